Source: an optimization exercise on an open RTL-to-GDS flow (aim: small area). Production flows keep margins and buffers that such runs may drop. Only simulation tests tie the RTL to the original design; equivalence was not proved. Order is by start time. A run may have started before the one above it ended, and the first run may already hold edits. Not every run is shown, and edits may drop behaviour that the tests do not exercise. Power and IR drop assume default switching activity.

`design/flow/run.sh`:
```
#!/bin/bash
# synth_recipe.tcl (not shown) runs the flow's synth.tcl, then flattens the netlist and writes it again
# the make line also repeats each setting of config.mk as NAME=value (left out here)
make -C /OpenROAD-flow-scripts/flow DESIGN_CONFIG=/design/flow/config.mk WORK_HOME=/design/flow/orfs CLKGATE_MAP_FILE= SYNTH_SCRIPT=/design/flow/synth_recipe.tcl finish
```
`design/flow/config.mk`:
```
export PLATFORM = sky130hd
export DESIGN_NAME = ReConf_FirFilter
export DESIGN_NICKNAME = ReConf_FirFilter
export VERILOG_FILES = /design/flow/design.v
export SDC_FILE = /design/flow/constraint.sdc
export NUM_CORES = 4
export LEC_CHECK = 0
export CAP_MARGIN = 30
export CORE_MARGIN = 2
export CORE_UTILIZATION = 40
export SLEW_MARGIN = 40
```
`design/flow/constraint.sdc`:
```
create_clock -name core_clock -period 12.0 [get_ports {iClk12M}]
set_input_delay 2.4000 -clock core_clock [delete_from_list [all_inputs] [get_ports {iClk12M}]]
set_output_delay 2.4000 -clock core_clock [all_outputs]
set_load 0.01 [all_outputs]
```
`design/flow/design.v`:
```
module Controller (
    input               iClk12M,         
    input               iRsn,            
    input               iEnSample600k,   
    input               iCoeffUpdateFlag, 
    input       [5:0]   iNumOfCoeff,     
    input       [5:0]   iAddrRam,        
    output reg  [3:0]   oCsnRam,         
    output reg  [3:0]   oWrnRam,         
    output reg  [15:0]  oAddrRam,        
    output reg          oEnDelay,        
    output reg  [3:0]   oEnMul,          
    output reg  [3:0]   oEnAdd,          
    output reg  [3:0]   oEnAcc           
);
    parameter IDLE         = 2'b00;       
    parameter COEFF_UPDATE = 2'b01;       
    parameter FILTER_OP    = 2'b10;       
    reg [1:0] current_state, next_state;  
    reg [5:0] rCoeffCnt;                 
    reg [5:0] rSampleCnt;                
    always @(posedge iClk12M or negedge iRsn) begin
        if (!iRsn)
            current_state <= IDLE;
        else
            current_state <= next_state;
    end
    always @(*) begin
        case (current_state)
            IDLE: begin
                next_state = iCoeffUpdateFlag ? COEFF_UPDATE : FILTER_OP;
            end
            COEFF_UPDATE: begin
                next_state = (rCoeffCnt >= iNumOfCoeff) ? FILTER_OP : COEFF_UPDATE;
            end
            FILTER_OP: begin
                next_state = iCoeffUpdateFlag ? COEFF_UPDATE : FILTER_OP;
            end
            default: next_state = IDLE;
        endcase
    end
    always @(posedge iClk12M or negedge iRsn) begin
        if (!iRsn)
            rCoeffCnt <= 6'h0;
        else if (current_state == COEFF_UPDATE)
            rCoeffCnt <= (rCoeffCnt >= iNumOfCoeff) ? 6'h0 : rCoeffCnt + 1'b1;
        else
            rCoeffCnt <= 6'h0;
    end
    always @(posedge iClk12M or negedge iRsn) begin
        if (!iRsn) begin
            oCsnRam <= 4'hF;
            oWrnRam <= 4'hF;
            oAddrRam <= 16'h0;
            oEnDelay <= 1'b0;
            oEnMul <= 4'h0;
            oEnAdd <= 4'h0;
            oEnAcc <= 4'h0;
        end
        else begin
            case (current_state)
                COEFF_UPDATE: begin
                    oCsnRam <= 4'h0;      
                    oWrnRam <= 4'h0;      
                    oAddrRam <= {4{iAddrRam[3:0]}};   
                    oEnDelay <= 1'b0;     
                    oEnMul <= 4'h0;       
                    oEnAdd <= 4'h0;
                    oEnAcc <= 4'h0;
                end
                FILTER_OP: begin
                    oCsnRam <= 4'h0;      
                    oWrnRam <= 4'hF;      
                    oAddrRam <= {4{rCoeffCnt[3:0]}};
                    oEnDelay <= iEnSample600k;
                    oEnMul <= {4{iEnSample600k}};
                    oEnAdd <= {4{iEnSample600k}};
                    oEnAcc <= {4{iEnSample600k}};
                end
                default: begin
                    oCsnRam <= 4'hF;
                    oWrnRam <= 4'hF;
                    oAddrRam <= 16'h0;
                    oEnDelay <= 1'b0;
                    oEnMul <= 4'h0;
                    oEnAdd <= 4'h0;
                    oEnAcc <= 4'h0;
                end
            endcase
        end
    end
endmodule
module SpSram10x16 (
    input               iClk,            
    input               iRsn,            
    input               iCsn,            
    input               iWrn,            
    input       [3:0]   iAddr,           
    input      [15:0]   iWrDt,           
    output reg [15:0]   oRdDt,           
    output reg [159:0]  oCoeff           
);
    reg [15:0] rMem [0:9];
    integer i;
    always @(posedge iClk) begin
        if (!iCsn && !iWrn && iAddr < 4'd10)
            rMem[iAddr] <= iWrDt;
    end
    always @(posedge iClk or negedge iRsn) begin
        if (!iRsn) begin
            oRdDt <= 16'h0;
            oCoeff <= 160'h0;
        end
        else if (!iCsn && iWrn) begin
            if (iAddr < 4'd10) begin
                oRdDt <= rMem[iAddr];
            end
            oCoeff <= {rMem[9], rMem[8], rMem[7], rMem[6], rMem[5],
                      rMem[4], rMem[3], rMem[2], rMem[1], rMem[0]};
        end
    end
endmodule
module DelayChain (
    input               iClk,            
    input               iRsn,            
    input               iEnDelay,        
    input               iEnSample600k,   
    input       [2:0]   iFirIn,          
    output      [29:0]  oDelay1_10,      
    output      [29:0]  oDelay11_20,     
    output      [29:0]  oDelay21_30,     
    output      [29:0]  oDelay31_40      
);
    reg [2:0] rShiftReg [0:39];  
    integer i;
    always @(posedge iClk or negedge iRsn) begin
        if (!iRsn) begin
            for (i = 0; i < 40; i = i + 1)
                rShiftReg[i] <= 3'b0;
        end
        else if (iEnDelay && iEnSample600k) begin   
            rShiftReg[0] <= iFirIn;
            for (i = 1; i < 40; i = i + 1)
                rShiftReg[i] <= rShiftReg[i-1];
        end
    end
    assign oDelay1_10   = {rShiftReg[9],  rShiftReg[8],  rShiftReg[7],  rShiftReg[6],  rShiftReg[5],
                          rShiftReg[4],  rShiftReg[3],  rShiftReg[2],  rShiftReg[1],  rShiftReg[0]};
    assign oDelay11_20  = {rShiftReg[19], rShiftReg[18], rShiftReg[17], rShiftReg[16], rShiftReg[15],
                          rShiftReg[14], rShiftReg[13], rShiftReg[12], rShiftReg[11], rShiftReg[10]};
    assign oDelay21_30  = {rShiftReg[29], rShiftReg[28], rShiftReg[27], rShiftReg[26], rShiftReg[25],
                          rShiftReg[24], rShiftReg[23], rShiftReg[22], rShiftReg[21], rShiftReg[20]};
    assign oDelay31_40  = {rShiftReg[39], rShiftReg[38], rShiftReg[37], rShiftReg[36], rShiftReg[35],
                          rShiftReg[34], rShiftReg[33], rShiftReg[32], rShiftReg[31], rShiftReg[30]};
endmodule
module MacUnit (
    input               iEnMul,          
    input               iEnAdd,          
    input               iEnAcc,          
    input      [29:0]   iDelay,          
    input      [159:0]  iCoeff,          
    output     [15:0]   oMacResult       
);
    wire [15:0] wMulResult [0:9];        
    wire [15:0] wAddResult;              
    reg  [15:0] rMacResult;              
    wire [2:0] wDelay [0:9];
    wire [15:0] wCoeff [0:9];
    generate
        genvar j;
        for (j = 0; j < 10; j = j + 1) begin : signal_split
            assign wDelay[j] = iDelay[29-j*3 -: 3];
            assign wCoeff[j] = iCoeff[159-j*16 -: 16];
        end
    endgenerate
    generate
        genvar k;
        for (k = 0; k < 10; k = k + 1) begin : mul_stage
            assign wMulResult[k] = {{13{wDelay[k][2]}}, wDelay[k]} * wCoeff[k];
        end
    endgenerate
    assign wAddResult = wMulResult[0] + wMulResult[1] + wMulResult[2] + 
                       wMulResult[3] + wMulResult[4] + wMulResult[5] + 
                       wMulResult[6] + wMulResult[7] + wMulResult[8] + 
                       wMulResult[9];
    assign oMacResult = (iEnMul && iEnAdd && iEnAcc) ? wAddResult : 16'h0;
endmodule
module FinalSum (
    input               iClk,
    input               iRsn,
    input               iEnDelay,        
    input               iEnSample600k,   
    input      [15:0]   iMac1,
    input      [15:0]   iMac2,
    input      [15:0]   iMac3,
    input      [15:0]   iMac4,
    output reg [15:0]   oFirOut
);
    reg [17:0] sum_stage1_a, sum_stage1_b;
    reg [18:0] final_sum;
    always @(posedge iClk or negedge iRsn) begin
        if (!iRsn) begin
            sum_stage1_a <= 18'h0;
            sum_stage1_b <= 18'h0;
        end else if (iEnDelay && iEnSample600k) begin   
            sum_stage1_a <= {iMac1[15], iMac1[15:0]} + {iMac2[15], iMac2[15:0]};
            sum_stage1_b <= {iMac3[15], iMac3[15:0]} + {iMac4[15], iMac4[15:0]};
        end
    end
    always @(posedge iClk or negedge iRsn) begin
        if (!iRsn) begin
            oFirOut <= 16'h0;
        end else begin
            final_sum = {sum_stage1_a[17], sum_stage1_a} + {sum_stage1_b[17], sum_stage1_b};
            if (final_sum[18] && !final_sum[17])
                oFirOut <= 16'h8000;   
            else if (!final_sum[18] && final_sum[17])
                oFirOut <= 16'h7FFF;   
            else
                oFirOut <= final_sum[16:1];   
        end
    end
endmodule
module ReConf_FirFilter (
    input               iClk12M,          
    input               iRsn,             
    input               iEnSample600k,    
    input               iCoeffUpdateFlag,  
    input       [2:0]   iFirIn,           
    input       [5:0]   iNumOfCoeff,      
    input       [5:0]   iAddrRam,         
    input      [15:0]   iWrDtRam,         
    output     [15:0]   oFirOut           
);
    wire [3:0]  wCsnRam;                  
    wire [3:0]  wWrnRam;                  
    wire [15:0] wAddrRam;                 
    wire [15:0] wRdDtRam [0:3];           
    wire [159:0] wCoeff [0:3];            
    wire [3:0]  wEnMul;                   
    wire [3:0]  wEnAdd;                   
    wire [3:0]  wEnAcc;                   
    wire        wEnDelay;                 
    wire [29:0] wDelay1_10;               
    wire [29:0] wDelay11_20;              
    wire [29:0] wDelay21_30;              
    wire [29:0] wDelay31_40;              
    wire [15:0] wMac1;                    
    wire [15:0] wMac2;                    
    wire [15:0] wMac3;                    
    wire [15:0] wMac4;                    
    Controller controller_inst (
        .iClk12M(iClk12M),
        .iRsn(iRsn),
        .iEnSample600k(iEnSample600k),
        .iCoeffUpdateFlag(iCoeffUpdateFlag),
        .iNumOfCoeff(iNumOfCoeff),
        .iAddrRam(iAddrRam),
        .oCsnRam(wCsnRam),
        .oWrnRam(wWrnRam),
        .oAddrRam(wAddrRam),
        .oEnDelay(wEnDelay),
        .oEnMul(wEnMul),
        .oEnAdd(wEnAdd),
        .oEnAcc(wEnAcc)
    );
    generate
        genvar i;
        for (i = 0; i < 4; i = i + 1) begin : ram_inst
            SpSram10x16 ram (
                .iClk(iClk12M),
                .iRsn(iRsn),
                .iCsn(wCsnRam[i]),
                .iWrn(wWrnRam[i]),
                .iAddr(wAddrRam[4*i+3 : 4*i]),
                .iWrDt(iWrDtRam),
                .oRdDt(wRdDtRam[i]),
                .oCoeff(wCoeff[i])         
            );
        end
    endgenerate
    DelayChain delay_chain_inst (
        .iClk(iClk12M),
        .iRsn(iRsn),
        .iEnDelay(wEnDelay),
        .iEnSample600k(iEnSample600k),   
        .iFirIn(iFirIn),
        .oDelay1_10(wDelay1_10),
        .oDelay11_20(wDelay11_20),
        .oDelay21_30(wDelay21_30),
        .oDelay31_40(wDelay31_40)
    );
    MacUnit mac1_inst (
        .iEnMul(wEnMul[0]),
        .iEnAdd(wEnAdd[0]),
        .iEnAcc(wEnAcc[0]),
        .iDelay(wDelay1_10),
        .iCoeff(wCoeff[0]),
        .oMacResult(wMac1)
    );
    MacUnit mac2_inst (
        .iEnMul(wEnMul[1]),
        .iEnAdd(wEnAdd[1]),
        .iEnAcc(wEnAcc[1]),
        .iDelay(wDelay11_20),
        .iCoeff(wCoeff[1]),
        .oMacResult(wMac2)
    );
    MacUnit mac3_inst (
        .iEnMul(wEnMul[2]),
        .iEnAdd(wEnAdd[2]),
        .iEnAcc(wEnAcc[2]),
        .iDelay(wDelay21_30),
        .iCoeff(wCoeff[2]),
        .oMacResult(wMac3)
    );
    MacUnit mac4_inst (
        .iEnMul(wEnMul[3]),
        .iEnAdd(wEnAdd[3]),
        .iEnAcc(wEnAcc[3]),
        .iDelay(wDelay31_40),
        .iCoeff(wCoeff[3]),
        .oMacResult(wMac4)
    );
    FinalSum final_sum_inst (
        .iClk(iClk12M),
        .iRsn(iRsn),
        .iEnDelay(wEnDelay),     
        .iEnSample600k(iEnSample600k),   
        .iMac1(wMac1),
        .iMac2(wMac2),
        .iMac3(wMac3),
        .iMac4(wMac4),
        .oFirOut(oFirOut)
    );
endmodule
```
==> results of run 1 <==
-- layer usage --
layer	vias up	track usage, %	part of all wire (%)
met1	26500	34.8	38
met3	573	4.53	7.5
met4	8	17.4	8.0
met2	2121	43.2	46
met5	-	0	0.017
li1	21400	-	-
-- synthesized netlist by cell type, types with 3 or more instances --
master	instances	area share, %
sky130_fd_sc_hd__nand3_1	17	0.11
sky130_fd_sc_hd__fa_1	1547	41
sky130_fd_sc_hd__xor2_1	75	0.88
sky130_fd_sc_hd__a31oi_1	7	0.059
sky130_fd_sc_hd__and3_1	9	0.075
sky130_fd_sc_hd__nand2b_1	409	3.4
sky130_fd_sc_hd__o21ai_0	73	0.49
sky130_fd_sc_hd__nor2b_1	121	1.0
sky130_fd_sc_hd__xnor2_1	272	3.2
sky130_fd_sc_hd__dfrtp_1	345	12
sky130_fd_sc_hd__a211o_1	5	0.059
sky130_fd_sc_hd__a21oi_1	70	0.47
sky130_fd_sc_hd__mux2i_1	4	0.054
sky130_fd_sc_hd__a22oi_1	5	0.050
sky130_fd_sc_hd__maj3_1	4	0.054
sky130_fd_sc_hd__nor2_1	125	0.63
sky130_fd_sc_hd__clkbuf_1	326	1.6
sky130_fd_sc_hd__xnor3_1	4	0.12
sky130_fd_sc_hd__a211oi_1	5	0.050
sky130_fd_sc_hd__inv_1	1695	8.5
sky130_fd_sc_hd__o211ai_1	6	0.060
sky130_fd_sc_hd__o31ai_1	4	0.040
sky130_fd_sc_hd__buf_2	11	0.074
sky130_fd_sc_hd__or3_1	7	0.059
sky130_fd_sc_hd__ha_1	314	5.3
sky130_fd_sc_hd__nand2_1	947	4.8
sky130_fd_sc_hd__nor3_1	35	0.23
sky130_fd_sc_hd__clkinv_1	8	0.040
sky130_fd_sc_hd__and2_1	435	3.6
sky130_fd_sc_hd__nand4_1	3	0.025
sky130_fd_sc_hd__o21a_1	17	0.17
sky130_fd_sc_hd__mux2_2	274	4.1
sky130_fd_sc_hd__or2_2	9	0.075
sky130_fd_sc_hd__a41oi_1	4	0.047
sky130_fd_sc_hd__o21bai_1	8	0.080
sky130_fd_sc_hd__edfxtp_1	160	6.4
sky130_fd_sc_hd__o41ai_1	3	0.035
sky130_fd_sc_hd__a21o_1	38	0.38
-- kinds of logic (layout without fill, tap and decap cells) --
group / after synthesis / in the layout / synth area share, %
and+or+nand+nor: 2126 / 2126 / 14.1
other: 0 / 8 / 0
buffers and inverters: 2043 / 1962 / 10.3
muxes: 278 / 278 / 4.18
DFF: 507 / 507 / 18.0
adders and majority gates: 1865 / 1865 / 46.7
xor gates and xnor gates: 351 / 351 / 4.19
AOI/OAI and AO/OA: 274 / 274 / 2.42
-- where the power goes --
part | total [mW] | internal [mW] | switching, mW
clock | 2.13 | 1.22 | 0.904
combinational | 10.4 | 4.25 | 6.15
sequential | 3.65 | 2.14 | 1.51
total | 16.2 | 7.62 | 8.56
-- state kept, by name, summed over array words and instances, names as in the netlist --
name / flops
ram_inst.ram.rMem: 160
delay_chain_inst.rShiftReg: 120
final_sum_inst.sum_stage1_a: 18
controller_inst.oWrnRam: 1
controller_inst.rCoeffCnt: 6
controller_inst.oEnAcc: 1
ram_inst.ram.oCoeff: 160
controller_inst.oAddrRam: 4
controller_inst.current_state: 2
controller_inst.oCsnRam: 1
final_sum_inst.sum_stage1_b: 18
final_sum_inst.oFirOut: 16
-- worst paths after layout --
| check | startpoint | to | slack [ps] | cells after the start |
|---|---|---|---|---|
| min reg2reg | ram_inst[0].ram.rMem[7][9] | ram_inst[3].ram.oCoeff[121] | 470 | 1 |
| max in group asynchronous | iRsn | delay_chain_inst.rShiftReg[34][2] | 8400 | 3 |
| max reg2reg | delay_chain_inst.rShiftReg[28][2] | final_sum_inst.sum_stage1_b[15] | 2210 | 27 |
| max | delay_chain_inst.rShiftReg[28][2] | final_sum_inst.sum_stage1_b[15] | 2210 | 27 |
| min | ram_inst[0].ram.rMem[7][9] | ram_inst[3].ram.oCoeff[121] | 470 | 1 |
| min in group asynchronous | iRsn | final_sum_inst.oFirOut[11] | 1650 | 1 |
-- final cells by class --
class | count | area [um2] | area share, %
Multi-Input combinational cell | 4894 | 53700 | 66.9
Sequential cell | 507 | 13500 | 16.9
Inverter | 1703 | 6390 | 7.97
Tap cell | 2480 | 3100 | 3.87
Clock buffer | 83 | 1820 | 2.27
Timing Repair Buffer | 138 | 1230 | 1.53
Clock inverter | 38 | 463 | 0.577
Antenna cell | 8 | 20.0 | 0.0250
-- critical path, cell delays in order (launching register included) --
cell	delay, ps
sky130_fd_sc_hd__dfrtp_1	750
sky130_fd_sc_hd__clkinv_1	820
sky130_fd_sc_hd__nor2_1	330
sky130_fd_sc_hd__fa_1	470
sky130_fd_sc_hd__fa_1	520
sky130_fd_sc_hd__fa_1	460
sky130_fd_sc_hd__fa_1	760
sky130_fd_sc_hd__fa_1	550
sky130_fd_sc_hd__fa_1	470
sky130_fd_sc_hd__fa_1	500
sky130_fd_sc_hd__inv_1	50
sky130_fd_sc_hd__fa_1	470
sky130_fd_sc_hd__inv_1	40
sky130_fd_sc_hd__ha_1	310
sky130_fd_sc_hd__o21ai_0	240
sky130_fd_sc_hd__o21bai_1	130
sky130_fd_sc_hd__a31oi_1	240
sky130_fd_sc_hd__o21ai_0	310
sky130_fd_sc_hd__o41ai_1	480
sky130_fd_sc_hd__xnor2_1	110
sky130_fd_sc_hd__and2_1	170
sky130_fd_sc_hd__ha_1	440
sky130_fd_sc_hd__and3_1	260
sky130_fd_sc_hd__a311oi_1	250
sky130_fd_sc_hd__nor2_1	70
sky130_fd_sc_hd__or3_1	300
sky130_fd_sc_hd__nand2_1	70
sky130_fd_sc_hd__o21ai_0	60
==> out/qor.json, run 1 <==
{
  "cts": {
    "clk_pin_slew_ps": 60,
    "clock_sink_count": 507,
    "clock_tree.htree_level_count": 3,
    "max-clock-path-buffers": 3,
    "cts_buffer_count": 67,
    "clock_insertion_delay_worst_skew_ps": 710,
    "clock_tree.root_cell": "sky130_fd_sc_hd__clkbuf_16",
    "cts_setup_buffers": 0,
    "post_cts_hold_buffer_count": 0,
    "cts_tree": "built",
    "post_cts_resized": 0
  },
  "global_route": {
    "number_of_global_route_vias_before_repair": 54500,
    "grt_max_degree": 109,
    "grt.overflow.total": 0,
    "grtUsageTotal_pct": 27.3,
    "grt_pass1_wl_um": 374000,
    "grt_antenna_before_repair": 14
  },
  "sta": {
    "hold_slack_ps": 470,
    "setup_viol": 0,
    "clock-skew-final_ps": 40.9,
    "setup_repair_after_global_routing_missed_its_margin": "no",
    "drv_slew": 0,
    "finalCritPeriodShare_pct": 81.6,
    "achievable-frequency_mhz": 102,
    "finalSetupTns_ps": 0,
    "report.final.hold_viol_count": 0,
    "timing.slew.headroom_pct": 39.3,
    "layout_min_cycle_time_ps": 9790,
    "worstMarginPinSlew_ps": 910,
    "setup_slack_ps": 2210
  },
  "critical_path": {
    "critical_path_class": "flop to flop",
    "crit_path_max_fanout": 10,
    "setup.worst_path.start_class": "flop",
    "worst_ep_arrival_time_ps": 10350,
    "cp.required_ps": 12560,
    "worst_setup_path_end_kind": "flop"
  },
  "cells_and_area": {
    "utilization_pct": 43.2,
    "final_common_cell": "sky130_fd_sc_hd__inv_1",
    "nNetsFinal": 9207,
    "post_route_cells_drive_above_1_share_pct": 7.67,
    "finalInstanceArea_um2": 80200,
    "num-fill-cells": 18000,
    "layoutNonFillerInstCount": 9851,
    "final_cell_mix": "sky130_fd_sc_hd__inv_1 (1,695), sky130_fd_sc_hd__fa_1 (1,547), sky130_fd_sc_hd__nand2_1 (946)",
    "area_growth_syn_to_layout_pct": 7.33
  },
  "detailed_routing": {
    "post_drt_wl_per_cell_um": 25.6,
    "route.final.wire_length_um": 252000,
    "firstDrtPassIters": 8,
    "routed_via_density": 5.14,
    "dr.first_iter.drc_count": 4242,
    "antenna_nets_post_route": 0,
    "num_vias": 50600,
    "drc": 0
  },
  "place": {
    "detailedPlacementHpwl_um": 205000,
    "dp_cells": 9720,
    "pre_cts_slack_ps": 2380,
    "gp_congestion": 1.03,
    "placedInstanceArea_um2": 77900,
    "port_buffer_cells": 48
  },
  "logic_synthesis": {
    "mappedNetlistArea_um2": 74700,
    "synth.avg_cell_area_um2": 10.0,
    "yosysUniqueCellTypes": 70,
    "yosysWarningCount": 7,
    "syn-instance-count": 7444,
    "synth-seq-area-share_pct": 18.0,
    "yosys_register_bits": 507,
    "ys.flop_type": "sky130_fd_sc_hd__dfrtp_1",
    "mappedNetlistNets": 9340,
    "synth_async_sr_flop_share_pct": 68.4,
    "synth_enable_flop_cells": 160
  },
  "floorplanning": {
    "die-area_um2": 190000,
    "die_h_um": 436,
    "initial_core_util_pct": 40.3,
    "placementRows": 158,
    "io_pins": 51,
    "die_x_um": 436,
    "core_um2": 186000
  },
  "outcome": {
    "outcome": "no timing/DRC/antenna violations"
  },
  "power": {
    "cellLeakagePower_nw": 38.3,
    "p_total_mw": 16.2,
    "powerDensity_nw_per_um2": 202,
    "peakVddDrop_mv": 0.539
  },
  "flow_run": {
    "cap_viol_max_count": 0
  },
  "hold_path": {
    "hold_crit_path_type": "flop to flop"
  }
}
--- run 2: outline of the changes from run 1 ---
design/flow/design.v: 336 -> 5836 lines; modules unchanged: 0
  Controller: edited, 92 -> 40 lines
  SpSram10x16: edited, 30 -> 18 lines
  DelayChain: edited, 33 -> 16 lines
  MacUnit: edited, 32 -> 5541 lines, shown in part
  FullAdd: new, 4 lines
  HalfAdd: new, 4 lines
  FinalSum: edited, 36 -> 167 lines
  ReConf_FirFilter: edited, 113 -> 46 lines
==> module Controller as of run 2 <==
module Controller (
    input              iClk12M,
    input              iRsn,
    input              iEnSample600k,
    input              iCoeffUpdateFlag,
    input      [5:0]   iNumOfCoeff,
    input      [5:0]   iAddrRam,
    output reg         oWrEn,       
    output reg [3:0]   oWrAddr,     
    output reg         oRdMode,     
    output reg         oRdMode1,    
    output             oSample      
);
    reg        rUpd, rFilt;         
    reg [5:0]  rCnt;
    reg        rEnD;
    wire       wDone = (rCnt >= iNumOfCoeff);
    always @(posedge iClk12M or negedge iRsn) begin
        if (!iRsn) begin
            rUpd     <= 1'b0;
            rFilt    <= 1'b0;
            rCnt     <= 6'd0;
            oWrEn    <= 1'b0;
            oRdMode  <= 1'b0;
            oRdMode1 <= 1'b0;
            rEnD     <= 1'b0;
        end else begin
            rUpd     <= rUpd ? !wDone : iCoeffUpdateFlag;
            rFilt    <= rUpd ? wDone : !iCoeffUpdateFlag;
            rCnt     <= (rUpd && !wDone) ? rCnt + 6'd1 : 6'd0;
            oWrEn    <= rUpd && (iAddrRam[3:0] < 4'd10);
            oRdMode  <= rFilt;
            oRdMode1 <= oRdMode;
            rEnD     <= rFilt && iEnSample600k;
        end
    end
    always @(posedge iClk12M)
        oWrAddr <= iAddrRam[3:0];
    assign oSample = rEnD && iEnSample600k;
endmodule
==> module SpSram10x16 as of run 2 <==
module SpSram10x16 (
    input              iClk,
    input              iWrEn,
    input      [3:0]   iAddr,
    input      [15:0]  iWrDt,
    output     [159:0] oCoeff       
);
    reg [15:0] rMem [0:9];
    genvar k;
    generate
        for (k = 0; k < 10; k = k + 1) begin : g_word
            always @(posedge iClk)
                if (iWrEn && iAddr == k)
                    rMem[k] <= iWrDt;
            assign oCoeff[16*k +: 16] = rMem[k];
        end
    endgenerate
endmodule
==> module DelayChain as of run 2 <==
module DelayChain (
    input              iClk,
    input              iRsn,
    input              iShift,
    input      [2:0]   iFirIn,
    output     [119:0] oDelay       
);
    reg [119:0] rLine;
    always @(posedge iClk or negedge iRsn) begin
        if (!iRsn)
            rLine <= 120'd0;
        else if (iShift)
            rLine <= {rLine[116:0], iFirIn};
    end
    assign oDelay = rLine;
endmodule
==> module MacUnit, changes in run 2, first 65 of 5571 lines <==
@@ -1,32 +1,5541 @@
 module MacUnit (
-    input               iEnMul,          
-    input               iEnAdd,          
-    input               iEnAcc,          
-    input      [29:0]   iDelay,          
-    input      [159:0]  iCoeff,          
-    output     [15:0]   oMacResult       
+    input  [159:0] iCoeff,    
+    input  [119:0] iDelay,    
+    output [63:0]  oMacN      
 );
-    wire [15:0] wMulResult [0:9];        
-    wire [15:0] wAddResult;              
-    reg  [15:0] rMacResult;              
-    wire [2:0] wDelay [0:9];
-    wire [15:0] wCoeff [0:9];
-    generate
-        genvar j;
-        for (j = 0; j < 10; j = j + 1) begin : signal_split
-            assign wDelay[j] = iDelay[29-j*3 -: 3];
-            assign wCoeff[j] = iCoeff[159-j*16 -: 16];
-        end
-    endgenerate
-    generate
-        genvar k;
-        for (k = 0; k < 10; k = k + 1) begin : mul_stage
-            assign wMulResult[k] = {{13{wDelay[k][2]}}, wDelay[k]} * wCoeff[k];
-        end
-    endgenerate
-    assign wAddResult = wMulResult[0] + wMulResult[1] + wMulResult[2] + 
-                       wMulResult[3] + wMulResult[4] + wMulResult[5] + 
-                       wMulResult[6] + wMulResult[7] + wMulResult[8] + 
-                       wMulResult[9];
-    assign oMacResult = (iEnMul && iEnAdd && iEnAcc) ? wAddResult : 16'h0;
+    wire s1;
+    wire c2;
+    wire s3;
+    wire c4;
+    wire s5;
+    wire c6;
+    wire s7;
+    wire c8;
+    wire s9;
+    wire c10;
+    wire s11;
+    wire c12;
+    wire s13;
+    wire c14;
+    wire s15;
+    wire c16;
+    wire s17;
+    wire c18;
+    wire s19;
+    wire c20;
+    wire s21;
+    wire c22;
+    wire s23;
+    wire c24;
+    wire s25;
+    wire c26;
+    wire s27;
+    wire c28;
+    wire s29;
+    wire c30;
==> module FullAdd as of run 2 <==
module FullAdd (input a, input b, input c, output s, output co);
    assign s = a ^ b ^ c;
    assign co = (a & b) | (a & c) | (b & c);
endmodule
==> module HalfAdd as of run 2 <==
module HalfAdd (input a, input b, output s, output co);
    assign s = a ^ b;
    assign co = a & b;
endmodule
==> module FinalSum as of run 2 <==
module FinalSum (
    input  [63:0] iMacN,      
    output [15:0] oSat
);
    wire s1;
    wire c2;
    wire s3;
    wire c4;
    wire s5;
    wire c6;
    wire s7;
    wire c8;
    wire s9;
    wire c10;
    wire s11;
    wire c12;
    wire s13;
    wire c14;
    wire s15;
    wire c16;
    wire s17;
    wire c18;
    wire s19;
    wire c20;
    wire s21;
    wire c22;
    wire s23;
    wire c24;
    wire s25;
    wire c26;
    wire s27;
    wire c28;
    wire s29;
    wire c30;
    wire s31;
    wire c32;
    wire s33;
    wire c34;
    wire s35;
    wire c36;
    wire s37;
    wire c38;
    wire s39;
    wire c40;
    wire s41;
    wire c42;
    wire s43;
    wire c44;
    wire s45;
    wire c46;
    wire s47;
    wire c48;
    wire s49;
    wire c50;
    wire s51;
    wire c52;
    wire s53;
    wire c54;
    wire s55;
    wire c56;
    wire s57;
    wire c58;
    wire s59;
    wire c60;
    wire s61;
    wire c62;
    wire s63;
    wire c64;
    wire s65;
    wire c66;
    wire s67;
    wire c68;
    wire c69;
    wire s70;
    wire c71;
    wire s72;
    wire c73;
    wire s74;
    wire c75;
    wire s76;
    wire c77;
    wire s78;
    wire c79;
    wire s80;
    wire c81;
    wire s82;
    wire c83;
    wire s84;
    wire c85;
    wire s86;
    wire c87;
    wire s88;
    wire c89;
    wire s90;
    wire c91;
    wire s92;
    wire c93;
    wire s94;
    wire c95;
    wire s96;
    wire c97;
    wire s98;
    wire c99;
    wire s100;
    wire c101;
    wire s102;
    wire c103;
    wire x104;
    assign s1 = ~(iMacN[0] ^ iMacN[16]);
    assign c2 = iMacN[0] | iMacN[16];
    FullAdd u4 (.a(iMacN[1]), .b(iMacN[17]), .c(c2), .s(s3), .co(c4));
    FullAdd u6 (.a(iMacN[2]), .b(iMacN[18]), .c(c4), .s(s5), .co(c6));
    FullAdd u8 (.a(iMacN[3]), .b(iMacN[19]), .c(c6), .s(s7), .co(c8));
    FullAdd u10 (.a(iMacN[4]), .b(iMacN[20]), .c(c8), .s(s9), .co(c10));
    FullAdd u12 (.a(iMacN[5]), .b(iMacN[21]), .c(c10), .s(s11), .co(c12));
    FullAdd u14 (.a(iMacN[6]), .b(iMacN[22]), .c(c12), .s(s13), .co(c14));
    FullAdd u16 (.a(iMacN[7]), .b(iMacN[23]), .c(c14), .s(s15), .co(c16));
    FullAdd u18 (.a(iMacN[8]), .b(iMacN[24]), .c(c16), .s(s17), .co(c18));
    FullAdd u20 (.a(iMacN[9]), .b(iMacN[25]), .c(c18), .s(s19), .co(c20));
    FullAdd u22 (.a(iMacN[10]), .b(iMacN[26]), .c(c20), .s(s21), .co(c22));
    FullAdd u24 (.a(iMacN[11]), .b(iMacN[27]), .c(c22), .s(s23), .co(c24));
    FullAdd u26 (.a(iMacN[12]), .b(iMacN[28]), .c(c24), .s(s25), .co(c26));
    FullAdd u28 (.a(iMacN[13]), .b(iMacN[29]), .c(c26), .s(s27), .co(c28));
    FullAdd u30 (.a(iMacN[14]), .b(iMacN[30]), .c(c28), .s(s29), .co(c30));
    FullAdd u32 (.a(iMacN[15]), .b(iMacN[31]), .c(c30), .s(s31), .co(c32));
    FullAdd u34 (.a(c32), .b(iMacN[15]), .c(iMacN[31]), .s(s33), .co(c34));
    assign s35 = ~(iMacN[32] ^ iMacN[48]);
    assign c36 = iMacN[32] | iMacN[48];
    FullAdd u38 (.a(iMacN[33]), .b(iMacN[49]), .c(c36), .s(s37), .co(c38));
    FullAdd u40 (.a(iMacN[34]), .b(iMacN[50]), .c(c38), .s(s39), .co(c40));
    FullAdd u42 (.a(iMacN[35]), .b(iMacN[51]), .c(c40), .s(s41), .co(c42));
    FullAdd u44 (.a(iMacN[36]), .b(iMacN[52]), .c(c42), .s(s43), .co(c44));
    FullAdd u46 (.a(iMacN[37]), .b(iMacN[53]), .c(c44), .s(s45), .co(c46));
    FullAdd u48 (.a(iMacN[38]), .b(iMacN[54]), .c(c46), .s(s47), .co(c48));
    FullAdd u50 (.a(iMacN[39]), .b(iMacN[55]), .c(c48), .s(s49), .co(c50));
    FullAdd u52 (.a(iMacN[40]), .b(iMacN[56]), .c(c50), .s(s51), .co(c52));
    FullAdd u54 (.a(iMacN[41]), .b(iMacN[57]), .c(c52), .s(s53), .co(c54));
    FullAdd u56 (.a(iMacN[42]), .b(iMacN[58]), .c(c54), .s(s55), .co(c56));
    FullAdd u58 (.a(iMacN[43]), .b(iMacN[59]), .c(c56), .s(s57), .co(c58));
    FullAdd u60 (.a(iMacN[44]), .b(iMacN[60]), .c(c58), .s(s59), .co(c60));
    FullAdd u62 (.a(iMacN[45]), .b(iMacN[61]), .c(c60), .s(s61), .co(c62));
    FullAdd u64 (.a(iMacN[46]), .b(iMacN[62]), .c(c62), .s(s63), .co(c64));
    FullAdd u66 (.a(iMacN[47]), .b(iMacN[63]), .c(c64), .s(s65), .co(c66));
    FullAdd u68 (.a(c66), .b(iMacN[47]), .c(iMacN[63]), .s(s67), .co(c68));
    assign c69 = s1 | s35;
    FullAdd u71 (.a(s3), .b(s37), .c(c69), .s(s70), .co(c71));
    FullAdd u73 (.a(s5), .b(s39), .c(c71), .s(s72), .co(c73));
    FullAdd u75 (.a(s7), .b(s41), .c(c73), .s(s74), .co(c75));
    FullAdd u77 (.a(s9), .b(s43), .c(c75), .s(s76), .co(c77));
    FullAdd u79 (.a(s11), .b(s45), .c(c77), .s(s78), .co(c79));
    FullAdd u81 (.a(s13), .b(s47), .c(c79), .s(s80), .co(c81));
    FullAdd u83 (.a(s15), .b(s49), .c(c81), .s(s82), .co(c83));
    FullAdd u85 (.a(s17), .b(s51), .c(c83), .s(s84), .co(c85));
    FullAdd u87 (.a(s19), .b(s53), .c(c85), .s(s86), .co(c87));
    FullAdd u89 (.a(s21), .b(s55), .c(c87), .s(s88), .co(c89));
    FullAdd u91 (.a(s23), .b(s57), .c(c89), .s(s90), .co(c91));
    FullAdd u93 (.a(s25), .b(s59), .c(c91), .s(s92), .co(c93));
    FullAdd u95 (.a(s27), .b(s61), .c(c93), .s(s94), .co(c95));
    FullAdd u97 (.a(s29), .b(s63), .c(c95), .s(s96), .co(c97));
    FullAdd u99 (.a(s31), .b(s65), .c(c97), .s(s98), .co(c99));
    FullAdd u101 (.a(s33), .b(s67), .c(c99), .s(s100), .co(c101));
    FullAdd u103 (.a(c34), .b(c68), .c(c101), .s(s102), .co(c103));
    assign x104 = c34 ^ c68 ^ c103;
    wire [18:1] f = ~{x104, s102, s100, s98, s96, s94, s92, s90, s88, s86, s84, s82, s80, s78, s76, s74, s72, s70};
    assign oSat = ( f[18] && !f[17]) ? 16'h8000 :
                  (!f[18] &&  f[17]) ? 16'h7FFF : f[16:1];
endmodule
==> module ReConf_FirFilter as of run 2 <==
module ReConf_FirFilter (
    input              iClk12M,
    input              iRsn,
    input              iEnSample600k,
    input              iCoeffUpdateFlag,
    input      [2:0]   iFirIn,
    input      [5:0]   iNumOfCoeff,
    input      [5:0]   iAddrRam,
    input      [15:0]  iWrDtRam,
    output reg [15:0]  oFirOut
);
    wire         wWrEn, wRdMode, wRdMode1, wSample;
    wire [3:0]   wWrAddr;
    wire [159:0] wCoeff;
    wire [119:0] wDelay;
    wire [63:0]  wMacN;
    wire [15:0]  wSat;
    Controller controller_inst (
        .iClk12M(iClk12M), .iRsn(iRsn), .iEnSample600k(iEnSample600k),
        .iCoeffUpdateFlag(iCoeffUpdateFlag), .iNumOfCoeff(iNumOfCoeff),
        .iAddrRam(iAddrRam), .oWrEn(wWrEn), .oWrAddr(wWrAddr),
        .oRdMode(wRdMode), .oRdMode1(wRdMode1), .oSample(wSample));
    SpSram10x16 ram_inst (
        .iClk(iClk12M), .iWrEn(wWrEn), .iAddr(wWrAddr), .iWrDt(iWrDtRam),
        .oCoeff(wCoeff));
    DelayChain delay_chain_inst (
        .iClk(iClk12M), .iRsn(iRsn), .iShift(wSample), .iFirIn(iFirIn),
        .oDelay(wDelay));
    MacUnit mac_inst (.iCoeff(wCoeff), .iDelay(wDelay), .oMacN(wMacN));
    FinalSum final_sum_inst (.iMacN(wMacN), .oSat(wSat));
    reg [15:0] rRes;
    reg        rOutLd;
    always @(posedge iClk12M or negedge iRsn) begin
        if (!iRsn) begin
            rRes    <= 16'h0;
            rOutLd  <= 1'b0;
            oFirOut <= 16'h0;
        end else begin
            if (wRdMode1)
                rRes <= wSat;
            rOutLd <= wSample;
            if (rOutLd)
                oFirOut <= rRes;
        end
    end
endmodule
--- a/design/flow/config.mk
+++ b/design/flow/config.mk
@@ -5,6 +5,7 @@
 export SDC_FILE = /design/flow/constraint.sdc
 export NUM_CORES = 4
 export LEC_CHECK = 0
+export ABC_AREA = 1
 export CAP_MARGIN = 30
 export CORE_MARGIN = 2
 export CORE_UTILIZATION = 40
==> run 2 against run 1 <==
Effect of this change: the layout now fails its checks (negative setup slack); critical path depth is 14 higher; worst hold slack worse by 110 ps; core utilization is 8.2 points higher; register-to-register slack worse by 4400 ps; via count is 1.9% higher; cell area is 22% lower; count of clock-buffer cells in the layout is 12 lower; largest cell class unchanged; wire length is 21% higher; sequential cell count is 178 lower; synthesized area is 34% lower; critical endpoint is now rRes[9]; sequential share of layout area is 2.5 points lower.
==> out/qor.json, run 2 <==
{
  "outcome": {
    "outcome": "complete, but fails checks",
    "layout_violations": "negative setup slack"
  },
  "floorplanning": {
    "initial_core_util_pct": 40.2,
    "die-area_um2": 125000,
    "core_um2": 122000,
    "io_pins": 51,
    "die_h_um": 354,
    "die_x_um": 354,
    "placementRows": 128
  },
  "cells_and_area": {
    "layout_top_registers": "ram_inst.rMem x160, delay_chain_inst.rLine x120",
    "nNetsFinal": 7717,
    "final_common_cell": "sky130_fd_sc_hd__inv_1",
    "layoutNonFillerInstCount": 8395,
    "top_register": "ram_inst.rMem",
    "num-fill-cells": 11600,
    "largest_register_ff_count": 160,
    "post_route_cells_drive_above_1_share_pct": 23.9,
    "final_cell_mix": "sky130_fd_sc_hd__inv_1 (1,165), sky130_fd_sc_hd__buf_4 (1,134), sky130_fd_sc_hd__nand2_1 (1,118)",
    "area_growth_syn_to_layout_pct": 27.7
  },
  "cts": {
    "clk_pin_slew_ps": 60,
    "clock_sink_count": 329,
    "clock_tree.htree_level_count": 2,
    "cts_tree": "built",
    "clock_tree.root_cell": "sky130_fd_sc_hd__clkbuf_16",
    "cts_buffer_count": 49,
    "clock_insertion_delay_worst_skew_ps": 690,
    "post_cts_hold_buffer_count": 0,
    "max-clock-path-buffers": 3
  },
  "logic_synthesis": {
    "synth_async_sr_flop_share_pct": 50.2,
    "ys.flop_type": "sky130_fd_sc_hd__dfrtp_1",
    "synth.top_cell.area_share_pct": 35.1,
    "yosysWarningCount": 5,
    "synth-seq-area-share_pct": 18.4,
    "yosysUniqueCellTypes": 41,
    "synth_top_family_by_area": "adder cells",
    "synth_simple_gate_area_share_pct": 12.0,
    "post_synth_fa_ha_maj_area_fraction_pct": 37.7,
    "synth.cells.most_frequent": "sky130_fd_sc_hd__inv_1 (1,185), sky130_fd_sc_hd__nand2_1 (1,130), sky130_fd_sc_hd__fa_1 (859)",
    "synth.most_common_cell": "sky130_fd_sc_hd__inv_1",
    "synth.avg_cell_area_um2": 8.52,
    "post_synth_main_area_contributors": "sky130_fd_sc_hd__fa_1 (35%), sky130_fd_sc_hd__edfxtp_1 (9.8%), sky130_fd_sc_hd__inv_1 (9.1%)",
    "synth_top_cell_by_area": "sky130_fd_sc_hd__fa_1",
    "mappedNetlistNets": 6743,
    "synth.area.mux_share_pct": 0.0230,
    "mappedNetlistArea_um2": 49000,
    "yosys.area_share.xor_xnor_pct": 1.15,
    "synth-compound-area-share_pct": 18.5,
    "synth_enable_flop_cells": 160,
    "syn-instance-count": 5747,
    "yosys_register_bits": 329
  },
  "detailed_routing": {
    "post_drt_wl_per_cell_um": 36.4,
    "firstDrtPassIters": 8,
    "routed_via_density": 6.14,
    "antenna_nets_post_route": 0,
    "drc": 0,
    "num_vias": 51600,
    "dr.first_iter.drc_count": 8043,
    "route.final.wire_length_um": 306000
  },
  "sta": {
    "setup_viol": 16,
    "timing.slew.headroom_pct": 35.3,
    "layout_min_cycle_time_ps": 14170,
    "drv_slew": 0,
    "finalCritPeriodShare_pct": 118,
    "hold_slack_ps": 358,
    "setup_slack_ps": -2170,
    "report.final.hold_viol_count": 0,
    "clock-skew-final_ps": 36.7,
    "finalSetupTns_ps": -34320,
    "achievable-frequency_mhz": 70.6,
    "setup_repair_after_global_routing_missed_its_margin": "yes",
    "worstMarginPinSlew_ps": 968
  },
  "place": {
    "dp_cells": 8275,
    "port_buffer_cells": 48,
    "detailedPlacementHpwl_um": 253000,
    "gp_congestion": 1.15
  },
  "global_route": {
    "grt.overflow.total": 0,
    "number_of_global_route_vias_before_repair": 50500,
    "grt_antenna_before_repair": 20,
    "grt_max_degree": 98,
    "grtUsageTotal_pct": 48.3,
    "grt_pass1_wl_um": 411000
  },
  "critical_path": {
    "timing.critical_path.max_delay_family": "adder cells",
    "worst_setup_path_end_kind": "flop",
    "crit_path_max_fanout": 13,
    "timing.critical_path.slowest_stage_cell": "sky130_fd_sc_hd__fa_1",
    "setup.worst_path.start_class": "flop",
    "worstPathBufferInverterCount": 10,
    "cp.required_ps": 12530,
    "crit_path_max_incr_delay_ps": 620,
    "startpoint": "ram_inst.rMem[2][0]",
    "rr_startpoint": "ram_inst.rMem[2][0]",
    "critical_path_class": "flop to flop",
    "critPathMostFrequentCell": "sky130_fd_sc_hd__fa_2",
    "worst_ep_arrival_time_ps": 14700
  },
  "hold_path": {
    "hold_crit_path_type": "flop to flop",
    "hold_crit_start": "controller_inst.oRdMode"
  },
  "flow_run": {
    "cap_viol_max_count": 0
  }
}
run 2: repair_timing:
item	4_1_cts	5_1_grt
setup buffers	15	5
gates resized for setup	33	50
endpoints found under the setup margin	16	16
pin swaps	25	46
run 2: area by class of cell:
class                           count  area (um2)  area share [%]
Clock buffer                       71        1410            2.26
Antenna cell                        8        20.0          0.0320
Clock inverter                     21         234           0.374
Inverter                         1262        4740            7.58
Multi-Input combinational cell   3830       34900            55.8
Tap cell                         1625        2030            3.25
Sequential cell                   329        9020            14.4
Timing Repair Buffer             1249       10200            16.3
run 2: cell families after synthesis:
| logic type | after synthesis |
|---|---|
| mux | 1 |
| xor+xnor | 62 |
| simple gates | 1466 |
| compound gates | 1340 |
| flops | 329 |
| buf+inv | 1588 |
| fa+ha+maj | 961 |
run 2: per-layer routing:
metal,track usage (%),share of wire (%)
met5,1.47,0.12
met4,29.5,8.3
met3,19.3,14
met2,71.5,42
met1,59.0,36
run 2: worst paths after layout:
check | cells after the start | slack [ps] | to
hold reg to reg | 0 | 360 | controller_inst.oRdMode1
min in group asynchronous | 1 | 1730 | delay_chain_inst.rLine[119]
max in group asynchronous | 3 | 8500 | delay_chain_inst.rLine[39]
setup / recovery | 41 | -2170 | rRes[9]
hold / removal | 0 | 360 | controller_inst.oRdMode1
setup reg to reg | 41 | -2170 | rRes[9]
run 2: metrics by stage:
stage	setup WS (ps)	util [%]	area (um2)
floorplan	-728	-	49900
global placement	-2100	49.7	60500
detailed placement	-2130	49.7	60500
CTS	-2060	51.2	62300
global route	-2380	51.4	62500
finish	-2170	51.4	62500
Power of run 2 is not shown: default switching activity piles up to over one toggle a cycle in this logic, so the estimate is an artifact.
==> inputs of run 3 (changes only) <==
--- a/design/flow/config.mk
+++ b/design/flow/config.mk
@@ -10,3 +10,5 @@
 export CORE_MARGIN = 2
 export CORE_UTILIZATION = 40
 export SLEW_MARGIN = 40
+export SYNTH_HIERARCHICAL = 1
+export SYNTH_MINIMUM_KEEP_SIZE = 0
==> run 3 against run 2 <==
Effect of this change: still fails the layout checks on negative setup slack; cell count decreased by 9.1%; fmax up 2.7%; critical endpoint is now rRes[13]; first-iteration DRC count shrank 10%; clock skew up 12 ps; largest cell class unchanged; wire length down 12%; sequential share of layout area increased by 1.0 points; setup slack gained 370 ps; non-clock buffer count shrank 51; critical path depth down 5; via count is 7.4% lower.
==> out/qor.json, run 3 <==
{
  "logic_synthesis": {
    "synth.top_cell.area_share_pct": 36.9,
    "yosysUniqueCellTypes": 50,
    "synth_top_cell_by_area": "sky130_fd_sc_hd__fa_1",
    "post_synth_main_area_contributors": "sky130_fd_sc_hd__fa_1 (37%), sky130_fd_sc_hd__o22ai_1 (11%), sky130_fd_sc_hd__edfxtp_1 (10%)",
    "mappedNetlistArea_um2": 46600,
    "syn-instance-count": 5190,
    "yosys_register_bits": 329,
    "yosysWarningCount": 11,
    "synth.cells.most_frequent": "sky130_fd_sc_hd__nand2_1 (921), sky130_fd_sc_hd__fa_1 (859), sky130_fd_sc_hd__o22ai_1 (821)",
    "synth.most_common_cell": "sky130_fd_sc_hd__nand2_1",
    "synth-seq-area-share_pct": 19.4,
    "mappedNetlistNets": 6186,
    "synth_enable_flop_cells": 160,
    "ys.flop_type": "sky130_fd_sc_hd__dfrtp_1",
    "synth_async_sr_flop_share_pct": 50.2,
    "synth.avg_cell_area_um2": 8.97
  },
  "cells_and_area": {
    "largest_register_ff_count": 160,
    "layout_top_registers": "ram_inst.rMem x160, delay_chain_inst.rLine x120",
    "area_growth_syn_to_layout_pct": 25.5,
    "final_common_cell": "sky130_fd_sc_hd__buf_4",
    "final_cell_mix": "sky130_fd_sc_hd__buf_4 (1,121), sky130_fd_sc_hd__nand2_1 (896), sky130_fd_sc_hd__o22ai_1 (813)",
    "top_register": "ram_inst.rMem",
    "nNetsFinal": 7063,
    "finalInstanceArea_um2": 58400,
    "post_route_cells_drive_above_1_share_pct": 25.4,
    "utilization_pct": 50.4
  },
  "outcome": {
    "layout_violations": "negative setup slack",
    "outcome": "complete, but fails checks"
  },
  "critical_path": {
    "cp.required_ps": 12550,
    "crit_path_max_fanout": 8,
    "timing.critical_path.slowest_stage_cell": "sky130_fd_sc_hd__fa_1",
    "crit_path_max_incr_delay_ps": 730,
    "critical_path_class": "flop to flop",
    "worst_ep_arrival_time_ps": 14350,
    "setup.worst_path.start_class": "flop",
    "worst_setup_path_end_kind": "flop"
  },
  "detailed_routing": {
    "dr.first_iter.drc_count": 7221,
    "antenna_nets_post_route": 0,
    "post_drt_wl_per_cell_um": 35.3,
    "firstDrtPassIters": 6,
    "routed_via_density": 6.26,
    "drc": 0,
    "num_vias": 47800,
    "route.final.wire_length_um": 269000
  },
  "sta": {
    "achievable-frequency_mhz": 72.4,
    "worstMarginPinSlew_ps": 977,
    "drv_slew": 0,
    "clock-skew-final_ps": 49.0,
    "setup_repair_after_global_routing_missed_its_margin": "yes",
    "timing.slew.headroom_pct": 34.6,
    "setup_viol": 16,
    "setup_slack_ps": -1800,
    "report.final.hold_viol_count": 0,
    "layout_min_cycle_time_ps": 13800,
    "finalCritPeriodShare_pct": 115
  },
  "cts": {
    "max-clock-path-buffers": 3,
    "post_cts_hold_buffer_count": 0,
    "clk_pin_slew_ps": 60,
    "cts_tree": "built",
    "clock_tree.root_cell": "sky130_fd_sc_hd__clkbuf_16",
    "clock_sink_count": 329,
    "clock_tree.htree_level_count": 2,
    "cts_buffer_count": 47,
    "clock_insertion_delay_worst_skew_ps": 710
  },
  "place": {
    "detailedPlacementHpwl_um": 227000,
    "port_buffer_cells": 48,
    "gp_congestion": 1.11,
    "pre_cts_slack_ps": -2460,
    "placedInstanceArea_um2": 56100
  },
  "floorplanning": {
    "core_um2": 116000,
    "io_pins": 51,
    "die_h_um": 345,
    "initial_core_util_pct": 40.2,
    "placementRows": 125,
    "die_x_um": 345,
    "die-area_um2": 119000
  },
  "global_route": {
    "grt.overflow.total": 0,
    "grt_pass1_wl_um": 371000,
    "grt_antenna_before_repair": 11,
    "grt_max_degree": 82,
    "number_of_global_route_vias_before_repair": 47400,
    "grtUsageTotal_pct": 44.9
  },
  "flow_run": {
    "cap_viol_max_count": 0
  },
  "hold_path": {
    "hold_crit_path_type": "flop to flop"
  }
}
## run 3: Yosys stat by module (local to each module, per instance)
module            copies in the design  area [um2]  cells
MacUnit                              1       16700   3271
DelayChain                           1        4480    507
Controller                           1         712     79
FinalSum                             1         334     75
HalfAdd                             81        12.5      1
SpSram10x16                          1        4890    181
ReConf_FirFilter                     1        1290    137
FullAdd                            859        20.0      1
## run 3: timing repair
| item | in CTS | in global routing |
|---|---|---|
| setup buffers | 9 | 3 |
| cloned | 2 | 0 |
| resized for setup | 103 | 76 |
| setup endpoints to repair | 16 | 16 |
| pin swaps | 79 | 103 |
## run 3: worst paths after layout
| check | start | to | slack (ps) | depth (start not counted) |
|---|---|---|---|---|
| max in group asynchronous | iRsn | delay_chain_inst.rLine[71] | 8510 | 4 |
| min in group asynchronous | iRsn | controller_inst.oRdMode1 | 1610 | 1 |
| min | oFirOut[3] | oFirOut[3] | 470 | 2 |
| max reg2reg | ram_inst.rMem[1][0] | rRes[13] | -1800 | 36 |
| max | ram_inst.rMem[1][0] | rRes[13] | -1800 | 36 |
| min reg2reg | oFirOut[3] | oFirOut[3] | 470 | 2 |
## run 3: logic make-up after synthesis
logic type,share of synthesized area [%]
AO/OA/AOI/OAI,20.6
AND/OR/NAND/NOR,11.1
adder cells (fa/ha/maj),39.7
buffers and inverters,8.09
flip-flops,19.4
XOR/XNOR,1.23
## run 3: cell type report
type                       instances  area [um2]
sequential                       329        9010
clock buffer                      62        1320
inverter                         527        2000
timing repair buffer            1198        9400
fill                           11000       57500
tap                             1524        1910
antenna                            1        2.50
clock inverter                    26         315
multi-input combinational       3964       34500
## run 3: stage by stage
stage               instances  TNS (ps)  hold slack (ps)
floorplan                5190    -19110              331
global placement         7523    -35970              454
detailed placement       7527    -38550              458
CTS                      7626    -28790              474
global route             7630    -33600              484
finish                   7631    -28350              469
## run 3: per-layer routing
metal	wire length (um)	GRT usage [%]	part of all wire (%)
met1	97600	54.6	36
met4	21000	26.1	7.8
met3	36400	17.6	14
met2	114000	67.6	42
met5	50	0	0.019
## run 3: critical path, delay by kind of cell, from the launching register on
family	cells	cell delay, ps
AOI/OAI and AO/OA	2	240
and+or+nand+nor	5	460
adders and majority gates	27	12380
DFF	1	400
buffers and inverters	2	170
Power of run 3 is not shown: the default activity estimate is doubtful for this run.
## Run 4: large edit since run 3, in outline
design/flow/design.v: 5836 -> 5876 lines; modules unchanged: 5
  MacUnit: edited, 5541 -> 5570 lines, shown in part
  FinalSumAB: new, 98 lines
  FinalSumOut: new, 75 lines
  ReConf_FirFilter: edited, 46 -> 51 lines
  removed: FinalSum
==> module MacUnit, changes in run 4, first 117 of 8591 lines <==
@@ -33,38 +33,38 @@
     wire c28;
     wire s29;
     wire c30;
-    wire x31;
-    wire s32;
-    wire c33;
-    wire s34;
-    wire c35;
-    wire s36;
-    wire c37;
-    wire s38;
-    wire c39;
-    wire s40;
-    wire c41;
-    wire s42;
-    wire c43;
-    wire s44;
-    wire c45;
-    wire s46;
-    wire c47;
-    wire s48;
-    wire c49;
-    wire s50;
-    wire c51;
-    wire s52;
-    wire c53;
-    wire s54;
-    wire c55;
-    wire s56;
-    wire c57;
-    wire s58;
-    wire c59;
-    wire s60;
-    wire c61;
-    wire x62;
+    wire s31;
+    wire c32;
+    wire s33;
+    wire c34;
+    wire s35;
+    wire c36;
+    wire s37;
+    wire c38;
+    wire s39;
+    wire c40;
+    wire s41;
+    wire c42;
+    wire s43;
+    wire c44;
+    wire s45;
+    wire c46;
+    wire s47;
+    wire c48;
+    wire s49;
+    wire c50;
+    wire s51;
+    wire c52;
+    wire s53;
+    wire c54;
+    wire s55;
+    wire c56;
+    wire s57;
+    wire c58;
+    wire s59;
+    wire c60;
+    wire s61;
+    wire c62;
     wire s63;
     wire c64;
     wire s65;
@@ -95,38 +95,38 @@
     wire c90;
     wire s91;
     wire c92;
-    wire x93;
-    wire s94;
-    wire c95;
-    wire s96;
-    wire c97;
-    wire s98;
-    wire c99;
-    wire s100;
-    wire c101;
-    wire s102;
-    wire c103;
-    wire s104;
-    wire c105;
-    wire s106;
-    wire c107;
-    wire s108;
-    wire c109;
-    wire s110;
-    wire c111;
-    wire s112;
-    wire c113;
-    wire s114;
-    wire c115;
-    wire s116;
-    wire c117;
-    wire s118;
-    wire c119;
-    wire s120;
-    wire c121;
-    wire s122;
-    wire c123;
-    wire x124;
+    wire s93;
+    wire c94;
+    wire s95;
+    wire c96;
+    wire s97;
+    wire c98;
+    wire s99;
+    wire c100;
+    wire s101;
+    wire c102;
==> module FinalSumAB as of run 4 <==
module FinalSumAB (
    input  [63:0] iMacN,      
    output [35:0] oABN        
);
    wire s1;
    wire c2;
    wire s3;
    wire c4;
    wire s5;
    wire c6;
    wire s7;
    wire c8;
    wire s9;
    wire c10;
    wire s11;
    wire c12;
    wire s13;
    wire c14;
    wire s15;
    wire c16;
    wire s17;
    wire c18;
    wire s19;
    wire c20;
    wire s21;
    wire c22;
    wire s23;
    wire c24;
    wire s25;
    wire c26;
    wire s27;
    wire c28;
    wire s29;
    wire c30;
    wire s31;
    wire c32;
    wire s33;
    wire c34;
    wire s35;
    wire c36;
    wire s37;
    wire c38;
    wire s39;
    wire c40;
    wire s41;
    wire c42;
    wire s43;
    wire c44;
    wire s45;
    wire c46;
    wire s47;
    wire c48;
    wire s49;
    wire c50;
    wire s51;
    wire c52;
    wire s53;
    wire c54;
    wire s55;
    wire c56;
    wire s57;
    wire c58;
    wire s59;
    wire c60;
    assign s1 = ~(iMacN[0] ^ iMacN[16]);
    assign c2 = iMacN[0] | iMacN[16];
    FullAdd u4 (.a(iMacN[1]), .b(iMacN[17]), .c(c2), .s(s3), .co(c4));
    FullAdd u6 (.a(iMacN[2]), .b(iMacN[18]), .c(c4), .s(s5), .co(c6));
    FullAdd u8 (.a(iMacN[3]), .b(iMacN[19]), .c(c6), .s(s7), .co(c8));
    FullAdd u10 (.a(iMacN[4]), .b(iMacN[20]), .c(c8), .s(s9), .co(c10));
    FullAdd u12 (.a(iMacN[5]), .b(iMacN[21]), .c(c10), .s(s11), .co(c12));
    FullAdd u14 (.a(iMacN[6]), .b(iMacN[22]), .c(c12), .s(s13), .co(c14));
    FullAdd u16 (.a(iMacN[7]), .b(iMacN[23]), .c(c14), .s(s15), .co(c16));
    FullAdd u18 (.a(iMacN[8]), .b(iMacN[24]), .c(c16), .s(s17), .co(c18));
    FullAdd u20 (.a(iMacN[9]), .b(iMacN[25]), .c(c18), .s(s19), .co(c20));
    FullAdd u22 (.a(iMacN[10]), .b(iMacN[26]), .c(c20), .s(s21), .co(c22));
    FullAdd u24 (.a(iMacN[11]), .b(iMacN[27]), .c(c22), .s(s23), .co(c24));
    FullAdd u26 (.a(iMacN[12]), .b(iMacN[28]), .c(c24), .s(s25), .co(c26));
    FullAdd u28 (.a(iMacN[13]), .b(iMacN[29]), .c(c26), .s(s27), .co(c28));
    FullAdd u30 (.a(iMacN[14]), .b(iMacN[30]), .c(c28), .s(s29), .co(c30));
    assign s31 = ~(iMacN[32] ^ iMacN[48]);
    assign c32 = iMacN[32] | iMacN[48];
    FullAdd u34 (.a(iMacN[33]), .b(iMacN[49]), .c(c32), .s(s33), .co(c34));
    FullAdd u36 (.a(iMacN[34]), .b(iMacN[50]), .c(c34), .s(s35), .co(c36));
    FullAdd u38 (.a(iMacN[35]), .b(iMacN[51]), .c(c36), .s(s37), .co(c38));
    FullAdd u40 (.a(iMacN[36]), .b(iMacN[52]), .c(c38), .s(s39), .co(c40));
    FullAdd u42 (.a(iMacN[37]), .b(iMacN[53]), .c(c40), .s(s41), .co(c42));
    FullAdd u44 (.a(iMacN[38]), .b(iMacN[54]), .c(c42), .s(s43), .co(c44));
    FullAdd u46 (.a(iMacN[39]), .b(iMacN[55]), .c(c44), .s(s45), .co(c46));
    FullAdd u48 (.a(iMacN[40]), .b(iMacN[56]), .c(c46), .s(s47), .co(c48));
    FullAdd u50 (.a(iMacN[41]), .b(iMacN[57]), .c(c48), .s(s49), .co(c50));
    FullAdd u52 (.a(iMacN[42]), .b(iMacN[58]), .c(c50), .s(s51), .co(c52));
    FullAdd u54 (.a(iMacN[43]), .b(iMacN[59]), .c(c52), .s(s53), .co(c54));
    FullAdd u56 (.a(iMacN[44]), .b(iMacN[60]), .c(c54), .s(s55), .co(c56));
    FullAdd u58 (.a(iMacN[45]), .b(iMacN[61]), .c(c56), .s(s57), .co(c58));
    FullAdd u60 (.a(iMacN[46]), .b(iMacN[62]), .c(c58), .s(s59), .co(c60));
    assign oABN = {iMacN[63], iMacN[47], c60, s59, s57, s55, s53, s51, s49, s47, s45, s43, s41, s39, s37, s35, s33, s31, iMacN[31], iMacN[15], c30, s29, s27, s25, s23, s21, s19, s17, s15, s13, s11, s9, s7, s5, s3, s1};
endmodule
==> module FinalSumOut as of run 4 <==
module FinalSumOut (
    input  [35:0] iABN,       
    output [15:0] oSat
);
    wire s1;
    wire c2;
    wire s3;
    wire c4;
    wire s5;
    wire c6;
    wire s7;
    wire c8;
    wire c9;
    wire s10;
    wire c11;
    wire s12;
    wire c13;
    wire s14;
    wire c15;
    wire s16;
    wire c17;
    wire s18;
    wire c19;
    wire s20;
    wire c21;
    wire s22;
    wire c23;
    wire s24;
    wire c25;
    wire s26;
    wire c27;
    wire s28;
    wire c29;
    wire s30;
    wire c31;
    wire s32;
    wire c33;
    wire s34;
    wire c35;
    wire s36;
    wire c37;
    wire s38;
    wire c39;
    wire s40;
    wire c41;
    wire s42;
    wire c43;
    wire x44;
    FullAdd u2 (.a(iABN[15]), .b(iABN[16]), .c(iABN[17]), .s(s1), .co(c2));
    FullAdd u4 (.a(c2), .b(iABN[16]), .c(iABN[17]), .s(s3), .co(c4));
    FullAdd u6 (.a(iABN[33]), .b(iABN[34]), .c(iABN[35]), .s(s5), .co(c6));
    FullAdd u8 (.a(c6), .b(iABN[34]), .c(iABN[35]), .s(s7), .co(c8));
    assign c9 = iABN[0] | iABN[18];
    FullAdd u11 (.a(iABN[1]), .b(iABN[19]), .c(c9), .s(s10), .co(c11));
    FullAdd u13 (.a(iABN[2]), .b(iABN[20]), .c(c11), .s(s12), .co(c13));
    FullAdd u15 (.a(iABN[3]), .b(iABN[21]), .c(c13), .s(s14), .co(c15));
    FullAdd u17 (.a(iABN[4]), .b(iABN[22]), .c(c15), .s(s16), .co(c17));
    FullAdd u19 (.a(iABN[5]), .b(iABN[23]), .c(c17), .s(s18), .co(c19));
    FullAdd u21 (.a(iABN[6]), .b(iABN[24]), .c(c19), .s(s20), .co(c21));
    FullAdd u23 (.a(iABN[7]), .b(iABN[25]), .c(c21), .s(s22), .co(c23));
    FullAdd u25 (.a(iABN[8]), .b(iABN[26]), .c(c23), .s(s24), .co(c25));
    FullAdd u27 (.a(iABN[9]), .b(iABN[27]), .c(c25), .s(s26), .co(c27));
    FullAdd u29 (.a(iABN[10]), .b(iABN[28]), .c(c27), .s(s28), .co(c29));
    FullAdd u31 (.a(iABN[11]), .b(iABN[29]), .c(c29), .s(s30), .co(c31));
    FullAdd u33 (.a(iABN[12]), .b(iABN[30]), .c(c31), .s(s32), .co(c33));
    FullAdd u35 (.a(iABN[13]), .b(iABN[31]), .c(c33), .s(s34), .co(c35));
    FullAdd u37 (.a(iABN[14]), .b(iABN[32]), .c(c35), .s(s36), .co(c37));
    FullAdd u39 (.a(s1), .b(s5), .c(c37), .s(s38), .co(c39));
    FullAdd u41 (.a(s3), .b(s7), .c(c39), .s(s40), .co(c41));
    FullAdd u43 (.a(c4), .b(c8), .c(c41), .s(s42), .co(c43));
    assign x44 = c4 ^ c8 ^ c43;
    wire [18:1] f = ~{x44, s42, s40, s38, s36, s34, s32, s30, s28, s26, s24, s22, s20, s18, s16, s14, s12, s10};
    assign oSat = ( f[18] && !f[17]) ? 16'h8000 :
                  (!f[18] &&  f[17]) ? 16'h7FFF : f[16:1];
endmodule
==> module ReConf_FirFilter, changes in run 4 <==
@@ -27,20 +27,25 @@
         .iClk(iClk12M), .iRsn(iRsn), .iShift(wSample), .iFirIn(iFirIn),
         .oDelay(wDelay));
     MacUnit mac_inst (.iCoeff(wCoeff), .iDelay(wDelay), .oMacN(wMacN));
-    FinalSum final_sum_inst (.iMacN(wMacN), .oSat(wSat));
-    reg [15:0] rRes;
+    wire [35:0]  wABN;
+    FinalSumAB final_ab_inst (.iMacN(wMacN), .oABN(wABN));
+    reg [35:0] rABN;
     reg        rOutLd;
     always @(posedge iClk12M or negedge iRsn) begin
         if (!iRsn) begin
-            rRes    <= 16'h0;
-            rOutLd  <= 1'b0;
-            oFirOut <= 16'h0;
+            rABN   <= {36{1'b1}};
+            rOutLd <= 1'b0;
         end else begin
             if (wRdMode1)
-                rRes <= wSat;
+                rABN <= wABN;
             rOutLd <= wSample;
-            if (rOutLd)
-                oFirOut <= rRes;
         end
     end
+    FinalSumOut final_out_inst (.iABN(rABN), .oSat(wSat));
+    always @(posedge iClk12M or negedge iRsn) begin
+        if (!iRsn)
+            oFirOut <= 16'h0;
+        else if (rOutLd)
+            oFirOut <= wSat;
+    end
 endmodule
removed: design/flow/run.sh
==> design/flow/flow/run.sh (new file) <==
#!/bin/bash
set -euo pipefail
here=$(pwd)
bash standard.sh SYNTH_SCRIPT="$here/flow/synth.tcl" finish > "$here/flow_make.log" 2>&1
==> design/flow/flow/abc.script (new file) <==
strash
dch -f
amap
topo
stime -c
==> design/flow/flow/synth.tcl (new file) <==
set my_abc_script [file join [file dirname [file normalize [info script]]] abc.script]
set ::env(SYNTH_KEEP_MODULES) "FullAdd HalfAdd"
proc synth {args} { yosys synth -nofsm -noshare -noabc {*}$args }
proc abc {args} {
  set i [lsearch -exact $args -script]
  if { $i >= 0 } { lset args [expr {$i + 1}] $::my_abc_script }
  yosys abc {*}$args
}
proc extract_fa {args} { yosys extract_fa {*}$args FullAdd HalfAdd }
source $::env(SCRIPTS_DIR)/synth.tcl
# left out here: clear keep_hierarchy, flatten, clean up, hide names made inside functions, write 1_2_yosys.v
==> design/flow/standard.sh (new file) <==
#!/bin/bash
# synth_recipe.tcl (not shown) runs the flow's synth.tcl, then flattens the netlist and writes it again
# the make line also repeats each setting of config.mk as NAME=value (left out here)
make -C /OpenROAD-flow-scripts/flow DESIGN_CONFIG=/design/flow/config.mk WORK_HOME=/design/flow/orfs CLKGATE_MAP_FILE= SYNTH_SCRIPT=/design/flow/synth_recipe.tcl "${@:-finish}"
==> design/flow/config.mk (replaced) <==
export PLATFORM = sky130hd
export DESIGN_NAME = ReConf_FirFilter
export DESIGN_NICKNAME = ReConf_FirFilter
export VERILOG_FILES = /design/flow/design.v
export SDC_FILE = /design/flow/constraint.sdc
export NUM_CORES = 4
export LEC_CHECK = 0
export ABC_AREA = 1
export CAP_MARGIN = 10
export CELL_PAD_IN_SITES_DETAIL_PLACEMENT = 1
export CELL_PAD_IN_SITES_GLOBAL_PLACEMENT = 1
export CORE_MARGIN = 2
export CORE_UTILIZATION = 45
export CTS_CLUSTER_DIAMETER = 100
export CTS_CLUSTER_SIZE = 30
export GPL_TIMING_DRIVEN = 0
export SETUP_SLACK_MARGIN = 0.1
export SLEW_MARGIN = 10
==> run 4 against run 3 <==
Effect of this change: synthesized cell count is 44% lower; highest routed layer unchanged; synthesized area down 14%; critical path type unchanged; cell count decreased by 44%; core utilization rose by 0.88 points; first-iteration DRC count up 61%; sequential cell count grew 20; the run now finishes clean; critical path depth fell by 10.
==> out/qor.json, run 4 <==
{
  "critical_path": {
    "crit-reg2reg-capture": "rABN[14]",
    "worst_setup_path_end_kind": "flop",
    "crit_path_end": "rABN[14]",
    "startpoint": "ram_inst.rMem[1][0]",
    "cp.required_ps": 12570,
    "worst_setup_slack_for_register_to_register_paths_ps": 210,
    "crit_path_max_fanout": 13,
    "setup.worst_path.start_class": "flop",
    "critical_path_class": "flop to flop",
    "worst_r2r_path_depth": 26,
    "rr_startpoint": "ram_inst.rMem[1][0]",
    "worst_ep_arrival_time_ps": 12360
  },
  "detailed_routing": {
    "firstDrtPassIters": 27,
    "routed_via_density": 8.91,
    "drc": 0,
    "antenna_nets_post_route": 0,
    "num_vias": 38200,
    "route.final.wire_length_um": 222000,
    "dr.first_iter.drc_count": 11600,
    "post_drt_wl_per_cell_um": 51.9
  },
  "cts": {
    "clock_insertion_delay_worst_skew_ps": 620,
    "cts_setup_buffers": 0,
    "max-clock-path-buffers": 3,
    "clk_pin_slew_ps": 110,
    "post_cts_hold_buffer_count": 0,
    "post_cts_resized": 0,
    "clock_tree.root_cell": "sky130_fd_sc_hd__clkbuf_16",
    "cts_buffer_count": 19,
    "clock_tree.htree_level_count": 1,
    "cts_tree": "built",
    "clock_sink_count": 349
  },
  "logic_synthesis": {
    "synth.cells.most_frequent": "sky130_fd_sc_hd__fa_1 (904), sky130_fd_sc_hd__a222oi_1 (900), sky130_fd_sc_hd__clkinv_1 (270)",
    "synth-seq-area-share_pct": 23.8,
    "yosysUniqueCellTypes": 25,
    "post_synth_main_area_contributors": "sky130_fd_sc_hd__fa_1 (45%), sky130_fd_sc_hd__a222oi_1 (22%), sky130_fd_sc_hd__edfxtp_1 (12%)",
    "synth_async_sr_flop_share_pct": 53.0,
    "mappedNetlistNets": 3858,
    "yosys_register_bits": 349,
    "synth_enable_flop_cells": 160,
    "synth_top_cell_by_area": "sky130_fd_sc_hd__fa_1",
    "synth.most_common_cell": "sky130_fd_sc_hd__fa_1",
    "mappedNetlistArea_um2": 40200,
    "synth.avg_cell_area_um2": 13.8,
    "ys.flop_type": "sky130_fd_sc_hd__edfxtp_1",
    "syn-instance-count": 2906,
    "synth.top_cell.area_share_pct": 45.0,
    "yosysWarningCount": 5
  },
  "floorplanning": {
    "core_um2": 88500,
    "placementRows": 109,
    "die_x_um": 303,
    "initial_core_util_pct": 45.5,
    "io_pins": 51,
    "die-area_um2": 91800,
    "die_h_um": 303
  },
  "sta": {
    "setup_viol": 0,
    "clock-skew-final_ps": 21.5,
    "achievable-frequency_mhz": 84.8,
    "drv_slew": 0,
    "worstMarginPinSlew_ps": 1310,
    "setup_repair_after_global_routing_missed_its_margin": "no",
    "report.final.hold_viol_count": 0,
    "finalCritPeriodShare_pct": 98.3,
    "timing.slew.headroom_pct": 12.8,
    "setup_slack_ps": 205,
    "layout_min_cycle_time_ps": 11790
  },
  "cells_and_area": {
    "post_route_cells_drive_above_1_share_pct": 12.0,
    "utilization_pct": 51.3,
    "final_cell_mix": "sky130_fd_sc_hd__fa_1 (904), sky130_fd_sc_hd__a222oi_1 (900), sky130_fd_sc_hd__clkinv_1 (269)",
    "area_growth_syn_to_layout_pct": 12.9,
    "largest_register_ff_count": 160,
    "top_register": "ram_inst.rMem",
    "final_common_cell": "sky130_fd_sc_hd__fa_1",
    "num-fill-cells": 8640,
    "layout_top_registers": "ram_inst.rMem x160, delay_chain_inst.rLine x120, rABN x36",
    "nNetsFinal": 4056
  },
  "global_route": {
    "grt_max_degree": 99,
    "grtUsageTotal_pct": 48.0,
    "number_of_global_route_vias_before_repair": 40700,
    "grt_antenna_before_repair": 4,
    "grt.overflow.total": 0,
    "grt_pass1_wl_um": 307000
  },
  "flow_run": {
    "cap_viol_max_count": 0
  },
  "outcome": {
    "outcome": "no timing/DRC/antenna violations"
  },
  "place": {
    "port_buffer_cells": 48,
    "gp_congestion": 1.06,
    "detailedPlacementHpwl_um": 169000,
    "pre_cts_slack_ps": 508
  },
  "hold_path": {
    "hold_crit_path_type": "flop to flop"
  }
}
-- run 4: layer usage --
layer / up-vias / routed length (um) / track usage (%)
met5: - / 16 / 0.207
met4: 2 / 16400 / 25.4
met3: 1203 / 37500 / 20.7
met2: 4353 / 93200 / 70.5
met1: 19600 / 75300 / 60.1
li1: 13000 / - / -
-- run 4: logic make-up (layout without fill, tap and decap cells) --
group	Yosys count	in the layout	share of synthesized area, %
adders and majority gates	917	917	45.4
other	0	2	0
buffers and inverters	270	481	2.52
and+or+nand+nor	267	267	2.63
DFF	349	349	23.8
AOI/OAI and AO/OA	1103	1103	25.7
-- run 4: Yosys stat by module (local to each module, per instance) --
module            flip-flops and latches  copies in the design  area [um2]
FullAdd                                0                   904        20.0
ReConf_FirFilter                     349                     1       22000
HalfAdd                                0                    13        12.5
-- run 4: final cells by class --
cell class	count	area (um2)	area share, %
Clock buffer	22	487	1.07
Antenna cell	2	5.00	0.0110
Timing Repair Buffer	177	2470	5.45
Clock inverter	12	166	0.367
Tap cell	1165	1460	3.21
Multi-Input combinational cell	2287	30200	66.6
Inverter	270	1020	2.24
Sequential cell	349	9560	21.1
-- run 4: worst min path at each step --
stage	slack (ps)	cells past startpoint	end	startpoint
after floorplan	330	0	controller_inst.oRdMode1	controller_inst.oRdMode
after global placement	330	0	controller_inst.oRdMode1	controller_inst.oRdMode
after detailed placement	360	0	controller_inst.oRdMode1	controller_inst.oRdMode
after CTS	390	0	controller_inst.oRdMode1	controller_inst.oRdMode
after global routing	410	0	controller_inst.oRdMode1	controller_inst.oRdMode
final	380	0	controller_inst.oRdMode1	controller_inst.oRdMode
-- run 4: worst max-delay path, cell delays in order (launching register included) --
cell and delay, ps:
sky130_fd_sc_hd__edfxtp_1 700, sky130_fd_sc_hd__ha_1 340, sky130_fd_sc_hd__fa_1 390, sky130_fd_sc_hd__fa_1 780, sky130_fd_sc_hd__a222oi_1 370, sky130_fd_sc_hd__clkinv_1 140, sky130_fd_sc_hd__nand2_1 140, sky130_fd_sc_hd__o21ai_0 150
sky130_fd_sc_hd__fa_1 540, sky130_fd_sc_hd__fa_1 420, sky130_fd_sc_hd__fa_1 420, sky130_fd_sc_hd__fa_1 480, sky130_fd_sc_hd__fa_1 430, sky130_fd_sc_hd__fa_1 420, sky130_fd_sc_hd__fa_1 520, sky130_fd_sc_hd__fa_1 450
sky130_fd_sc_hd__fa_1 430, sky130_fd_sc_hd__fa_1 490, sky130_fd_sc_hd__fa_1 610, sky130_fd_sc_hd__fa_1 510, sky130_fd_sc_hd__fa_1 430, sky130_fd_sc_hd__fa_1 430, sky130_fd_sc_hd__fa_1 430, sky130_fd_sc_hd__fa_1 400
sky130_fd_sc_hd__fa_1 410, sky130_fd_sc_hd__fa_1 700, sky130_fd_sc_hd__o22a_1 180
-- run 4: metrics by stage --
| stage | instances | instance area (um2) | hold WS (ps) | TNS [ps] |
|---|---|---|---|---|
| floorplan | 2906 | 40200 | 331 | 0 |
| CTS | 4282 | 45400 | 387 | 0 |
| finish | 4284 | 45400 | 382 | 0 |
| global placement | 4119 | 42200 | 333 | -19030 |
| global route | 4282 | 45400 | 406 | 0 |
| detailed placement | 4248 | 44700 | 361 | 0 |
Power of run 4 is not shown: default switching activity piles up to over one toggle a cycle in this logic, so the estimate is an artifact.
## Run 5: large edit since run 4, in outline
design/flow/design.v: 5876 -> 5521 lines; modules unchanged: 8
  MacUnit: edited, 5570 -> 5210 lines, shown in part
  SelDec: new, 5 lines
==> module MacUnit, changes in run 5, first 105 of 8672 lines <==
@@ -163,76 +163,76 @@
     wire c158;
     wire s159;
     wire c160;
-    wire na161;
-    wire nb162;
-    wire ns163;
-    wire nc164;
-    wire nc165;
-    wire nc166;
+    wire ga161;
+    wire gb162;
+    wire gs163;
+    wire ga164;
+    wire gb165;
+    wire gs166;
     wire pp167;
-    wire nc168;
-    wire nc169;
-    wire nc170;
+    wire pp168;
+    wire pp169;
+    wire pp170;
     wire pp171;
-    wire nc172;
-    wire nc173;
-    wire nc174;
+    wire pp172;
+    wire pp173;
+    wire pp174;
     wire pp175;
-    wire nc176;
-    wire nc177;
-    wire nc178;
+    wire pp176;
+    wire pp177;
+    wire pp178;
     wire pp179;
-    wire nc180;
-    wire nc181;
-    wire nc182;
-    wire pp183;
-    wire nc184;
-    wire nc185;
-    wire nc186;
-    wire pp187;
-    wire nc188;
-    wire nc189;
-    wire nc190;
+    wire pp180;
+    wire pp181;
+    wire pp182;
+    wire ga183;
+    wire gb184;
+    wire gs185;
+    wire ga186;
+    wire gb187;
+    wire gs188;
+    wire pp189;
+    wire pp190;
     wire pp191;
-    wire nc192;
-    wire nc193;
-    wire nc194;
+    wire pp192;
+    wire pp193;
+    wire pp194;
     wire pp195;
-    wire nc196;
-    wire nc197;
-    wire nc198;
+    wire pp196;
+    wire pp197;
+    wire pp198;
     wire pp199;
-    wire nc200;
-    wire nc201;
-    wire nc202;
+    wire pp200;
+    wire pp201;
+    wire pp202;
     wire pp203;
-    wire nc204;
-    wire nc205;
-    wire nc206;
-    wire pp207;
-    wire nc208;
-    wire nc209;
-    wire nc210;
+    wire ga204;
+    wire gb205;
+    wire gs206;
+    wire ga207;
+    wire gb208;
+    wire gs209;
+    wire pp210;
     wire pp211;
-    wire nc212;
-    wire nc213;
-    wire nc214;
+    wire pp212;
+    wire pp213;
+    wire pp214;
     wire pp215;
-    wire nc216;
==> module SelDec as of run 5 <==
module SelDec (input x, input y, output ga, output gb, output gs);
    assign ga = x & ~y;
    assign gb = ~x & y;
    assign gs = x & y;
endmodule
--- a/design/flow/flow/synth.tcl
+++ b/design/flow/flow/synth.tcl
@@ -1,5 +1,5 @@
 set my_abc_script [file join [file dirname [file normalize [info script]]] abc.script]
-set ::env(SYNTH_KEEP_MODULES) "FullAdd HalfAdd"
+set ::env(SYNTH_KEEP_MODULES) "FullAdd HalfAdd SelDec"
 proc synth {args} { yosys synth -nofsm -noshare -noabc {*}$args }
 proc abc {args} {
   set i [lsearch -exact $args -script]
==> run 5 against run 4 <==
Effect of this change: die area grew 3.5%; critical endpoint unchanged; cell count grew 4.8%; sequential cell count unchanged; setup slack gained 120 ps; wire length down 11%; highest routed layer is now met4.
==> out/qor.json, run 5 <==
{
  "outcome": {
    "outcome": "no timing/DRC/antenna violations"
  },
  "cells_and_area": {
    "post_route_cells_drive_above_1_share_pct": 3.06,
    "area_growth_syn_to_layout_pct": 7.44,
    "final_cell_mix": "sky130_fd_sc_hd__fa_1 (904), sky130_fd_sc_hd__a222oi_1 (901), sky130_fd_sc_hd__clkinv_1 (389)",
    "top_register": "ram_inst.rMem",
    "antenna-diode-count": 0,
    "final_common_cell": "sky130_fd_sc_hd__fa_1",
    "largest_register_ff_count": 160,
    "nNetsFinal": 4239,
    "layout_top_registers": "ram_inst.rMem x160, delay_chain_inst.rLine x120, rABN x36"
  },
  "sta": {
    "clock-skew-final_ps": 45.2,
    "worstMarginPinSlew_ps": 1230,
    "finalCritPeriodShare_pct": 97.3,
    "setup_repair_after_global_routing_missed_its_margin": "no",
    "setup_viol": 0,
    "finalSetupTns_ps": 0,
    "layout_min_cycle_time_ps": 11680,
    "drv_slew": 0,
    "achievable-frequency_mhz": 85.7,
    "report.final.hold_viol_count": 0,
    "timing.slew.headroom_pct": 17.8
  },
  "floorplanning": {
    "die-area_um2": 95000,
    "die_h_um": 308,
    "io_pins": 51,
    "placementRows": 111,
    "initial_core_util_pct": 45.4,
    "die_x_um": 308,
    "core_um2": 91700
  },
  "logic_synthesis": {
    "synth.avg_cell_area_um2": 13.0,
    "synth.cells.most_frequent": "sky130_fd_sc_hd__fa_1 (904), sky130_fd_sc_hd__a222oi_1 (901), sky130_fd_sc_hd__clkinv_1 (390)",
    "syn-instance-count": 3202,
    "synth_enable_flop_cells": 160,
    "ys.flop_type": "sky130_fd_sc_hd__edfxtp_1",
    "yosysUniqueCellTypes": 25,
    "post_synth_main_area_contributors": "sky130_fd_sc_hd__fa_1 (43%), sky130_fd_sc_hd__a222oi_1 (22%), sky130_fd_sc_hd__edfxtp_1 (12%)",
    "synth.most_common_cell": "sky130_fd_sc_hd__fa_1",
    "synth_async_sr_flop_share_pct": 53.0,
    "yosysWarningCount": 5,
    "mappedNetlistArea_um2": 41600,
    "synth_top_cell_by_area": "sky130_fd_sc_hd__fa_1",
    "yosys_register_bits": 349,
    "mappedNetlistNets": 4154,
    "synth-seq-area-share_pct": 23.0,
    "synth.top_cell.area_share_pct": 43.5
  },
  "detailed_routing": {
    "dr.first_iter.drc_count": 11400,
    "post_drt_wl_per_cell_um": 43.9,
    "route.final.wire_length_um": 197000,
    "routed_via_density": 8.33,
    "drc": 0,
    "antenna_nets_post_route": 0,
    "firstDrtPassIters": 15,
    "num_vias": 37400
  },
  "cts": {
    "cts_setup_buffers": 0,
    "post_cts_resized": 0,
    "clock_tree.root_cell": "sky130_fd_sc_hd__clkbuf_16",
    "post_cts_hold_buffer_count": 0,
    "max-clock-path-buffers": 3,
    "cts_buffer_count": 22,
    "clk_pin_slew_ps": 110,
    "cts_tree": "built",
    "clock_tree.htree_level_count": 1,
    "clock_sink_count": 349,
    "clock_insertion_delay_worst_skew_ps": 630
  },
  "place": {
    "gp_congestion": 1.05,
    "port_buffer_cells": 48,
    "detailedPlacementHpwl_um": 160000
  },
  "critical_path": {
    "worst_ep_arrival_time_ps": 12250,
    "setup.worst_path.start_class": "flop",
    "crit_path_max_fanout": 13,
    "worst_setup_path_end_kind": "flop",
    "cp.required_ps": 12570,
    "critical_path_class": "flop to flop",
    "worst_setup_slack_for_register_to_register_paths_ps": 330
  },
  "global_route": {
    "grt_max_degree": 119,
    "grtUsageTotal_pct": 41.5,
    "number_of_global_route_vias_before_repair": 40000,
    "grt_pass1_wl_um": 282000,
    "grt_antenna_before_repair": 0,
    "grt.overflow.total": 0
  },
  "flow_run": {
    "cap_viol_max_count": 0
  },
  "hold_path": {
    "hold_crit_path_type": "flop to flop"
  }
}
run 5: cell types whose count changed after synthesis, moves of 5 or more:
cell	before	now
sky130_fd_sc_hd__a21oi_1	8	3
sky130_fd_sc_hd__nor2_1	204	381
sky130_fd_sc_hd__clkinv_1	270	390
sky130_fd_sc_hd__o22a_1	36	156
sky130_fd_sc_hd__o22ai_1	118	1
run 5: cells by family (layout without fill, tap and decap cells):
kind of cell,Yosys count,after routing,synth area share (%)
AO/OA/AOI/OAI,1101,1101,25.5
AND/OR/NAND/NOR,445,445,4.16
adder cells (fa/ha/maj),917,917,43.9
buffers and inverters,390,491,3.52
flip-flops,349,349,23.0
run 5: stage by stage:
stage	util (%)	cell area [um2]	hold WS, ps	worst slack, ps	instances
after detailed placement	47.9	43900	343	372	4449
after floorplan	-	41600	331	1920	3202
after global routing	48.8	44700	377	106	4489
final	48.8	44700	367	325	4489
after CTS	48.8	44700	369	373	4489
after global placement	47.6	43600	333	432	4436
run 5: final cells by class:
type                            instances  area (um2)
Fill cell                            9296       46900
Multi-Input combinational cell       2463       30700
Sequential cell                       349        9560
Tap cell                             1186        1480
Inverter                              390        1470
Timing Repair Buffer                   61         718
Clock buffer                           26         587
Clock inverter                         14         268
run 5: final timing paths:
path                                         startpoint                        end  cells past startpoint
worst max-delay path                ram_inst.rMem[0][0]                   rABN[14]                     25
worst min-delay path            controller_inst.oRdMode   controller_inst.oRdMode1                      0
worst max register to register      ram_inst.rMem[0][0]                   rABN[14]                     25
worst min register to register  controller_inst.oRdMode   controller_inst.oRdMode1                      0
max in group asynchronous                          iRsn                 oFirOut[1]                      2
min in group asynchronous                          iRsn  delay_chain_inst.rLine[0]                      1
run 5: modules after synthesis, one instance, submodules excluded:
module	flip-flops and latches	area, um2
ReConf_FirFilter	349	21100
FullAdd	0	20.0
SelDec	0	18.8
HalfAdd	0	12.5
run 5: layer usage:
layer	vias to the layer above	share of wire (%)	GRT usage [%]
met1	19300	35	54.8
met5	-	0	0
met2	3691	44	62.9
met3	851	12	7.05
li1	13600	-	-
met4	0	8.4	28.1
run 5: worst max-delay path, cell delays in order, from the launching register on:
cell                       delay [ps]
sky130_fd_sc_hd__edfxtp_1         670
sky130_fd_sc_hd__ha_1             330
sky130_fd_sc_hd__fa_1             370
sky130_fd_sc_hd__fa_1             750
sky130_fd_sc_hd__a222oi_1         400
sky130_fd_sc_hd__clkinv_1         140
sky130_fd_sc_hd__o21ai_0          280
sky130_fd_sc_hd__fa_1             510
sky130_fd_sc_hd__fa_1             430
sky130_fd_sc_hd__fa_1             420
sky130_fd_sc_hd__fa_1             480
sky130_fd_sc_hd__fa_1             420
sky130_fd_sc_hd__fa_1             410
sky130_fd_sc_hd__fa_1             510
sky130_fd_sc_hd__fa_1             430
sky130_fd_sc_hd__fa_1             410
sky130_fd_sc_hd__fa_1             490
sky130_fd_sc_hd__fa_1             480
sky130_fd_sc_hd__fa_1             440
sky130_fd_sc_hd__fa_1             430
sky130_fd_sc_hd__fa_1             400
sky130_fd_sc_hd__fa_1             440
sky130_fd_sc_hd__fa_1             400
sky130_fd_sc_hd__fa_1             580
sky130_fd_sc_hd__fa_1             830
sky130_fd_sc_hd__o22a_1           180
Power of run 5 is left out for the same reason.
==> inputs of run 6 (changes only) <==
--- a/design/flow/config.mk
+++ b/design/flow/config.mk
@@ -14,5 +14,5 @@
 export CTS_CLUSTER_DIAMETER = 100
 export CTS_CLUSTER_SIZE = 30
 export GPL_TIMING_DRIVEN = 0
-export SETUP_SLACK_MARGIN = 0.1
+export SETUP_SLACK_MARGIN = 0.3
 export SLEW_MARGIN = 10
==> run 6 against run 5 <==
Effect of this change: still clean; synthesized cell count stayed put; worst hold slack hardly changed; core utilization is 0.052 points higher; sequential share of layout area hardly changed; first-iteration DRC count hardly changed; cell count is 0.13% higher; via count is 0.55% higher.
==> out/qor.json, run 6 <==
{
  "detailed_routing": {
    "num_vias": 37600,
    "post_drt_wl_per_cell_um": 43.9,
    "firstDrtPassIters": 14,
    "antenna_nets_post_route": 0,
    "routed_via_density": 8.37,
    "route.final.wire_length_um": 197000,
    "drc": 0,
    "dr.first_iter.drc_count": 11400
  },
  "cts": {
    "clock_insertion_delay_worst_skew_ps": 630,
    "clk_pin_slew_ps": 110,
    "post_cts_hold_buffer_count": 0,
    "clock_tree.htree_level_count": 1,
    "cts_buffer_count": 22,
    "cts_tree": "built",
    "clock_sink_count": 349,
    "max-clock-path-buffers": 3,
    "clock_tree.root_cell": "sky130_fd_sc_hd__clkbuf_16"
  },
  "cells_and_area": {
    "final_common_cell": "sky130_fd_sc_hd__fa_1",
    "post_route_cells_drive_above_1_share_pct": 3.26,
    "final_cell_mix": "sky130_fd_sc_hd__fa_1 (903), sky130_fd_sc_hd__a222oi_1 (901), sky130_fd_sc_hd__clkinv_1 (389)",
    "largest_register_ff_count": 160,
    "antenna-diode-count": 0,
    "nNetsFinal": 4245,
    "area_growth_syn_to_layout_pct": 7.55,
    "layoutNonFillerInstCount": 4495,
    "num-fill-cells": 9298,
    "layout_top_registers": "ram_inst.rMem x160, delay_chain_inst.rLine x120, rABN x36",
    "top_register": "ram_inst.rMem"
  },
  "sta": {
    "worstMarginPinSlew_ps": 1230,
    "layout_min_cycle_time_ps": 11500,
    "finalSetupTns_ps": 0,
    "drv_slew": 0,
    "setup_repair_after_global_routing_missed_its_margin": "no",
    "finalCritPeriodShare_pct": 95.8,
    "timing.slew.headroom_pct": 17.7,
    "setup_viol": 0,
    "achievable-frequency_mhz": 87.0,
    "report.final.hold_viol_count": 0,
    "clock-skew-final_ps": 46.8
  },
  "critical_path": {
    "worstPathCellList": "ha_1 > fa_1 > fa_1 > fa_1 > a222oi_1 > fa_1 > fa_1 > clkinv_1 > fa_1 > fa_1 > fa_1 > fa_1 > fa_1 > fa_1 > fa_1 > fa_1 > fa_1 > fa_1 > fa_1 > fa_1 > fa_1 > fa_1 > o22a_1",
    "worst_setup_slack_for_register_to_register_paths_ps": 500,
    "worstPathBufferInverterCount": 1,
    "timing.critical_path.max_delay_family": "adder cells",
    "crit_path_max_fanout": 13,
    "critical_path_class": "flop to flop",
    "cp.required_ps": 12570,
    "timing.critical_path.slowest_stage_cell": "sky130_fd_sc_hd__fa_1",
    "crit_path_max_incr_delay_ps": 1260,
    "critPathMostFrequentCell": "sky130_fd_sc_hd__fa_1",
    "worst_ep_arrival_time_ps": 12070,
    "worst_setup_path_end_kind": "flop",
    "setup.worst_path.start_class": "flop"
  },
  "logic_synthesis": {
    "synth_async_sr_flop_share_pct": 53.0,
    "ys.flop_type": "sky130_fd_sc_hd__edfxtp_1",
    "synth.most_common_cell": "sky130_fd_sc_hd__fa_1",
    "yosys_register_bits": 349,
    "mappedNetlistArea_um2": 41600,
    "synth.top_cell.area_share_pct": 43.5,
    "yosysWarningCount": 5,
    "synth-seq-area-share_pct": 23.0,
    "synth_top_cell_by_area": "sky130_fd_sc_hd__fa_1",
    "synth.cells.most_frequent": "sky130_fd_sc_hd__fa_1 (904), sky130_fd_sc_hd__a222oi_1 (901), sky130_fd_sc_hd__clkinv_1 (390)",
    "mappedNetlistNets": 4154,
    "post_synth_main_area_contributors": "sky130_fd_sc_hd__fa_1 (43%), sky130_fd_sc_hd__a222oi_1 (22%), sky130_fd_sc_hd__edfxtp_1 (12%)",
    "synth.avg_cell_area_um2": 13.0,
    "yosysUniqueCellTypes": 25,
    "synth_enable_flop_cells": 160,
    "syn-instance-count": 3202
  },
  "floorplanning": {
    "die-area_um2": 95000,
    "die_h_um": 308,
    "core_um2": 91700,
    "placementRows": 111,
    "io_pins": 51,
    "die_x_um": 308,
    "initial_core_util_pct": 45.4
  },
  "global_route": {
    "grt.overflow.total": 0,
    "number_of_global_route_vias_before_repair": 40000,
    "grtUsageTotal_pct": 41.5,
    "grt_pass1_wl_um": 282000,
    "grt_max_degree": 119,
    "grt_antenna_before_repair": 0
  },
  "flow_run": {
    "cap_viol_max_count": 0
  },
  "place": {
    "gp_congestion": 1.05,
    "detailedPlacementHpwl_um": 160000,
    "port_buffer_cells": 48,
    "dp_cells": 4449
  },
  "hold_path": {
    "hold_crit_path_type": "flop to flop"
  },
  "outcome": {
    "outcome": "no timing/DRC/antenna violations"
  }
}
-- run 6: cell counts after synthesis --
Identical to the previous run, type by type.
-- run 6: logic make-up (layout without fill, tap and decap cells) --
group / after synthesis / in the layout / synth area share, %
buffers and inverters: 390 / 497 / 3.52
AND/OR/NAND/NOR: 445 / 445 / 4.16
flip-flops: 349 / 349 / 23.0
AO/OA/AOI/OAI: 1101 / 1101 / 25.5
adder cells (fa/ha/maj): 917 / 917 / 43.9
-- run 6: timing repair --
item                                    4_1_cts  5_1_grt
endpoints found under the setup margin        0        3
gates resized for setup                       0        1
setup buffers                                 0        6
-- run 6: final timing paths --
path                                         start                   endpoint  cells after the start
max in group asynchronous                     iRsn   controller_inst.oRdMode1                      2
max                            ram_inst.rMem[4][0]                   rABN[14]                     23
min                        controller_inst.oRdMode   controller_inst.oRdMode1                      0
min in group asynchronous                     iRsn  delay_chain_inst.rLine[0]                      1
max reg2reg                    ram_inst.rMem[4][0]                   rABN[14]                     23
min reg2reg                controller_inst.oRdMode   controller_inst.oRdMode1                      0
-- run 6: per-stage QoR --
stage | hold WS, ps | setup slack, ps | cell area (um2) | util, %
after floorplan | 331 | 1920 | 41600 | -
after global placement | 333 | 432 | 43600 | 47.6
after detailed placement | 343 | 372 | 43900 | 47.9
after CTS | 369 | 373 | 44700 | 48.8
after global routing | 377 | 373 | 44800 | 48.9
final | 367 | 504 | 44800 | 48.9
-- run 6: per-layer routing --
metal / GRT usage (%) / part of all wire [%]
met2: 62.9 / 44
met4: 28.1 / 8.7
met5: 0 / 0
met3: 7.05 / 12
met1: 54.8 / 35
-- run 6: area by class of cell --
class | instances | area [um2] | area share (%)
multi-input combinational | 2463 | 30700 | 68.4
sequential | 349 | 9560 | 21.3
tap | 1186 | 1480 | 3.31
inverter | 390 | 1470 | 3.28
timing repair buffer | 67 | 763 | 1.70
clock buffer | 26 | 587 | 1.31
clock inverter | 14 | 268 | 0.598
-- run 6: modules after synthesis, one instance, submodules excluded --
module / flops+latches / cell area (um2)
ReConf_FirFilter: 349 / 21100
FullAdd: 0 / 20.0
SelDec: 0 / 18.8
HalfAdd: 0 / 12.5
-- run 6: worst reg2reg max path, cell delays in order (launching register included) --
cell	delay, ps
sky130_fd_sc_hd__edfxtp_1	740
sky130_fd_sc_hd__ha_1	390
sky130_fd_sc_hd__fa_1	380
sky130_fd_sc_hd__fa_1	410
sky130_fd_sc_hd__fa_1	1260
sky130_fd_sc_hd__a222oi_1	240
sky130_fd_sc_hd__fa_1	580
sky130_fd_sc_hd__fa_1	530
sky130_fd_sc_hd__clkinv_1	80
sky130_fd_sc_hd__fa_1	430
sky130_fd_sc_hd__fa_1	410
sky130_fd_sc_hd__fa_1	510
sky130_fd_sc_hd__fa_1	430
sky130_fd_sc_hd__fa_1	410
sky130_fd_sc_hd__fa_1	490
sky130_fd_sc_hd__fa_1	480
sky130_fd_sc_hd__fa_1	440
sky130_fd_sc_hd__fa_1	430
sky130_fd_sc_hd__fa_1	400
sky130_fd_sc_hd__fa_1	430
sky130_fd_sc_hd__fa_1	400
sky130_fd_sc_hd__fa_1	570
sky130_fd_sc_hd__fa_1	820
sky130_fd_sc_hd__o22a_1	180
Power of run 6 is left out for the same reason.

==> separate check: timing with driven ports <==
In the flow no input, the clock included, has a driving cell. The finished layouts below were timed again as built, in two steps.
Step 1, drivers: a clkbuf_16 drives iClk12M and a buf_2 each remaining input, both assumed.
Step 2 times the ports against the registers' clock, not the clock port: input delays grow and output delays shrink by t, the midpoint of the rising clock arrivals with the driver on.
Slacks: ideal / step 1 / step 2; pairs: ideal / step 1.
run | shift t [ns] | setup WS [ns] | worst setup path after step 2 | slew at the worst register clock pin (ns)
run 1 | 0.774 | 2.210 / 2.210 / 2.210 | register to register | 0.07 / 0.07
run 2 | 0.758 | -2.172 / -2.172 / -2.172 | register to register | 0.07 / 0.07
run 3 | 0.758 | -1.804 / -1.804 / -1.804 | register to register | 0.08 / 0.08
run 4 | 0.683 | 0.205 / 0.205 / 0.205 | register to register | 0.12 / 0.12
run 5 | 0.686 | 0.325 / 0.325 / 0.325 | register to register | 0.12 / 0.12
run 6 | 0.686 | 0.504 / 0.504 / 0.504 | register to register | 0.12 / 0.12
